Background: an optimization exercise with open tools, aiming at small area. Do not read the settings as production practice.
Only simulation tests tie the RTL to the original design; equivalence was not proved.
The runs stand in the order in which they began. Some may have run side by side, so a run need not build on the results above it, and the first need not be the original design.
The series may have gaps, and a smaller design here may also do less where the tests do not look.
The clock port is modelled as an ideal driver; clocking choices that lean on that would not hold on a real chip.

==> design/flow/design.v <==
module key_debouce(
    input wire clk,
	 input wire rst_n,
	 input wire key,
	 output reg flag,
	 output reg key_value
);
parameter  cnt_max = 10'd1_000;
reg [9:0] cnt_delay;
reg key_reg;
always@(posedge clk or negedge rst_n)begin
   if(!rst_n)begin
	  key_reg<=1'b1;
	  cnt_delay<=10'd0;
	end
	else begin
	  key_reg <=key; 
   if(key_reg == 1'b1 && key ==1'b0)begin
	  cnt_delay<=cnt_max;
    end
	 else if(cnt_delay<=10'd0)begin
	   cnt_delay<=10'd0;
    end
	 else begin
	 cnt_delay<=cnt_delay - 1'd1;
    end
  end
end
always@(posedge clk or negedge rst_n)begin
  if(!rst_n)begin
  flag<=1'b0;
  end
  else if(cnt_delay == 10'd1)begin
  flag<=1'b1;
  end
  else begin
    flag<=1'b0;
  end
end
always@(posedge clk or negedge rst_n)begin
  if(!rst_n)begin
    key_value<=1'd1;
	 end
	else if(cnt_delay ==10'd1)begin
	  key_value<=key;
	  end
	else begin
	  key_value<=key_value;
 end
end
endmodule
module key_count(
   input wire clk,
	input wire rst_n,
	input wire [1:0] key,
	output reg [19:0] number,
	output reg [1:0] number_zhuangtai
);
always@(posedge clk or negedge rst_n)begin
  if(!rst_n)begin
  number<=20'd0;
  end
  else if(key[0])begin
  number<=number+3'd5;
  end
  else if(key[1])begin
  number<=number+4'd10;
  end
  else if(number>=5'd30)begin
  number<=3'd5;
  end
  else if(number==5'd25)begin
  number<=20'd0;
  end
  else begin
  number<=number;
  end
end
reg[16:0] cnt;
always @(posedge clk or negedge rst_n)begin
if(!rst_n)begin
    cnt<=1'b0;
	 number_zhuangtai<=1'b0;
end
else if (number == 5'd25)begin
        cnt<=1'b0;
		  number_zhuangtai<=1'b1;
end
else if (number == 5'd30)begin
        cnt<=1'b0;
		  number_zhuangtai<=2'b11;
end
else if(cnt==17'd100_000 -1)begin
	     cnt<=1'b0;
		  number_zhuangtai<=1'b0;
end
else begin
	     cnt<=cnt+1'b1;
		  number_zhuangtai<=number_zhuangtai;
end
end
endmodule
module seg_decode(
  input wire clk,
  input wire rst_n,
  input wire [5:0] sel,
  input wire [19:0] number,
  output reg [7:0] seg
);
reg [3:0] seg_value;
always@(*)begin
  case(sel)
     6'b011111: seg_value = number%10;
     6'b101111: seg_value = (number%100)/10;
	  default:seg_value=4'd0;
	  endcase
  end
always@(*)begin
if (sel==6'b011111)begin
  case(seg_value)
			4'd0:		   seg <= 8'b1100_0000; 
			4'd1:		   seg <= 8'b1111_1001; 
			4'd2: 		seg <= 8'b1010_0100; 
			4'd3: 		seg <= 8'b1011_0000; 
			4'd4: 		seg <= 8'b1001_1001; 
			4'd5: 		seg <= 8'b1001_0010; 
			4'd6: 		seg <= 8'b1000_0010; 
			4'd7: 		seg <= 8'b1111_1000; 
			4'd8: 		seg <= 8'b1000_0000; 
			4'd9:    	seg <= 8'b1001_0000; 
        default:     seg <= 8'b1100_0000;
  endcase
  end
  else if(sel==6'b101111)begin
    case(seg_value)
			4'd0:		   seg <= 8'b0100_0000; 
			4'd1:		   seg <= 8'b0111_1001; 
			4'd2: 		seg <= 8'b0010_0100; 
			4'd3: 		seg <= 8'b1011_0000; 
			4'd4: 		seg <= 8'b1001_1001; 
			4'd5: 		seg <= 8'b1001_0010; 
			4'd6: 		seg <= 8'b1000_0010; 
			4'd7: 		seg <= 8'b1111_1000; 
			4'd8: 		seg <= 8'b1000_0000; 
			4'd9:    	seg <= 8'b1001_0000; 
        default:     seg <= 8'b1100_0000;
  endcase
 end
 else begin
     seg<= 8'b0100_0000;
 end
end
endmodule
module sel_driver(
    input wire clk,
	 input wire rst_n,
	 output reg [5:0]sel
);
parameter max_num=10'd999;
reg[9:0] cnt;
always@(posedge clk or negedge rst_n)begin
    if(!rst_n)begin
	   cnt<=10'd0;
	 end
	 else if(cnt==max_num)begin
	   cnt<=10'd0;
	 end
	 else begin
	   cnt<=cnt +1'd1;
		end
end
always@(posedge clk or negedge rst_n)begin
  if(!rst_n)begin
  sel<=6'b011111;
 end
 else if(cnt==max_num)begin
   sel<={sel[0],sel[5:1]};
	end
  else begin
    sel<=sel;
	end
end
endmodule
module led(
       input wire clk,  
		 input wire rst_n,
		 input wire [1:0] number_zhuangtai,
		 output reg [3:0] led
);
reg[13:0] cnt;
reg [1:0]  flag;
always @(posedge clk or negedge rst_n)begin
if(!rst_n)
    cnt<=1'b0;
else
    if(cnt==14'd10_000 -1)
	     cnt<=1'b0;
	 else 
	     cnt<=cnt+1'b1;
end
always @(posedge clk or negedge rst_n)begin
      if(!rst_n)
		   flag<=1'b0;
		else if(cnt==14'd10_000 -1)
		    flag<=flag+1'b1;
		else 
		     flag<=flag;
end
always @(posedge clk or negedge rst_n)begin
      if(!rst_n)
		    led<=4'b1111;
		else if(number_zhuangtai==2'b11)begin
		    case(flag) 
			      2'b00: led<=4'b0001;
					2'b01: led<=4'b0010;
					2'b10: led<=4'b0100;
					2'b11: led<=4'b1000;
					default : led<=4'b1111;
			 endcase
		end
		else if(number_zhuangtai == 1'b1) begin
		    case(flag) 
			      2'b00: led<=4'b1111;
					2'b01: led<=4'b0000;
					2'b10: led<=4'b1111;
					2'b11: led<=4'b0000;
			 default : led<=4'b1111;
			 endcase
		end
		else begin
		    led <=4'b0000;
		end
end
endmodule 
module beep(
     input wire clk,
	  input wire rst_n,
	  input wire [1:0] number_zhuangtai,
	  output reg beep
);
reg[13:0] cnt;
reg [1:0]  flag;
always @(posedge clk or negedge rst_n)begin
if(!rst_n)
    cnt<=1'b0;
else
    if(cnt==14'd10_000 -1)
	     cnt<=1'b0;
	 else 
	     cnt<=cnt+1'b1;
end
always @(posedge clk or negedge rst_n)begin
      if(!rst_n)
		   flag<=1'b0;
		else if(cnt==14'd10_000 -1)
		    flag<=flag+1'b1;
		else 
		     flag<=flag;
end
always @(posedge clk or negedge rst_n)begin
      if(!rst_n)begin
		   beep<=1'b1;
		end
		else if(number_zhuangtai ==1'b1)begin
		case(flag) 
			      2'b00: beep<=1'b1;
					2'b01: beep<=1'b0;
					2'b10: beep<=1'b1;
					2'b11: beep<=1'b0;
					default : beep<=1'b0;
			 endcase
		end
		else if(number_zhuangtai ==2'b11)begin
		case(flag) 
			      2'b00: beep<=1'b0;
					2'b01: beep<=1'b0;
					2'b10: beep<=1'b1;
					2'b11: beep<=1'b1;
					default : beep<=1'b0;
			 endcase
		end
		else begin
		   beep<=1'b1;
		end
end
endmodule 
module key_counter_top(
   input wire clk,
	input wire rst_n,
	input wire [1:0] key,
	output wire [5:0] sel,
	output wire [7:0] seg,
	output wire [3:0] numberled,
	output wire number_beep
);
wire [1:0] flag;
wire [1:0] key_value;
wire [19:0] number;
wire [1:0] number_zhuangtai;
key_count key_count_inst(
.clk(clk),
.rst_n(rst_n),
.key({flag[1]&&~key_value[1],flag[0]&&~key_value[0]}),
.number(number),
.number_zhuangtai(number_zhuangtai)
);
seg_decode seg_decode_inst(
.clk(clk),
.rst_n(rst_n),
.sel(sel),
.number(number),
.seg(seg)
);
sel_driver sel_driver_inst(
.clk(clk),
.rst_n(rst_n),
.sel(sel)
);
key_debouce key_debouce1(
.clk(clk),
.rst_n(rst_n),
.key(key[0]),
.flag(flag[0]),
.key_value(key_value[0])
);
key_debouce key_debouce2(
.clk(clk),
.rst_n(rst_n),
.key(key[1]),
.flag(flag[1]),
.key_value(key_value[1])
);
led number_led(
.clk(clk),
.rst_n(rst_n),
.number_zhuangtai(number_zhuangtai),
.led(numberled)
);
beep numberbeep(
.clk(clk),
.rst_n(rst_n),
.number_zhuangtai(number_zhuangtai),
.beep(number_beep)
);
endmodule
==> design/flow/run.sh <==
#!/bin/bash
# synth_recipe.tcl (not shown) runs the flow's synth.tcl, then flattens the netlist and writes it again
# the make line also repeats each setting of config.mk as NAME=value (left out here)
make -C /OpenROAD-flow-scripts/flow DESIGN_CONFIG=/design/flow/config.mk WORK_HOME=/design/flow/orfs CLKGATE_MAP_FILE= SYNTH_SCRIPT=/design/flow/synth_recipe.tcl finish
==> design/flow/config.mk <==
export PLATFORM = sky130hd
export DESIGN_NAME = key_counter_top
export DESIGN_NICKNAME = key_counter_top
export VERILOG_FILES = /design/flow/design.v
export SDC_FILE = /design/flow/constraint.sdc
export NUM_CORES = 4
export LEC_CHECK = 0
export CAP_MARGIN = 20
export CORE_MARGIN = 2
export CORE_UTILIZATION = 40
export SLEW_MARGIN = 20
==> design/flow/constraint.sdc <==
create_clock -name core_clock -period 70.0 [get_ports {clk}]
set_input_delay 14.0000 -clock core_clock [delete_from_list [all_inputs] [get_ports {clk}]]
set_output_delay 14.0000 -clock core_clock [all_outputs]
set_load 0.01 [all_outputs]
==> run notes, run 1 <==
The met3 routing resource usage after global routing was 3.33%. The tools report the kind of start point of the critical path as a flop. The quantity of I/O buffers inserted on ports was 22; the cell count after synthesis was 2975.

The initial utilization of the core area, before any placement, comes to 40.3%. Counting flops and latches in the post-synthesis netlist gives 118. The minimum clock period was 38560 ps; the average cell area after synthesis was 7.11 um^2. The proportion of netlist area held by the largest area contributor came out at 12.3%. The buffer type at the clock tree root is clkbuf_16. In this run the deepest clock path goes through 2 buffers. In this run the worst setup path begins at key_count_inst.number[2]. TritonCTS built the clock tree. Summing all multi-input logic gate instances after layout gives 17300 um^2.

Most instantiated flip-flop cell in the synthesis netlist: dfrtp_1. The final setup slack of the worst path was 31440 ps; the layout net count was 2942. The tool flagged a number of max-cap violations equal to 0.

The tools report the startpoint of the lowest-slack register-to-register path as key_count_inst.number[2]. By area the synthesized netlist is led by dfrtp_1, xnor2_1, nand2_1, nor2_1, a21oi_1. The number of remaining DRC errors came out at 0.

The number of endpoints failing setup at the final stage was 0. For the number of buffers added by the clock tree synthesis step, the log shows 17. After detailed routing, the number of vias per cell comes to 6.68.

The vertical die dimension was 234 um. The worst hold-check path type was flop to flop. Of the cells placed in the final design, the portion with a size suffix greater than 1 is 8.18%.

The global routing stage identified its most utilized layer as met2. The number of setup buffers added after CTS is 0. The detail-routed net length per standard cell was 21.6 um.

The largest net degree at the start of global routing is 78. The tools report the aggregate routed wire length as 77800 um. The count of distinct cell types in the synthesized netlist came out at 140. In this run the horizontal extent of the chip is 234 um.

Critical setup path kind: flop to primary output. In this design, the stage delay of the slowest critical-path cell is 980 ps. The detail route stage leaves a number of antenna-violating nets equal to 0. Setup total negative slack on the finished layout was measured at 0 ps. Global routing used 27.6% of the available tracks across all layers.

The first global-routing pass estimated 123000 um of wire. At the end of routability-driven placement, the weighted congestion stood at 1.01. The tools report the H-tree level count as 4. The run gives 2365 as the DRC marker count from the first detailed-route iteration. The floorplan step defined a core boundary enclosing 52400 um^2. For the pin with the worst max-slew slack, the measured transition is 1140 ps. For this run, the top clock speed supported by timing is 25.9 MHz.

The logs give 6 for the number of detailed-routing iterations run before antenna repair and 44.1% for the global routing usage on met2. The die area is 54700 um^2. The largest registers in the layout are key_count_inst.number (20), key_count_inst.cnt (17). In this run, post-CTS repair resized a total of 0 instances. The endpoint class of the critical path is a primary output.

Across all layers, the routed design uses 24100 vias. The final-report hold violation count was 0; the Yosys warning count was 6. The logic depth of the worst register-to-register path came out at 39. At the worst endpoint, the arrival time is 24560 ps. The fraction of registers with async set/reset is 100%. Setup repair after global routing left no endpoint under its margin. In the final layout, flip-flops and latches occupy 2970 um^2. Clock latency on the worst-skew pair, taken at its later pin, is 410 ps.

The number of hold buffers added after CTS was 0. The clock-pin transition on the worst setup and hold timing paths is 50 ps, and the part of the Yosys area used for sequential elements is 14.0%. The part of the cycle the worst path needs came out at 55.1%.

The via count of the first global-routing pass is 22400. The smallest hold slack was 473 ps; the end-of-flow core utilization was 42.8%. The floorplan has 84 rows. The relative slew slack came out at 22.1%.

The maximum net fanout on the critical path came out at 24. The synthesized design contains 0 enable-type register cells. Slowest cell on the critical path: a2111oi_0. Before CTS, the worst setup slack after placement is 32470 ps. The run finished with no timing, DRC or antenna violations. The max-slew violation count was 0. The dominant cell type by count on the critical path was mux2i_1. Relative to the synthesized area, the layout overhead comes to 6.09%.

At the worst endpoint, the required time is 56000 ps. Following the worst setup path forward leads to its endpoint at seg[7]. Detailed placement finished with a half-perimeter wire length of 59500 um. The worst setup skew after layout is 10.6 ps, and the fill cell instance count of the final layout is 5360. The mapped netlist covers 21100 um^2. The endpoint identified for the worst register-to-register timing path is key_count_inst.number[16].

Number of flip-flops in the largest register: 20. Global routing used 38.1% of the available met1 tracks. The largest total area in the synthesized netlist belongs to dfrtp_1.

The number of top-level pins is 23. Ranked by flip-flop count, first place goes to key_count_inst.number. The total congestion overflow is 0, and the initial antenna violation count is 1. The number of clock sinks was 118; the flop-to-flop setup slack was 54940 ps.
-- Yosys cell counts, types with 25 or more instances --
library cell,instances
buf_2,38
dfrtp_1,104
nor4_1,38
nand2_1,302
a211oi_1,41
xor2_1,63
o211ai_1,67
o21ai_1,37
nand4_1,43
nor2_1,301
nor3_1,99
o22ai_1,28
xnor2_1,173
inv_1,60
a31oi_1,67
ha_1,29
mux2i_1,56
a21o_1,35
o21a_1,29
nand2b_1,38
o31ai_1,30
clkbuf_1,85
or3_1,39
and2_1,43
a21oi_1,166
and3_1,60
or2_2,25
nand3_1,150
o21ai_0,161
-- cell usage in the layout (no fill, tap or decap), drive strengths merged, types with 19 or more instances in the layout --
cell type	Yosys	layout
inv	62	62
xnor2	177	177
nand4	44	44
nor3	105	105
o21a	31	31
nand2b	39	39
o22ai	30	30
nand2	304	304
o21ai	204	204
a21o	35	35
a211o	19	19
and2	45	45
nand3	151	151
mux2i	58	58
o31ai	32	32
a21oi	174	174
mux2	23	23
a2111oi	19	19
xor2	65	65
clkbuf	85	27
o211a	21	21
and3	61	61
o2111ai	23	23
nor4	45	45
or4	22	22
buf	58	37
a211oi	47	47
o211ai	72	72
nor2	303	303
ha	29	29
or2	36	36
clkdlybuf4s50	0	21
a31oi	69	69
dfrtp	104	104
or3	39	39
-- worst min-delay path by stage --
stage | start | endpoint | cells past startpoint
floorplan | key_count_inst.number_zhuangtai[0] | numberbeep.beep | 1
global route | sel_driver_inst.sel[1] | sel_driver_inst.sel[0] | 2
detailed placement | sel_driver_inst.sel[3] | sel_driver_inst.sel[2] | 2
global placement | sel_driver_inst.sel[3] | sel_driver_inst.sel[2] | 2
CTS | sel_driver_inst.sel[3] | sel_driver_inst.sel[2] | 2
finish | sel_driver_inst.sel[3] | sel_driver_inst.sel[2] | 2
-- critical path, delay by kind of cell, from the launching register on --
kind | cells | cell delay [ps]
and+or+nand+nor | 16 | 6300
xor gates and xnor gates | 2 | 1020
muxes | 6 | 2310
DFF | 1 | 800
AOI/OAI and AO/OA | 32 | 11260
buffers and inverters | 4 | 1450
adders and majority gates | 3 | 960
-- layout make-up --
class                   count  area share, %
diodes                      1         0.0112
clock buffers              27           2.24
clock inverters             5          0.112
inverters                  66           1.10
multi-input cells        2648           77.3
flip-flops and latches    118           13.2
well taps                 688           3.84
repair buffers             58           2.18
-- routing by layer --
| metal | vias to the layer above | share of wire, % |
|---|---|---|
| li1 | 11300 | - |
| met1 | 11600 | 44 |
| met2 | 1082 | 45 |
| met3 | 156 | 7.3 |
| met4 | 0 | 3.5 |
| met5 | - | 0 |
-- per-stage QoR --
stage / area [um^2] / cells
after floorplan: 21100 / 2975
after global placement: 21900 / 3578
after detailed placement: 21900 / 3578
after CTS: 22400 / 3610
after global routing: 22400 / 3610
final: 22400 / 3611
-- cells by family (layout without fill, tap and decap cells) --
| family | Yosys count | after routing | synth area share [%] |
|---|---|---|---|
| other | 0 | 1 | 0 |
| and+or+nand+nor | 1279 | 1279 | 30.8 |
| muxes | 81 | 81 | 4.04 |
| xor gates and xnor gates | 242 | 242 | 10.2 |
| adders and majority gates | 34 | 34 | 1.96 |
| AOI/OAI and AO/OA | 1012 | 1012 | 34.9 |
| DFF | 118 | 118 | 14.0 |
| buffers and inverters | 209 | 156 | 4.02 |
Power of run 1 is not shown: the default activity estimate is doubtful for this run.
==> inputs of run 2 (changes only) <==
==> design/flow/design.v (replaced) <==
module key_debouce(
    input  wire clk,
    input  wire rst_n,
    input  wire key,
    output reg  press
);
localparam [9:0] WIDLE = 10'b1010101010;
localparam [9:0] WLAST = 10'b0010101010;
localparam [9:0] WLOAD = 10'b0010100110;
localparam [9:0] WMASK = 10'b1111011111;
reg key_reg;
reg [9:0] r;
wire fe   = key_reg & ~key;
wire last = (r & WMASK) == (WLAST & WMASK);
wire fb   = last ? WIDLE[0] : ~(r[9] ^ r[6]);
always @(posedge clk or negedge rst_n) begin
  if (!rst_n) begin
    key_reg <= 1'b1;
    r       <= WIDLE;
    press   <= 1'b0;
  end else begin
    key_reg <= key;
    r       <= fe ? WLOAD : {~r[8:0], fb};
    press   <= last & ~key;
  end
end
endmodule
module key_count(
    input  wire clk,
    input  wire rst_n,
    input  wire p0,           
    input  wire p1,           
    output reg  [3:0] n,
    output reg  [1:0] status
);
localparam [16:0] TLAST = 17'b00111001101000000;
wire ge30 = n[3] | (n[2] & n[1]);         
wire is25 = n[2] & ~n[1] & n[0];          
wire is30 = n[2] & n[1] & ~n[0];          
wire set  = is25 | is30;
reg [16:0] t;
wire tlast = (t == TLAST);
always @(posedge clk or negedge rst_n) begin
  if (!rst_n) begin
    n <= 4'd0;
  end else if (p0) begin
    n <= n + 4'd1;
  end else if (p1) begin
    n <= n + 4'd2;
  end else if (ge30) begin
    n <= 4'd1;
  end else if (is25) begin
    n <= 4'd0;
  end
end
always @(posedge clk) begin
  t <= set ? 17'd0 : {~t[15:0], t[16] ^ t[2]};
end
always @(posedge clk or negedge rst_n) begin
  if (!rst_n)
    status <= 2'b00;
  else if (is25)
    status <= 2'b01;
  else if (is30)
    status <= 2'b11;
  else if (tlast)
    status <= 2'b00;
end
endmodule
module seg_decode(
    input  wire [2:0] j,
    input  wire [3:0] n,
    output reg  [7:0] seg
);
always @(*) begin
  if (~j[2] & ~j[0])
    seg = n[0] ? 8'b1001_0010 : 8'b1100_0000;
  else if (~j[1] & j[0])
    case (n[3:1])
      3'd0: seg = 8'b0100_0000;
      3'd1: seg = 8'b0111_1001;
      3'd2: seg = 8'b0010_0100;
      3'd3: seg = 8'b1011_0000;
      default: seg = 8'b1001_1001;
    endcase
  else
    seg = 8'b0100_0000;
end
endmodule
module sel_driver(
    input  wire clk,
    input  wire rst_n,
    output wire ay,           
    output reg  [2:0] j,
    output wire [5:0] sel
);
localparam [9:0] AX = 10'b1000111000;
localparam [9:0] AY = 10'b0001110000;
reg [9:0] a;
wire ax = a[8:0] == AX[8:0];
assign ay = a[9:1] == AY[9:1];
always @(posedge clk or negedge rst_n) begin
  if (!rst_n) begin
    a <= AY;
    j <= 3'b000;
  end else begin
    a <= {a[8:0], a[9] ^ a[6] ^ ax};
    if (ax)
      j <= {j[1:0], ~j[2]};
  end
end
assign sel[5] = ~(~j[2] & ~j[0]);
assign sel[4] = ~(~j[1] &  j[0]);
assign sel[3] = ~(~j[2] &  j[1]);
assign sel[2] = ~( j[2] &  j[0]);
assign sel[1] = ~( j[1] & ~j[0]);
assign sel[0] = ~( j[2] & ~j[1]);
endmodule
module led(
    input  wire clk,
    input  wire rst_n,
    input  wire ay,
    input  wire [1:0] status,
    output reg  [3:0] led,
    output wire beep
);
reg [3:0] d;
reg [1:0] f;
reg [1:0] ps;
wire d9 = d[3] & d[0];
always @(posedge clk or negedge rst_n) begin
  if (!rst_n) begin
    d  <= 4'd9;
    f  <= 2'd3;
    ps <= 2'b10;
  end else begin
    ps <= status;
    if (ay) begin
      d <= d9 ? 4'd0 : d + 4'd1;
      if (d9)
        f <= f + 2'd1;
    end
  end
end
always @(*) begin
  case (ps)
    2'b11:   led = 4'b0001 << f;
    2'b01:   led = f[0] ? 4'b0000 : 4'b1111;
    2'b10:   led = 4'b1111;
    default: led = 4'b0000;
  endcase
end
beep beep_inst(.ps(ps), .f(f), .beep(beep));
endmodule
module beep(
    input  wire [1:0] ps,
    input  wire [1:0] f,
    output wire beep
);
assign beep = ~((ps == 2'b01 & f[0]) | (ps == 2'b11 & ~f[1]));
endmodule
module key_counter_top(
   input wire clk,
   input wire rst_n,
   input wire [1:0] key,
   output wire [5:0] sel,
   output wire [7:0] seg,
   output wire [3:0] numberled,
   output wire number_beep
);
wire [1:0] press;
wire [3:0] n;
wire [1:0] status;
wire [2:0] j;
wire ay;
key_debouce key_debouce1(.clk(clk), .rst_n(rst_n), .key(key[0]), .press(press[0]));
key_debouce key_debouce2(.clk(clk), .rst_n(rst_n), .key(key[1]), .press(press[1]));
key_count key_count_inst(.clk(clk), .rst_n(rst_n), .p0(press[0]), .p1(press[1]),
                         .n(n), .status(status));
sel_driver sel_driver_inst(.clk(clk), .rst_n(rst_n), .ay(ay), .j(j), .sel(sel));
seg_decode seg_decode_inst(.j(j), .n(n), .seg(seg));
led number_led(.clk(clk), .rst_n(rst_n), .ay(ay), .status(status),
               .led(numberled), .beep(number_beep));
endmodule
==> run 2 against run 1 <==
Still clean. Die area down 87%. Critical path depth down 58. Maximum frequency up 140%. Setup slack better by 23000 ps. Global-route usage down 14 points. First-iteration DRC count down 96%. Routed wire length down 94%. Sequential share of layout area up 39 points. Critical path type unchanged. Largest cell class is now sequential cells. Highest routed layer unchanged.
==> run notes, run 2 <==
Number of antenna cells inserted: 0 (-1). The maximum number of buffers from clock root to sink is 2 (unchanged). Vertical die dimension: 85.5 um (-63%).

For the required time at the endpoint of the critical path, the log shows 56000 ps (about the same). The worst register-to-register path begins at key_count_inst.n[1]. The run gives 2650 um^2 (-87%) as the area of the mapped netlist. The x dimension of the die came out at 85.5 um (-63%). In this design, the largest share of critical-path delay is due to adder cells. The routability congestion estimate from global placement came out at 0.848 (-16%).

The die area came out at 7300 um^2 (-87%). The endpoint class of the critical path was a primary output. Part of the cycle the worst path needs: 22.9% (-32 points).

Leaving out fill and tap cells, the most frequent cells in the layout are nor2_1, dfrtp_1, nand2_1. The tools report the number of rows created at floorplan as 29 (-65%). The tools report the buffer type at the clock tree root as clkbuf_8. The worst setup path is launched from a flop. The aggregate routed wire length was 4310 um (-94%); the synthesis-to-finish area growth was 19.4%.

The run finished with no timing, DRC or antenna violations. The critical setup path kind is flop to primary output. The arrival time of the worst setup path was 2000 ps (-22560 ps). The run gives 1665 (-93%) as the total vias in the final route. The tools report the worst setup skew after layout as 7.48 ps (-3.14 ps). Counting stages on the worst path, the most repeated cell is ha_1. The run gives 0 (unchanged) as the reported max-cap violation count. The average cell area after synthesis came out at 11.4 um^2 (+61%). The run gives 6390 um^2 (-88%) as the core region area. For the global-route wire length before repair, the log shows 7910 um (-94%). In the synthesized netlist the dominant register cell turns out to be dfrtp_1.

The number of top-level pins came out at 23 (unchanged). For the setup fix buffers added after clock tree synthesis, the log shows 0 (unchanged). Proportion of netlist area held by the largest area contributor: 29.2% (+17 points). For the Yosys warning count, the log shows 5 (-1). The fraction of final layout cells sized beyond drive strength 1 was 18.0% (+9.8 points). The relative slew slack was 58.8% (+37 points). The starting utilization of the core area was 41.6% (+1.2 points). Sorting the synthesized cells by how often they occur yields nor2_1, dfrtp_1, nand2_1. The signal on the critical path passes through ha_1 -> ha_1 -> nor3_1 -> o21bai_1 -> clkdlybuf4s50_1.

The slowest stage of the critical path is the clkdlybuf4s50_1 cell. The detail-routed net length per standard cell is 12.5 um (-42%), and the number of routed nets with antenna violations is 0 (unchanged). Hold path startpoint: sel_driver_inst.a[4]. The transition time at the pin with the least slew margin came out at 618 ps (-521 ps). Most frequently used cell type in the post-synthesis netlist: nor2_1. The part of the Yosys area used for sequential elements came out at 61.9% (+48 points).

The min-delay analysis places its worst path in the category flop to flop. Worst path buffer plus inverter count: 1 (-3). The vias per cell is 4.84 (-28%), and the count of hold-fix buffers inserted at cts is 0 (unchanged). The cell count after synthesis is 232 (-92%). The tools report the number of resized instances in the post-cts repair step as 0 (unchanged).

Maximum net fanout on the critical path: 5 (-79%). The setup TNS after final layout is 0 ps (unchanged), and the clock-pin transition on the worst setup and hold timing paths is 70 ps (+20 ps). The quantity of I/O buffers inserted on ports was 22 (unchanged). Leaving out fill and tap cells, the most frequent cell in the layout is nor2_1.

Summed over all instances, the cell type with the most area after synthesis is dfrtp_1. H-tree level count: 3 (-1). The biggest cell delay along the critical path is 480 ps (-500 ps). DRC marker count from the first detailed-route iteration: 99 (-96%). The number of buffers added by the clock tree synthesis step was 9 (-8); the number of flip-flops in the largest register was 17 (-15%).

The minimum clock period is 16000 ps (-22560 ps). The number of detailed-routing iterations run before antenna repair was 6 (unchanged). Insertion delay to the later sink of the worst-skew pair: 340 ps (-70 ps). Register with the highest flop count: key_count_inst.t. The number of synthesized flops with an enable pin is 0 (unchanged). The number of endpoints failing setup at the final stage is 0 (unchanged), and the number of register bits inferred by synthesis is 68 (-42%).

The launch point of the critical path was key_count_inst.n[1]. By area the synthesized netlist is led by dfrtp_1, dfstp_2, dfxtp_1, nor2_1, ha_1. Setup repair after global routing left no endpoint under its margin. TritonCTS built the clock tree. The number of remaining DRC errors is 0 (unchanged), and the fraction of registers with async set/reset is 75.0% (-25 points). The highest achievable clock rate was 62.5 MHz (+140%). The logs give 41 (-71%) for the count of distinct cell types in the synthesized netlist and 0 (unchanged) for the max-slew violation count.

The tools report the detailed placer's ending HPWL as 3000 um (-95%). The initial antenna violation count was 0 (-1); the total congestion overflow was 0 (unchanged). The tools report the layout net count as 277 (-91%). For the largest net degree at the start of global routing, the log shows 52 (-33%). Final-report hold violation count: 0 (unchanged). The via count of the first global-routing pass is 1697 (-92%), and the number of clock sinks is 68 (-42%).

The tools report the total global-route track usage as 14.1% (-14 points).
==> run 2: cell families (layout without fill, tap and decap cells) <==
kind of cell / after synthesis / after routing / synth area share (%)
flops: 68 / 68 / 61.9
fa+ha+maj: 11 / 11 / 5.19
xor+xnor: 4 / 4 / 1.32
mux: 6 / 6 / 2.73
compound gates: 28 / 28 / 6.88
buf+inv: 18 / 53 / 2.78
simple gates: 97 / 97 / 19.2
==> run 2: final cells by class <==
cell class | instances | area (um^2)
Clock buffer | 10 | 128
Clock inverter | 6 | 88.8
Fill cell | 560 | 3220
Inverter | 14 | 52.6
Multi-Input combinational cell | 146 | 938
Sequential cell | 68 | 1640
Tap cell | 77 | 96.3
Timing Repair Buffer | 23 | 223
==> run 2: worst register-to-register path, stage by stage, from the launching register on <==
cell      delay, ps
dfrtp_1         430
ha_1            280
inv_1            70
ha_1            150
inv_1            80
nor4b_4         290
a21oi_1          70
o221ai_1        210
==> run 2: per-layer routing <==
metal | share of wire (%) | wire length [um] | up-vias | GRT usage (%)
met3 | 2.7 | 118 | 10 | 3.21
met1 | 52 | 2220 | 785 | 19.8
li1 | - | - | 847 | -
met5 | 0 | 0 | - | 0
met2 | 43 | 1860 | 23 | 19.6
met4 | 2.3 | 100 | 0 | 8.66
==> run 2: through the flow <==
stage,utilization (%),worst slack (ps),instances,hold slack (ps),cell area (um^2)
6_report,49.6,54000,344,367,3170
5_1_grt,49.6,53820,344,376,3170
4_1_cts,49.6,53960,344,368,3170
3_5_place_dp,46.2,54340,328,359,2950
3_3_place_gp,46.2,54360,328,355,2950
2_1_floorplan,-,54870,232,354,2650
==> run 2: path summary, 6_finish.rpt <==
| check | to | slack (ps) | cells after the start |
|---|---|---|---|
| min reg2reg | sel_driver_inst.a[5] | 370 | 0 |
| max reg2reg | key_count_inst.n[3] | 68300 | 7 |
| max | seg[4] | 54000 | 5 |
| max in group asynchronous | sel_driver_inst.a[0] | 55820 | 2 |
| min in group asynchronous | key_debouce2.r[2] | 13750 | 2 |
| min | sel_driver_inst.a[5] | 370 | 0 |
Power of run 2 is not shown: the default activity estimate is doubtful for this run.
==> inputs of run 3 (changes only) <==
--- a/design/flow/config.mk
+++ b/design/flow/config.mk
@@ -6,4 +6,5 @@
 export NUM_CORES = 4
 export LEC_CHECK = 0
+export ABC_AREA = 1
 export CAP_MARGIN = 20
 export CORE_MARGIN = 2
==> run 3 against run 2 <==
Maximum frequency down 0.61%. Global-route usage is 0.52 points lower. Critical path depth did not move. Largest cell class unchanged. Routed wire length hardly changed. Non-clock buffer count unchanged. Final cell count grew 16%. Synthesized cell count rose by 23%. First-iteration DRC count rose by 3.0%.
==> run notes, run 3 <==
The flow ran to the end and the layout has no timing, DRC or antenna violations. The logic depth of the worst register-to-register path came out at 6 (-1). The setup fix buffers added after clock tree synthesis is 0 (unchanged), and the worst path buffer plus inverter count is 1 (unchanged).

The most instantiated flip-flop cell in the synthesis netlist was dfrtp_1. Among all cell types in the netlist, the one instantiated most often is nand2_1. The maximum number of buffers from clock root to sink is 2 (unchanged). The global-route wire length before repair was 7670 um (-3.0%); the proportion of synthesized area in mux cells was 0% (-2.7 points). Number of buffers added by the clock tree synthesis step: 9 (unchanged). The maximum net fanout on the critical path was 6 (+1). In this run the critical register-to-register path is captured at key_count_inst.n[2]. The DRC marker count from the first detailed-route iteration was 102 (+3.0%); the part of the Yosys area used for sequential elements was 61.0% (-0.83 points). The logs give 0 ps (unchanged) for the setup TNS after final layout and 3 (unchanged) for the H-tree level count.

The number of rows created at floorplan is 29 (unchanged). The worst setup skew after layout was 9.98 ps (+2.50 ps). The tools report the aggregate routed wire length as 4310 um (about the same). The count of distinct cell types in the synthesized netlist was 28 (-32%). The startpoint identified for the worst register-to-register timing path is key_count_inst.n[1]. dfrtp_1 takes more of the synthesized area than any other cell. Detailed placer's ending HPWL: 2960 um (-1.3%). The cell that appears most often on the critical path is ha_1.

The post-layout instance area was 3220 um^2 (+1.7%). The tools report the buffer type at the clock tree root as clkbuf_8. On the critical path the largest part of the delay comes from buffers and inverters. The x dimension of the die works out to 86.0 um (+0.65%). The launch point of the critical path is key_count_inst.n[1]. The minimum clock period is 16100 ps (+98.3 ps), and the die area is 7400 um^2 (+1.3%). For the smallest hold slack, the log shows 362 ps (-4.49 ps). The top cell types in the final layout, fill and taps aside, are nand2_1, nor2_1, inv_1. The number of flip-flops in the largest register came out at 17 (unchanged). The arrival time of the worst setup path came out at 2100 ps (+100 ps). The max-slew violation count is 0 (unchanged), and the number of remaining DRC errors is 0 (unchanged).

For the via count of the first global-routing pass, the log shows 1770 (+4.3%). The number of clock sinks is 68 (unchanged), and the insertion delay to the later sink of the worst-skew pair is 340 ps (about the same). The path class of the tightest hold or removal check is flop to flop.

The hold path startpoint is sel_driver_inst.a[5]. The run gives 285 (+23%) as the cell count after synthesis. The run gives 0 (unchanged) as the number of antenna cells inserted.

In the post-synthesis netlist, the biggest area contributors are dfrtp_1, dfstp_2, dfxtp_1, nand2_1, nor2_1. The count of placed standard cells including taps was 383 (+17%); the required time at the endpoint of the critical path was 56000 ps (about the same). The relative slew slack was 58.7% (about the same). Setup repair after global routing left no endpoint under its margin. The vertical die dimension is 86.0 um (+0.65%).

The path with the worst hold slack has its endpoint at sel_driver_inst.a[6]. Kind of start point of the critical path: a flop. For the count of hold-fix buffers inserted at cts, the log shows 0 (unchanged). The vias per cell was 4.63 (-4.4%); the final-report hold violation count was 0 (unchanged). The clock-pin transition on the worst setup and hold timing paths came out at 80 ps (about the same).

The critical setup path kind is flop to primary output. The fraction of final layout cells sized beyond drive strength 1 works out to 14.6% (-3.4 points). The run gives 0 (unchanged) as the number of routed nets with antenna violations. Reported max-cap violation count: 0 (unchanged). The run gives 13.5% (-0.52 points) as the total global-route track usage. The number of synthesized flops with an enable pin works out to 0 (unchanged).

The fraction of registers with async set/reset was 75.0% (unchanged); the number of detailed-routing iterations run before antenna repair was 4 (-2). The biggest cell delay along the critical path works out to 500 ps (+20 ps). The average cell area after synthesis came out at 9.44 um^2 (-17%).

Relative to the synthesized area, the layout overhead comes to 19.8%. For the placed cell area, the log shows 2990 um^2 (+1.3%). For the total congestion overflow, the log shows 0 (unchanged). The tools report the number of resized instances in the post-cts repair step as 0 (unchanged).

The proportion of netlist area held by the largest area contributor works out to 28.8% (-0.39 points). The quantity of I/O buffers inserted on ports came out at 22 (unchanged). TritonCTS built the clock tree.

The flop-to-flop setup slack came out at 68550 ps (+250 ps). The dominant combinational cell family by area after synthesis is simple AND/OR/NAND/NOR gates. The initial antenna violation count was 0 (unchanged). The cell count of the worst hold path came out at 0 (unchanged). The fraction of synthesized cell area in xor and xnor cells was 1.30% (-0.018 points); the part of the cycle the worst path needs was 23.0% (+0.14 points). The transition time at the pin with the least slew margin is 619 ps (+0.837 ps), and the core region area is 6420 um^2 (+0.57%). For the starting utilization of the core area, the log shows 41.9% (+0.33 points). The detail-routed net length per standard cell was 10.8 um (-14%); the number of register bits inferred by synthesis was 68 (unchanged). Slowest cell on the critical path: clkdlybuf4s50_1. Routability congestion estimate from global placement: 0.796 (-6.1%). Leaving out fill and tap cells, the most frequent cell in the layout is nand2_1.

The layout net count is 332 (+20%), and the largest net degree at the start of global routing is 52 (unchanged). The number of endpoints failing setup at the final stage is 0 (unchanged). For the number of non-filler instances in the completed layout, the log shows 399 (+16%).

Walking the worst path, the cells encountered are ha_1 -> ha_1 -> o21ai_0 -> o221ai_1 -> clkdlybuf4s50_1. Adder and majority cell fraction of the synthesized area: 5.12% (-0.070 points). The endpoint class of the critical path was a primary output. The logs give 2690 um^2 (+1.4%) for the area of the mapped netlist and 62.1 MHz (-0.61%) for the highest achievable clock rate.

The number of top-level pins is 23 (unchanged), and the simple-gate portion of the synthesized area is 22.6% (+3.4 points). By count the netlist is led by nand2_1, nor2_1, inv_1. key_count_inst.t holds more flip-flops than any other register. The Yosys warning count came out at 5 (unchanged).

The complex-gate fraction of the synthesized area was 4.37% (-2.5 points). The tools report the total vias in the final route as 1847 (+11%).
## run 3: cell types whose count changed after synthesis, sizes merged, moves of 3 or more
cell	change
a211oi	-3
o21a	-4
mux2	-4
nand4	-3
nor4b	-5
nor2	+14
o21ai	+4
nand3	+15
inv	+21
or2	+3
nand2b	-7
nor2b	-3
nand2	+41
## run 3: per-stage QoR
step           setup WS [ps]  utilization (%)
2_1_floorplan          54790                -
4_1_cts                53890             50.2
5_1_grt                53780             50.2
6_report               53900             50.2
3_5_place_dp           54280             46.6
3_3_place_gp           54290             46.6
## run 3: worst max-delay path by stage
stage / endpoint / slack [ps] / cells after the start
after floorplan: seg[4] / 54790 / 4
after global placement: seg[4] / 54290 / 5
after detailed placement: seg[4] / 54280 / 5
after CTS: seg[4] / 53890 / 5
after global routing: seg[4] / 53780 / 5
final: seg[4] / 53900 / 5
## run 3: layout make-up
type                            count  area, um^2
Clock inverter                      4        32.5
Clock buffer                       12         199
Timing Repair Buffer               23         223
Fill cell                         587        3200
Sequential cell                    68        1640
Tap cell                           77        96.3
Inverter                           35         131
Multi-Input combinational cell    180         898
## run 3: cells by family after synthesis
family                   after synthesis
flip-flops                            68
AND/OR/NAND/NOR                      145
adder cells (fa/ha/maj)               11
XOR/XNOR                               4
buffers and inverters                 37
AO/OA/AOI/OAI                         20
## run 3: routing by layer
layer	vias up	wire length (um)	GRT usage, %
li1	955	-	-
met1	851	2130	17.5
met2	33	1900	19.9
met3	8	212	5.29
met4	0	64	6.49
met5	-	0	0
Power of run 3 is not shown: the default activity estimate is doubtful for this run.
==> inputs of run 4 (changes only) <==
--- a/design/flow/config.mk
+++ b/design/flow/config.mk
@@ -6,7 +6,9 @@
 export NUM_CORES = 4
 export LEC_CHECK = 0
-export ABC_AREA = 1
 export CAP_MARGIN = 20
 export CORE_MARGIN = 2
 export CORE_UTILIZATION = 40
+export CTS_BUF_LIST = sky130_fd_sc_hd__clkbuf_8
+export CTS_CLUSTER_DIAMETER = 100
+export CTS_CLUSTER_SIZE = 40
 export SLEW_MARGIN = 20
==> run 4 against run 3 <==
Still clean on timing, DRC and antenna. Hold slack better by 4.5 ps. Final cell count shrank 14%. Clock-buffer cell count down 3. Global-route usage increased by 0.52 points. Critical path depth unchanged. Sequential share of layout area grew 0.87 points. First-iteration DRC count is 6.9% higher. Utilization down 0.56 points. Setup slack improved by 100 ps. Final area is 1.7% lower. Largest cell class unchanged.
==> run notes, run 4 <==
The flow ran to the end and the layout has no timing, DRC or antenna violations. For the DRC marker count from the first detailed-route iteration, the log shows 109 (+6.9%). Total congestion overflow: 0 (unchanged).

Setup repair after global routing left no endpoint under its margin. The tools report the count of distinct cell types in the synthesized netlist as 41 (+46%). Dominant combinational cell family by area after synthesis: simple AND/OR/NAND/NOR gates. The number of endpoints failing setup at the final stage is 0 (unchanged).

Worst hold-check path type: flop to flop. Grouping stages by cell kind, the critical path spends the most delay in adder cells. Leaving out fill and tap cells, the most frequent cells in the layout are nor2_1, dfrtp_1, nand2_1.

The tools report the number of rows created at floorplan as 29 (unchanged). STA classifies the critical path startpoint as a flop. The H-tree level count is 3 (unchanged). The relative slew slack is 58.8% (+0.060 points), and the fraction of final layout cells sized beyond drive strength 1 is 18.0% (+3.4 points). Fraction of synthesized cell area in xor and xnor cells: 1.32% (+0.018 points). Number of clock sinks: 68 (unchanged). For the layout net count, the log shows 277 (-17%). The number of antenna cells inserted is 0 (unchanged).

The simple-gate portion of the synthesized area is 19.2% (-3.4 points), and the area of the mapped netlist is 2650 um^2 (-1.3%). The tools report the fill cell instance count of the final layout as 560 (-4.6%). Synthesis-to-finish area growth: 19.4%.

For this design, the slowest cell found on the critical path is clkdlybuf4s50_1. The logs give 0 (unchanged) for the final-report hold violation count and 0 (unchanged) for the initial antenna violation count. The adder and majority cell fraction of the synthesized area was 5.19% (+0.070 points); the complex-gate fraction of the synthesized area was 6.88% (+2.5 points). The tools report the number of top-level pins as 23 (unchanged). After synthesis, the most frequently instantiated cells are nor2_1, dfrtp_1, nand2_1. The tools report the aggregate routed wire length as 4300 um (-0.19%). The insertion delay to the later sink of the worst-skew pair is 340 ps (about the same), and the cell count after synthesis is 232 (-19%).

The number of detailed-routing iterations run before antenna repair is 6 (+2), and the biggest cell delay along the critical path is 480 ps (-20 ps). Maximum number of buffers from clock root to sink: 2 (unchanged). The fraction of registers with async set/reset works out to 75.0% (unchanged). The highest achievable clock rate was 62.5 MHz (+0.62%).

The minimum clock period came out at 16000 ps (-99.9 ps). The proportion of synthesized area in mux cells is 2.73% (+2.7 points). The tools report the number of buffers added by the clock tree synthesis step as 9 (unchanged).

For the max-slew violation count, the log shows 0 (unchanged). The transition time at the pin with the least slew margin is 618 ps (-0.902 ps), and the number of routed nets with antenna violations is 0 (unchanged). Yosys warning count: 5 (unchanged). The number of remaining DRC errors was 0 (unchanged).

The setup TNS after final layout came out at 0 ps (unchanged). The critical path in this run is classified as flop to primary output. The detailed placer's ending HPWL was 3000 um (+1.3%); the largest net degree at the start of global routing was 52 (unchanged). The area of the multi-input gates came out at 938 um^2 (+4.5%).

The endpoint class of the critical path is a primary output. The sequential standard cell area was 1640 um^2 (unchanged); the vias per cell was 4.85 (+4.7%). The tree is rooted in a clkbuf_8. Total vias in the final route: 1667 (-9.7%).

The count of hold-fix buffers inserted at cts is 0 (unchanged). By area the synthesized netlist is led by dfrtp_1, dfstp_2, dfxtp_1, nor2_1, ha_1. The starting utilization of the core area is 41.6% (-0.33 points), and the global-route wire length before repair is 7910 um (+3.1%).

The logs give 2000 ps (-100 ps) for the arrival time of the worst setup path and 56000 ps (about the same) for the required time at the endpoint of the critical path. The part of the cycle the worst path needs was 22.9% (-0.14 points). Leaving out fill and tap cells, the most frequent cell in the layout is nor2_1.

The most frequently used cell type in the post-synthesis netlist was nor2_1. The x dimension of the die came out at 85.5 um (-0.65%). The core region area was 6390 um^2 (-0.57%).

Average cell area after synthesis: 11.4 um^2 (+21%). Number of register bits inferred by synthesis: 68 (unchanged). The number of resized instances in the post-cts repair step is 0 (unchanged), and the detail-routed net length per standard cell is 12.5 um (+16%). key_count_inst.t holds more flip-flops than any other register. The synthesized design spends more area on one cell type than any other, namely dfrtp_1. The reported max-cap violation count is 0 (unchanged).

Most instantiated flip-flop cell in the synthesis netlist: dfrtp_1. Maximum net fanout on the critical path: 5 (-1). The via count of the first global-routing pass is 1697 (-4.1%), and the proportion of netlist area held by the largest area contributor is 29.2% (+0.39 points). The clock-pin transition on the worst setup and hold timing paths is 70 ps (about the same), and the routability congestion estimate from global placement is 0.848 (+6.5%). TritonCTS built the clock tree.

The number of synthesized flops with an enable pin is 0 (unchanged), and the part of the Yosys area used for sequential elements is 61.9% (+0.83 points). Vertical die dimension: 85.5 um (-0.65%). The run gives 14.1% (+0.52 points) as the total global-route track usage.

The dominant cell type by count on the critical path was ha_1. The die area was 7300 um^2 (-1.3%). Worst setup skew after layout: 6.87 ps (-3.12 ps). Quantity of I/O buffers inserted on ports: 22 (unchanged). Traced cell by cell, the critical path runs through ha_1 -> ha_1 -> nor3_1 -> o21bai_1 -> clkdlybuf4s50_1. The number of flip-flops in the largest register was 17 (unchanged).

The worst path buffer plus inverter count is 1 (unchanged), and the setup fix buffers added after clock tree synthesis is 0 (unchanged).
-- run 4: changes by cell type in the layout (fill, tap and decap cells not counted), sizes merged, moves of 4 or more --
cell	before	now
mux2	0	4
inv	37	15
nand3	17	2
nor2	53	39
nor4b	0	5
nand2b	0	7
nand2	63	22
o21ai	9	5
o21a	0	4
-- run 4: layer usage --
| layer | up-vias | wire length, um | GRT usage, % |
|---|---|---|---|
| li1 | 845 | - | - |
| met1 | 787 | 2200 | 19.8 |
| met3 | 9 | 138 | 3.21 |
| met5 | - | 0 | 0 |
| met2 | 26 | 1870 | 19.6 |
| met4 | 0 | 93 | 8.66 |
-- run 4: layout make-up --
class	count	share of cell area [%]
Timing Repair Buffer	23	7.03
Clock inverter	7	2.92
Inverter	14	1.66
Multi-Input combinational cell	146	29.6
Sequential cell	68	51.8
Clock buffer	9	3.91
Tap cell	77	3.04
-- run 4: path summary, 6_finish.rpt --
path | startpoint | to | slack (ps) | cells after the start
min reg2reg | sel_driver_inst.a[4] | sel_driver_inst.a[5] | 370 | 0
min in group asynchronous | rst_n | key_debouce2.r[2] | 13750 | 2
max in group asynchronous | rst_n | sel_driver_inst.a[0] | 55820 | 2
max | key_count_inst.n[1] | seg[4] | 54000 | 5
min | sel_driver_inst.a[4] | sel_driver_inst.a[5] | 370 | 0
max reg2reg | key_count_inst.n[1] | key_count_inst.n[3] | 68300 | 7
-- run 4: kinds of logic after synthesis --
| group | count (synthesis) |
|---|---|
| muxes | 6 |
| and+or+nand+nor | 97 |
| buffers and inverters | 18 |
| xor gates and xnor gates | 4 |
| adders and majority gates | 11 |
| DFF | 68 |
| AOI/OAI and AO/OA | 28 |
-- run 4: through the flow --
stage                     cell area, um^2  cells  hold WS [ps]  setup WS, ps  util (%)
after CTS                            3170    344           368         53960      49.6
after global placement               2950    328           355         54360      46.2
after detailed placement             2950    328           359         54340      46.2
after global routing                 3170    344           376         53820      49.6
after floorplan                      2650    232           354         54870         -
final                                3170    344           367         54000      49.6
-- run 4: worst register-to-register path: cells and delay by family (launching register included) --
kind                     cells  cell delay, ps
adder cells (fa/ha/maj)      2             430
buffers and inverters        2             150
AND/OR/NAND/NOR              1             290
AO/OA/AOI/OAI                2             290
flip-flops                   1             430
Power of run 4 is not shown: the default activity estimate is doubtful for this run.
==> inputs of run 5 (changes only) <==
--- a/design/flow/config.mk
+++ b/design/flow/config.mk
@@ -9,6 +9,6 @@
 export CORE_MARGIN = 2
 export CORE_UTILIZATION = 40
-export CTS_BUF_LIST = sky130_fd_sc_hd__clkbuf_8
-export CTS_CLUSTER_DIAMETER = 100
-export CTS_CLUSTER_SIZE = 40
+export CTS_BUF_LIST = sky130_fd_sc_hd__clkbuf_16
+export CTS_CLUSTER_DIAMETER = 500
+export CTS_CLUSTER_SIZE = 100
 export SLEW_MARGIN = 20
==> run 5 against run 4 <==
Still clean. Hold slack worse by 1.7 ps. Routed wire length up 0.21%. Global-route usage is 0.10 points lower. First-iteration DRC count is 47% lower. Critical path depth unchanged. Final cell count unchanged. Sequential share of layout area is 1.6 points lower. Clock skew fell by 2.3 ps. Die area unchanged. Final area up 3.2%. Highest routed layer unchanged.
==> run notes, run 5 <==
Yosys instantiated no cell more often than nor2_1. The final setup slack of the worst path was 54010 ps (+11.7 ps); the die area was 7300 um^2 (unchanged). In the layout the commonest cells are nor2_1, dfrtp_1, nand2_1.

The number of remaining DRC errors is 0 (unchanged). The minimum clock period was 15990 ps (-11.7 ps). The count of hold-fix buffers inserted at cts is 0 (unchanged), and the arrival time of the worst setup path is 1990 ps (about the same). The maximum net fanout on the critical path was 5 (unchanged). The detail-routed net length per standard cell came out at 12.5 um (+0.21%). The worst setup path is of the flop to primary output kind.

The run gives 54340 ps (unchanged) as the worst-case setup slack after placement. The vias per cell was 4.85 (unchanged); the smallest hold slack was 365 ps (-1.68 ps). For the number of buffers added by the clock tree synthesis step, the log shows 9 (unchanged).

The fraction of final layout cells sized beyond drive strength 1 is 18.0% (unchanged). Compared with the post-synthesis result, the final layout area differs by 23.2%. The tools report the flop-to-flop setup slack as 68310 ps (about the same). The part of the cycle the worst path needs was 22.8% (about the same). The logs give 0 (unchanged) for the number of antenna cells inserted and 1860 um (-0.48%) for the total met2 wirelength after detailed routing. The run finished with no timing, DRC or antenna violations. The reported max-cap violation count is 0 (unchanged). The logs give 277 (unchanged) for the layout net count and 0 (unchanged) for the setup fix buffers added after clock tree synthesis. The tools report the number of resized instances in the post-cts repair step as 0 (unchanged). The count of distinct cell types in the synthesized netlist came out at 41 (unchanged).

For the total vias in the final route, the log shows 1667 (unchanged). For the worst setup skew after layout, the log shows 4.57 ps (-2.30 ps). Highest metal layer with signal wires: met4. The number of register bits inferred by synthesis is 68 (unchanged). The proportion of netlist area held by the largest area contributor is 29.2% (unchanged).

The number of synthesized flops with an enable pin came out at 0 (unchanged). The run gives 29 (unchanged) as the number of rows created at floorplan. The area of the mapped netlist came out at 2650 um^2 (unchanged). The area of the multi-input gates was 938 um^2 (unchanged).

The setup TNS after final layout came out at 0 ps (unchanged). Kind of start point of the critical path: a flop. The routability congestion estimate from global placement is 0.848 (unchanged), and the number of endpoints failing setup at the final stage is 0 (unchanged). The required time at the endpoint of the critical path was 56000 ps (about the same); the quantity of I/O buffers inserted on ports was 22 (unchanged). The worst hold-check path type was flop to flop. The number of top-level pins was 23 (unchanged); the Yosys warning count was 5 (unchanged). Via count of the first global-routing pass: 1669 (-1.6%). The run gives 62.5 MHz (about the same) as the highest achievable clock rate. The fraction of registers with async set/reset is 75.0% (unchanged).

For the max-slew violation count, the log shows 0 (unchanged). The vertical die dimension works out to 85.5 um (unchanged). Register with the highest flop count: key_count_inst.t. The number of routed nets with antenna violations was 0 (unchanged). The logs give 2 (unchanged) for the maximum number of buffers from clock root to sink and 320 ps (-20 ps) for the insertion delay to the later sink of the worst-skew pair. The relative slew slack was 58.9% (+0.090 points); the fill cell instance count of the final layout was 552 (-1.4%).

By area the synthesized netlist is led by dfrtp_1, dfstp_2, dfxtp_1, nor2_1, ha_1. The routed length on met3 was 136 um (-1.4%). The core region area is 6390 um^2 (unchanged).

By count the netlist is led by nor2_1, dfrtp_1, nand2_1. Summed over all instances, the cell type with the most area after synthesis is dfrtp_1. The tools report the starting utilization of the core area as 41.6% (unchanged). The average cell area after synthesis works out to 11.4 um^2 (unchanged). The tools report the aggregate routed wire length as 4310 um (+0.21%).

The logs give 52 (unchanged) for the largest net degree at the start of global routing and 0 (unchanged) for the initial antenna violation count. The cell sitting at the root of the clock tree is a clkbuf_16. The total global-route track usage was 13.9% (-0.10 points).

TritonCTS built the clock tree. The detailed placer's ending HPWL was 3000 um (unchanged); the number of flip-flops in the largest register was 17 (unchanged). The number of clock sinks is 68 (unchanged). The worst setup path is captured at a primary output. The cell count after synthesis is 232 (unchanged), and the x dimension of the die is 85.5 um (unchanged). For the final-report hold violation count, the log shows 0 (unchanged). Most instantiated flip-flop cell in the synthesis netlist: dfrtp_1. The number of detailed-routing iterations run before antenna repair is 4 (-2), and the part of the Yosys area used for sequential elements is 61.9% (unchanged). The run gives 3 (unchanged) as the H-tree level count. The total congestion overflow is 0 (unchanged), and the transition time at the pin with the least slew margin is 617 ps (-1.35 ps). For the sequential standard cell area, the log shows 1640 um^2 (unchanged).

The global-route wire length before repair came out at 7770 um (-1.7%). The DRC marker count from the first detailed-route iteration was 58 (-47%). The clock-pin transition on the worst setup and hold timing paths came out at 50 ps (-20 ps). The library cell used most frequently in the layout, excluding fill and tap cells, is nor2_1.

The run gives 2190 um (-0.50%) as the wire length on met1. Setup repair after global routing left no endpoint under its margin.
[run 5: cell counts after synthesis]
Identical to the previous run, type by type.
[run 5: final cells by class]
type                       instances  area share (%)
clock buffer                       9            6.89
clock inverter                     7            2.83
inverter                          14            1.61
multi-input combinational        146            28.7
sequential                        68            50.2
tap                               77            2.95
timing repair buffer              23            6.81
[run 5: logic make-up after synthesis]
group / count (synthesis) / synth area share (%)
simple gates: 97 / 19.2
flops: 68 / 61.9
compound gates: 28 / 6.88
buf+inv: 18 / 2.78
fa+ha+maj: 11 / 5.19
mux: 6 / 2.73
xor+xnor: 4 / 1.32
[run 5: routing by layer]
metal / vias up / GRT usage (%)
li1: 842 / -
met1: 788 / 19.2
met2: 28 / 19.5
met3: 9 / 3.21
met4: 0 / 9.52
met5: - / 0
[run 5: final timing paths]
kind                                 startpoint              endpoint  depth (start not counted)
setup / recovery            key_count_inst.n[1]                seg[7]                          5
hold / removal             sel_driver_inst.a[4]  sel_driver_inst.a[5]                          0
setup reg to reg            key_count_inst.n[1]   key_count_inst.n[3]                          7
hold reg to reg            sel_driver_inst.a[4]  sel_driver_inst.a[5]                          0
max in group asynchronous                 rst_n       number_led.d[1]                          2
min in group asynchronous                 rst_n     key_debouce2.r[2]                          2
[run 5: per-stage QoR]
step	utilization [%]	area (um^2)	cells
after floorplan	-	2650	232
after global placement	46.2	2950	328
after detailed placement	46.2	2950	328
after CTS	51.2	3270	344
after global routing	51.2	3270	344
final	51.2	3270	344
[run 5: worst max-delay path, cell delays in order (launching register included)]
cell and delay [ps]:
dfrtp_1 420, ha_1 260, ha_1 200, nor2_1 60, o21ai_0 160, clkdlybuf4s50_1 570
Power of run 5 is not shown: the default activity estimate is doubtful for this run.
==> inputs of run 6 (changes only) <==
==> design/flow/design.v (replaced) <==
module key_debouce(
    input  wire clk,
    input  wire rst_n,
    input  wire key,
    output reg  press
);
localparam [9:0] WLAST = 10'b0001111111;
reg key_reg;
reg armed;
reg [9:0] r;
wire fe   = key_reg & ~key;
wire last = r == WLAST;
always @(posedge clk) begin
  r <= fe ? 10'd0 : {~r[8:0], r[9] ^ r[2]};
end
always @(posedge clk or negedge rst_n) begin
  if (!rst_n) begin
    key_reg <= 1'b1;
    armed   <= 1'b0;
    press   <= 1'b0;
  end else begin
    key_reg <= key;
    armed   <= fe | (armed & ~last);
    press   <= armed & last & ~key;
  end
end
endmodule
module key_count(
    input  wire clk,
    input  wire rst_n,
    input  wire p0,           
    input  wire p1,           
    output reg  [2:0] n,
    output reg  [1:0] status
);
localparam [16:0] TLAST = 17'b00111001101000000;
wire is25 = n[2] & ~n[1] &  n[0];
wire is30 = n[2] &  n[1] & ~n[0];
wire set  = n[2] & (n[1] ^ n[0]);
reg [16:0] t;
wire tlast = t == TLAST;
wire [2:0] n_inc1 = {(n[1] & n[0]) ? ~n[2] : n[2], n[0] ? ~n[1] : n[1], ~n[0]};
wire [2:0] n_inc2 = {n[1] ? ~n[2] : n[2], ~n[1], n[0]};
wire [2:0] n_hold = {n[2] & ~n[1] & ~n[0], n[1] & ~n[2], (n[0] & ~n[2]) | (n[2] & n[1])};
always @(posedge clk or negedge rst_n) begin
  if (!rst_n)
    n <= 3'd0;
  else
    n <= p0 ? n_inc1 : p1 ? n_inc2 : n_hold;
end
always @(posedge clk) begin
  t <= set ? 17'd0 : {~t[15:0], t[16] ^ t[2]};
end
always @(posedge clk or negedge rst_n) begin
  if (!rst_n)
    status <= 2'b00;
  else begin
    status[0] <= set | (status[0] & ~tlast);
    status[1] <= is30 | (status[1] & ~is25 & ~tlast);
  end
end
endmodule
module seg_decode(
    input  wire k0,
    input  wire k1,
    input  wire [2:0] n,
    output reg  [7:0] seg
);
always @(*) begin
  if (k0)
    seg = n[0] ? 8'b1001_0010 : 8'b1100_0000;
  else if (k1)
    case (n[2:1])
      2'd0: seg = 8'b0100_0000;
      2'd1: seg = 8'b0111_1001;
      2'd2: seg = 8'b0010_0100;
      default: seg = 8'b1011_0000;
    endcase
  else
    seg = 8'b0100_0000;
end
endmodule
module sel_driver(
    input  wire clk,
    input  wire rst_n,
    input  wire d0,
    output wire ay,
    output wire k0,           
    output wire k1,           
    output wire [5:0] sel
);
localparam [9:0] AX = 10'b1000111000;
localparam [9:0] AY = 10'b0001110000;
reg [9:0] a;
reg [1:0] m;
wire ax = a[8:0] == AX[8:0];
assign ay = a[9:1] == AY[9:1];
wire par = d0 ^ ay;
always @(posedge clk or negedge rst_n) begin
  if (!rst_n) begin
    a <= AY;
    m <= 2'b00;
  end else begin
    a <= {a[8:0], a[9] ^ a[6] ^ ax};
    if (ax)
      m <= {m[0], ~m[1] & ~m[0]};
  end
end
wire m0 = ~m[1] & ~m[0];
assign k0 = m0 & ~par;
assign k1 = m[0] & par;
assign sel[5] = ~k0;
assign sel[4] = ~k1;
assign sel[3] = ~(m[1] & ~par);
assign sel[2] = ~(m0 & par);
assign sel[1] = ~(m[0] & ~par);
assign sel[0] = ~(m[1] & par);
endmodule
module led(
    input  wire clk,
    input  wire rst_n,
    input  wire ay,
    input  wire [1:0] status,
    output wire d0,
    output reg  [3:0] led,
    output wire beep
);
reg [3:0] d;
reg [1:0] f;
reg [1:0] ps;
wire d9 = d[3] & d[0];
assign d0 = d[0];
always @(posedge clk or negedge rst_n) begin
  if (!rst_n) begin
    d  <= 4'd9;
    f  <= 2'd3;
    ps <= 2'b10;
  end else begin
    ps <= status;
    if (ay) begin
      d[0] <= ~d[0];
      d[1] <= (d[0] ? ~d[1] : d[1]) & ~d[3];
      d[2] <= (d[1] & d[0]) ? ~d[2] : d[2];
      d[3] <= d[3] ? ~d[0] : (d[2] & d[1] & d[0]);
      if (d9)
        f <= {f[0] ? ~f[1] : f[1], ~f[0]};
    end
  end
end
always @(*) begin
  case (ps)
    2'b11:   led = {f[1] & f[0], f[1] & ~f[0], ~f[1] & f[0], ~f[1] & ~f[0]};
    2'b01:   led = {4{~f[0]}};
    2'b10:   led = 4'b1111;
    default: led = 4'b0000;
  endcase
end
beep beep_inst(.ps(ps), .f(f), .beep(beep));
endmodule
module beep(
    input  wire [1:0] ps,
    input  wire [1:0] f,
    output wire beep
);
assign beep = ~((ps == 2'b01 & f[0]) | (ps == 2'b11 & ~f[1]));
endmodule
module key_counter_top(
   input wire clk,
   input wire rst_n,
   input wire [1:0] key,
   output wire [5:0] sel,
   output wire [7:0] seg,
   output wire [3:0] numberled,
   output wire number_beep
);
wire [1:0] press;
wire [2:0] n;
wire [1:0] status;
wire ay, d0, k0, k1;
key_debouce key_debouce1(.clk(clk), .rst_n(rst_n), .key(key[0]), .press(press[0]));
key_debouce key_debouce2(.clk(clk), .rst_n(rst_n), .key(key[1]), .press(press[1]));
key_count key_count_inst(.clk(clk), .rst_n(rst_n), .p0(press[0]), .p1(press[1]),
                         .n(n), .status(status));
sel_driver sel_driver_inst(.clk(clk), .rst_n(rst_n), .d0(d0), .ay(ay), .k0(k0), .k1(k1), .sel(sel));
seg_decode seg_decode_inst(.k0(k0), .k1(k1), .n(n), .seg(seg));
led number_led(.clk(clk), .rst_n(rst_n), .ay(ay), .status(status), .d0(d0),
               .led(numberled), .beep(number_beep));
endmodule
==> design/flow/flow/run.sh (new file) <==
#!/bin/bash
# Layout flow: the standard flow (standard.sh), changed in four ways:
#  - the port buffers are buf_1 (BUFFER_PORTS_ARGS);
#  - the buffers synthesis inserted are removed before placement (REMOVE_ABC_BUFFERS);
#  - before CTS, flow/pre_cts.tcl gives the clock CLKBUF_K clock buffers, each
#    driving the clock pins of a group of nearby flip-flops; CTS then finds the
#    clock already buffered and leaves it (no dummy loads either);
#  - (no power recovery: it undersizes the reset buffers).
# Each step's full output is in orfs/logs/; make's output in synth.log and layout.log.
set -euo pipefail
HERE=$(cd "$(dirname "$0")" && pwd)
export BUFFER_PORTS_ARGS="-buffer_cell sky130_fd_sc_hd__buf_1"
export REMOVE_ABC_BUFFERS=1
export PRE_CTS_TCL=$HERE/pre_cts.tcl
export CLKBUF_CELL=sky130_fd_sc_hd__clkbuf_8
export CLKBUF_K=4
export CTS_ARGS="-dont_use_dummy_load -sink_clustering_enable"
export RECOVER_POWER=0
bash standard.sh synth > synth.log 2>&1
bash standard.sh > layout.log 2>&1
==> design/flow/flow/pre_cts.tcl (new file) <==
# Clock distribution: the flip-flops are split into K groups by position
# (k-means), and one clock buffer at each group's centre drives its clock pins.
set cell $::env(CLKBUF_CELL)
set K $::env(CLKBUF_K)
set block [ord::get_db_block]
set dbu [$block getDbUnitsPerMicron]
set ffs {}
foreach inst [$block getInsts] {
  if {[[$inst getMaster] isSequential]} {
    set bb [$inst getBBox]
    lappend ffs [list $inst [expr {([$bb xMin] + [$bb xMax]) / 2.0 / $dbu}] [expr {([$bb yMin] + [$bb yMax]) / 2.0 / $dbu}]]
  }
}
set ffs [lsort -real -index 1 $ffs]
set n [llength $ffs]
# initial centres: spread along x
set cx {}; set cy {}
for {set k 0} {$k < $K} {incr k} {
  set f [lindex $ffs [expr {int(($k + 0.5) * $n / $K)}]]
  lappend cx [lindex $f 1]; lappend cy [lindex $f 2]
}
for {set it 0} {$it < 50} {incr it} {
  set sx [lrepeat $K 0.0]; set sy [lrepeat $K 0.0]; set cnt [lrepeat $K 0]
  set asg {}
  foreach f $ffs {
    set best 0; set bd 1e30
    for {set k 0} {$k < $K} {incr k} {
      set d [expr {abs([lindex $f 1] - [lindex $cx $k]) + abs([lindex $f 2] - [lindex $cy $k])}]
      if {$d < $bd} { set bd $d; set best $k }
    }
    lappend asg $best
    lset sx $best [expr {[lindex $sx $best] + [lindex $f 1]}]
    lset sy $best [expr {[lindex $sy $best] + [lindex $f 2]}]
    lset cnt $best [expr {[lindex $cnt $best] + 1}]
  }
  for {set k 0} {$k < $K} {incr k} {
    if {[lindex $cnt $k] > 0} {
      lset cx $k [expr {[lindex $sx $k] / [lindex $cnt $k]}]
      lset cy $k [expr {[lindex $sy $k] / [lindex $cnt $k]}]
    }
  }
}
for {set k 0} {$k < $K} {incr k} {
  set pins {}
  foreach f $ffs a $asg {
    if {$a == $k} {
      set inst [lindex $f 0]
      foreach it [$inst getITerms] {
        if {[[$it getMTerm] getSigType] == "CLOCK" || [[$it getMTerm] getName] == "CLK"} {
          lappend pins [get_pins -of_objects [get_cells [$inst getName]] -filter "name == CLK"]
        }
      }
    }
  }
  puts "clock buffer $k: [llength $pins] flip-flops at [lindex $cx $k] [lindex $cy $k]"
  insert_buffer -buffer_cell $cell -net clk -load_pins $pins -location [list [lindex $cx $k] [lindex $cy $k]] -buffer_name clkbuf_$k -net_name clknet_$k
}
==> design/flow/standard.sh (new file) <==
#!/bin/bash
# synth_recipe.tcl (not shown) runs the flow's synth.tcl, then flattens the netlist and writes it again
# the make line also repeats each setting of config.mk as NAME=value (left out here)
make -C /OpenROAD-flow-scripts/flow DESIGN_CONFIG=/design/flow/config.mk WORK_HOME=/design/flow/orfs CLKGATE_MAP_FILE= SYNTH_SCRIPT=/design/flow/synth_recipe.tcl "${@:-finish}"
--- a/design/flow/config.mk
+++ b/design/flow/config.mk
@@ -8,7 +8,4 @@
 export CAP_MARGIN = 20
 export CORE_MARGIN = 2
-export CORE_UTILIZATION = 40
-export CTS_BUF_LIST = sky130_fd_sc_hd__clkbuf_16
-export CTS_CLUSTER_DIAMETER = 500
-export CTS_CLUSTER_SIZE = 100
+export CORE_UTILIZATION = 70
 export SLEW_MARGIN = 20
removed: design/flow/run.sh
==> run 6 against run 5 <==
Utilization grew 26 points. Final cell count shrank 18%. Final area shrank 22%. Critical endpoint is now seg[4]. Largest cell class unchanged. Highest routed layer unchanged.
==> run notes, run 6 <==
The flow ran to the end and the layout has no timing, DRC or antenna violations. The vertical die dimension was 62.5 um (-27%); the area of the mapped netlist was 2400 um^2 (-9.7%). Counting instances in the post-synthesis netlist gives the leading cell types as nor2_1, dfxtp_1, dfrtp_1.

Fill cell instance count of the final layout: 223 (-60%). The number of flip-flops in the largest register was 17 (unchanged); the core region area was 3310 um^2 (-48%). The critical setup path kind was flop to primary output. Kind of start point of the critical path: a flop.

The insertion delay to the later sink of the worst-skew pair was 160 ps (-160 ps); the proportion of netlist area held by the largest area contributor was 30.9% (+1.7 points). The tools report the endpoint class of the critical path as a primary output. The required time at the endpoint of the critical path was 56000 ps (about the same). The Yosys warning count is 5 (unchanged), and the transition time at the pin with the least slew margin is 721 ps (+105 ps). The worst register-to-register path begins at sel_driver_inst.a[6]. Max-slew violation count: 0 (unchanged). The number of top-level pins is 23 (unchanged), and the vias per cell is 5.60 (+16%). The quantity of I/O buffers inserted on ports works out to 22 (unchanged). The highest achievable clock rate was 61.1 MHz (-2.3%); the clock-pin transition on the worst setup and hold timing paths was 100 ps (+50 ps).

In the synthesized netlist the dominant register cell turns out to be dfxtp_1. The count of hold-fix buffers inserted at cts came out at 0 (unchanged). The fraction of final layout cells sized beyond drive strength 1 is 9.36% (-8.6 points).

Number of detailed-routing iterations run before antenna repair: 5 (+1). The worst hold-check path type was flop to flop. For the die area, the log shows 3910 um^2 (-46%). The hold path startpoint is sel_driver_inst.a[4]. The number of rows created at floorplan was 21 (-28%); the part of the cycle the worst path needs was 23.4% (+0.54 points). The detailed placer's ending HPWL is 2970 um (-1.0%).

The register with the most flip-flops in the final layout is key_count_inst.t. In the post-synthesis netlist, the biggest area contributors are dfxtp_1, dfrtp_1, dfstp_2, nor2_1, xnor2_1. For the starting utilization of the core area, the log shows 72.4% (+31 points). Leaving out fill and tap cells, the most frequent cells in the layout are nor2_1, dfxtp_1, buf_1.

The final-report hold violation count came out at 0 (unchanged). The total global-route track usage came out at 21.7% (+7.8 points). The setup fix buffers added after clock tree synthesis came out at 0 (unchanged).

Of all cell types, the one taking the most synthesized area is dfxtp_1. The tools report the number of routed nets with antenna violations as 0 (unchanged). Leaving out fill and tap cells, the most frequent cell in the layout is nor2_1. The setup TNS after final layout is 0 ps (unchanged). The run gives 1530 um^2 (-6.9%) as the sequential standard cell area.

The routability congestion estimate from global placement is 0.794 (-6.4%). The minimum clock period was 16370 ps (+377 ps); the post-layout instance area was 2560 um^2 (-22%). The detail-routed net length per standard cell came out at 14.3 um (+14%). The initial antenna violation count was 0 (unchanged). Compared with the post-synthesis result, the final layout area differs by 6.74%. The average cell area after synthesis is 11.0 um^2 (-3.9%), and the area of the multi-input gates is 802 um^2 (-15%).

For the largest net degree at the start of global routing, the log shows 32 (-38%). The number of remaining DRC errors is 0 (unchanged), and the total congestion overflow is 0 (unchanged). The placed cell area was 2500 um^2 (-15%); the via count of the first global-routing pass was 1575 (-5.6%).

The logs give 63.8% (+2.0 points) for the part of the Yosys area used for sequential elements and 1575 (-5.5%) for the total vias in the final route. Tracing the worst setup path back leads to its startpoint at sel_driver_inst.a[6]. For the relative slew slack, the log shows 51.8% (-7.1 points).

The fraction of registers with async set/reset was 45.6% (-29 points). The count of distinct cell types in the synthesized netlist came out at 45 (+9.8%). The tools report the aggregate routed wire length as 4020 um (-6.6%).

The number of antenna cells inserted was 0 (unchanged). The global-route wire length before repair is 7100 um (-8.6%). The flop-to-flop setup slack is 68110 ps (-200 ps). Yosys instantiated no cell more often than nor2_1. The worst setup skew after layout is 19.5 ps (+14.9 ps). The logs give 218 (-6.0%) for the cell count after synthesis and 0 (unchanged) for the reported max-cap violation count. For the number of resized instances in the post-cts repair step, the log shows 0 (unchanged).

The maximum net fanout on the critical path was 9 (+4); the x dimension of the die was 62.5 um (-27%). The logs give 77.2% (+26 points) for the end-of-flow core utilization and 0 (unchanged) for the number of endpoints failing setup at the final stage. For the DRC marker count from the first detailed-route iteration, the log shows 74 (+28%).

The number of register bits inferred by synthesis was 68 (unchanged). For the smallest hold slack, the log shows 374 ps (+9.05 ps). Setup repair after global routing left no endpoint under its margin. The arrival time of the worst setup path was 2370 ps (+380 ps). The number of synthesized flops with an enable pin is 0 (unchanged).

The layout net count was 243 (-12%).
run 6: worst max-delay path, cell delays in order (launching register included):
cell	delay (ps)
dfstp_2	560
or3b_1	390
nor4_4	370
xnor2_1	270
clkinv_2	210
a32o_1	300
buf_1	120
run 6: area by class of cell, without the clock buffers:
cell class                 instances  share of cell area, %
inverter                           6                  0.930
multi-input combinational        134                   31.4
sequential                        68                   59.8
tap                               46                   2.25
timing repair buffer              23                   3.52
run 6: per-layer routing:
layer / share of wire [%] / track usage (%)
met1: 43 / 28.6
met2: 53 / 40.7
met3: 2.8 / 1.62
met4: 1.4 / 2.50
met5: 0 / 0
run 6: cells by family after synthesis:
family | after synthesis | share of synthesized area, %
simple gates | 93 | 20.1
flops | 68 | 63.8
compound gates | 27 | 7.62
buf+inv | 16 | 2.72
xor+xnor | 8 | 2.92
mux | 4 | 1.83
fa+ha+maj | 2 | 1.04
run 6: final timing paths:
check,endpoint,cells past startpoint
setup / recovery,seg[4],6
hold / removal,sel_driver_inst.a[5],0
setup reg to reg,number_led.d[0],4
hold reg to reg,sel_driver_inst.a[5],0
max in group asynchronous,key_debouce1.key_reg,2
min in group asynchronous,key_count_inst.n[1],2
run 6: metrics by stage:
stage	setup slack, ps	std cells
3_3_place_gp	53910	277
5_1_grt	53500	281
2_1_floorplan	54060	208
3_5_place_dp	53830	277
4_1_cts	53830	281
6_report	53630	281
Power of run 6 is not shown: the default activity estimate is doubtful for this run.
==> inputs of run 7 (changes only) <==
--- a/design/flow/flow/run.sh
+++ b/design/flow/flow/run.sh
@@ -13,6 +13,6 @@
 export REMOVE_ABC_BUFFERS=1
 export PRE_CTS_TCL=$HERE/pre_cts.tcl
-export CLKBUF_CELL=sky130_fd_sc_hd__clkbuf_8
-export CLKBUF_K=4
+export CLKBUF_CELL=sky130_fd_sc_hd__clkbuf_16
+export CLKBUF_K=2
 export CTS_ARGS="-dont_use_dummy_load -sink_clustering_enable"
 export RECOVER_POWER=0
==> run 7 against run 6 <==
Final area is 0.20% lower. Utilization is 0.15 points lower. Register-to-register slack hardly changed. Global-route usage is 0.24 points higher. First-iteration DRC count is 26% higher. Synthesized cell count stayed put. Maximum frequency hardly changed. Highest routed layer unchanged.
==> run notes, run 7 <==
The run gives 7160 um (+0.87%) as the global-route wire length before repair. The slowest stage of the critical path is the dfstp_2 cell. The tools report the Yosys warning count as 5 (unchanged). The most frequently used cell type in the post-synthesis netlist was nor2_1. The logs give 3310 um^2 (unchanged) for the core region area and 170 ps (about the same) for the insertion delay to the later sink of the worst-skew pair.

The run gives 63.8% (unchanged) as the part of the Yosys area used for sequential elements. Worst path buffer plus inverter count: 2 (unchanged). The fraction of synthesized cell area in xor and xnor cells came out at 2.92% (unchanged).

The number of non-filler instances in the completed layout is 279 (-0.71%), and the number of resized instances in the post-cts repair step is 0 (unchanged). The setup fix buffers added after clock tree synthesis is 0 (unchanged). The logs give 4 (-1) for the number of detailed-routing iterations run before antenna repair and 0 (unchanged) for the max-slew violation count. The area of the multi-input gates is 802 um^2 (unchanged). Total congestion overflow: 0 (unchanged).

Counting instances in the post-synthesis netlist gives the leading cell types as nor2_1, dfxtp_1, dfrtp_1. The final-report hold violation count is 0 (unchanged), and the sequential standard cell area is 1530 um^2 (unchanged). For the number of remaining DRC errors, the log shows 0 (unchanged). Count of placed standard cells including taps: 277 (unchanged).

The run gives 2970 um (unchanged) as the detailed placer's ending HPWL. The simple-gate portion of the synthesized area came out at 20.1% (unchanged). The tools report the fill cell instance count of the final layout as 222 (-0.45%).

The fraction of final layout cells sized beyond drive strength 1 was 8.58% (-0.78 points). The highest achievable clock rate was 61.1 MHz (about the same); the number of top-level pins was 23 (unchanged). The vias per cell came out at 5.71 (+1.9%).

The number of endpoints failing setup at the final stage came out at 0 (unchanged). Setup repair after global routing left no endpoint under its margin. The worst register-to-register path begins at sel_driver_inst.a[6]. The detail-routed net length per standard cell is 14.5 um (+1.5%).

The number of routed nets with antenna violations was 0 (unchanged). Counting flops per register, the top entry is key_count_inst.t. The critical path starts at sel_driver_inst.a[6]. The endpoint class of the critical path was a primary output. The via count of the first global-routing pass was 1586 (+0.70%); the proportion of synthesized area in mux cells was 1.83% (unchanged).

The total global-route track usage was 22.0% (+0.24 points); the number of synthesized flops with an enable pin was 0 (unchanged). The starting utilization of the core area was 72.4% (unchanged). The hold path startpoint was sel_driver_inst.a[4].

The kind of start point of the critical path was a flop. The area of the mapped netlist came out at 2400 um^2 (unchanged). The signal on the critical path passes through or3b_1 -> nor4_4 -> xnor2_1 -> clkinv_2 -> a32o_1 -> buf_1. For the initial antenna violation count, the log shows 0 (unchanged). The worst hold-check path type was flop to flop. The worst setup skew after layout came out at 4.56 ps (-14.9 ps).

The x dimension of the die is 62.5 um (unchanged), and the number of rows created at floorplan is 21 (unchanged). The routability congestion estimate from global placement was 0.794 (unchanged); the vertical die dimension was 62.5 um (unchanged). The tools report the count of hold-fix buffers inserted at cts as 0 (unchanged).

The fraction of registers with async set/reset was 45.6% (unchanged); the cell count after synthesis was 218 (unchanged). Largest net degree at the start of global routing: 36 (+13%). The run finished with no timing, DRC or antenna violations.

The DRC marker count from the first detailed-route iteration was 93 (+26%); the required time at the endpoint of the critical path was 56000 ps (about the same). For the layout net count, the log shows 241 (-0.82%). The complex-gate fraction of the synthesized area was 7.62% (unchanged); the synthesis-to-finish area growth was 6.53%.

The count of distinct cell types in the synthesized netlist was 45 (unchanged). The number of antenna cells inserted was 0 (unchanged). The run gives 1593 (+1.1%) as the total vias in the final route.

Sorting the synthesized cells by area gives the leading types as dfxtp_1, dfrtp_1, dfstp_2, nor2_1, xnor2_1. In this design, the largest share of critical-path delay is due to simple AND/OR/NAND/NOR gates. The average cell area after synthesis is 11.0 um^2 (unchanged). The biggest cell delay along the critical path works out to 560 ps (about the same).

The clock-pin transition on the worst setup and hold timing paths came out at 110 ps (about the same). The leading cell type in the layout, fill and taps excluded was nor2_1. Leaving out fill and tap cells, the most frequent cells in the layout are nor2_1, dfxtp_1, buf_1.

The aggregate routed wire length was 4060 um (+0.80%); the setup TNS after final layout was 0 ps (unchanged). The relative slew slack was 52.2% (+0.35 points); the minimum clock period was 16380 ps (+8.10 ps). The maximum net fanout on the critical path was 9 (unchanged). The part of the cycle the worst path needs was 23.4% (about the same). The reported max-cap violation count is 0 (unchanged), and the number of register bits inferred by synthesis is 68 (unchanged). The proportion of netlist area held by the largest area contributor was 30.9% (unchanged). Most instantiated flip-flop cell in the synthesis netlist: dfxtp_1. Of all cell types, the one taking the most synthesized area is dfxtp_1. The critical setup path kind is flop to primary output. The adder and majority cell fraction of the synthesized area was 1.04% (unchanged); the quantity of I/O buffers inserted on ports was 22 (unchanged).

The run gives 77.1% (-0.15 points) as the end-of-flow core utilization. Arrival time of the worst setup path: 2380 ps (about the same). The number of flip-flops in the largest register was 17 (unchanged). The tools report the die area as 3910 um^2 (unchanged). The dominant combinational cell family by area after synthesis is simple AND/OR/NAND/NOR gates. Transition time at the pin with the least slew margin: 716 ps (-5.26 ps).
==> run 7: worst paths after layout <==
| kind | cells after the start | endpoint | slack (ps) |
|---|---|---|---|
| max in group asynchronous | 2 | sel_driver_inst.a[6] | 55870 |
| hold / removal | 0 | sel_driver_inst.a[5] | 380 |
| min in group asynchronous | 2 | number_led.d[1] | 13820 |
| setup / recovery | 6 | seg[4] | 53620 |
| hold reg to reg | 0 | sel_driver_inst.a[5] | 380 |
| setup reg to reg | 4 | number_led.d[0] | 68120 |
==> run 7: cell families after synthesis <==
family,Yosys count
compound gates,27
flops,68
fa+ha+maj,2
mux,4
buf+inv,16
simple gates,93
xor+xnor,8
==> run 7: stage by stage <==
stage	hold WS, ps	setup WS (ps)	instance area [um^2]
final	380	53620	2550
after global routing	387	53480	2550
after CTS	365	53830	2550
after detailed placement	361	53830	2500
after global placement	354	53910	2500
after floorplan	346	54060	2350
==> run 7: area by class of cell, without the clock buffers <==
type,count,share of cell area (%)
sequential,68,59.9
multi-input combinational,134,31.4
timing repair buffer,23,3.53
tap,46,2.25
inverter,6,0.931
==> run 7: metal layers <==
metal	routed length, um	vias to the layer above	track usage, %
met4	37	0	2.78
met2	2170	25	40.9
li1	-	767	-
met1	1760	797	29.6
met3	92	4	0.901
met5	0	-	0
==> run 7: worst reg2reg max path, delay by kind of cell (launching register included) <==
family | cells | cell delay (ps)
buffers and inverters | 1 | 210
flip-flops | 1 | 560
AND/OR/NAND/NOR | 2 | 740
XOR/XNOR | 1 | 270
Power of run 7 is not shown: the default activity estimate is doubtful for this run.

[re-timing with driven ports]
How much do the figures lean on ideal ports? The routed layouts below were timed once more, with nothing changed but the port constraints. Step 1, drivers: a clkbuf_16 drives clk and a buf_2 each remaining input, both assumed. Step 2 adds t to the input delays and takes it off the output delays; t is the mean of the earliest and latest rising clock arrival at the registers after step 1. Input paths then give back, and output paths get back, about the clock's delay inside the block. Slacks: no drivers / after step 1 / after step 2; pairs: no drivers / after step 1.
run | t (ns) | setup WS [ns] | latest minus earliest clock arrival (ns) | worst slew at a driven data input, ns | pins driven straight from the clock port
run 1 | 0.443 | 31.438 / 31.399 / 31.842 | 0.010 / 0.010 | 0.03 | 1
run 2 | 0.361 | 53.996 / 53.968 / 54.329 | 0.008 / 0.008 | 0.03 | 1
run 3 | 0.365 | 53.898 / 53.868 / 54.233 | 0.012 / 0.012 | 0.03 | 1
run 4 | 0.360 | 53.998 / 53.970 / 54.330 | 0.007 / 0.007 | 0.03 | 1
run 5 | 0.355 | 54.009 / 53.976 / 54.331 | 0.005 / 0.005 | 0.03 | 1
run 6 | 0.209 | 53.632 / 53.577 / 53.786 | 0.019 / 0.020 | 0.03 | 4
run 7 | 0.214 | 53.624 / 53.581 / 53.795 | 0.005 / 0.005 | 0.03 | 2
After both steps setup and hold are still met in every run listed.
